This design comes from an exercise in tuning for small area on the open sky130 flow, not from production work. Where RTL was checked, it was by simulation tests only, not by an equivalence proof against the original. The runs stand in the order in which they began. Some may have run side by side, so a run need not build on the results above it, and the first need not be the original design. The series may have gaps, and a smaller design here may also do less where the tests do not look. No functional check of the RTL was part of runs 9, 12 and 13.

<file path="design/flow/design.v">
module uart_rx #(
parameter BIT_RATE     = 115_200,     
parameter CLK_HZ       = 50_000_000,  
parameter PAYLOAD_BITS = 8,           
parameter STOP_BITS    = 1            
) (
input  wire       clk          ,  
input  wire       resetn       ,  
input  wire       uart_rxd     ,  
input  wire       uart_rx_en   ,  
output wire       uart_rx_break,  
output wire       uart_rx_valid,  
output reg  [PAYLOAD_BITS-1:0] uart_rx_data    
);
localparam  BIT_P           = 1_000_000_000 * 1/BIT_RATE;
localparam  CLK_P           = 1_000_000_000 * 1/CLK_HZ;
localparam       CYCLES_PER_BIT     = BIT_P / CLK_P;
localparam       COUNT_REG_LEN      = 1+$clog2(CYCLES_PER_BIT);
reg rxd_reg;
reg rxd_reg_0;
reg [PAYLOAD_BITS-1:0] recieved_data;
reg [COUNT_REG_LEN-1:0] cycle_counter;
reg [3:0] bit_counter;
reg bit_sample;
reg [2:0] fsm_state;
reg [2:0] n_fsm_state;
localparam FSM_IDLE = 0;
localparam FSM_START= 1;
localparam FSM_RECV = 2;
localparam FSM_STOP = 3;
assign uart_rx_break = uart_rx_valid && ~|recieved_data;
assign uart_rx_valid = fsm_state == FSM_STOP && n_fsm_state == FSM_IDLE;
always @(posedge clk) begin
    if(!resetn) begin
        uart_rx_data  <= {PAYLOAD_BITS{1'b0}};
    end else if (fsm_state == FSM_STOP) begin
        uart_rx_data  <= recieved_data;
    end
end
wire next_bit     = cycle_counter == CYCLES_PER_BIT ||
                        fsm_state       == FSM_STOP && 
                        cycle_counter   == CYCLES_PER_BIT/2;
wire payload_done = bit_counter   == PAYLOAD_BITS  ;
always @(*) begin : p_n_fsm_state
    case(fsm_state)
        FSM_IDLE : n_fsm_state = rxd_reg      ? FSM_IDLE : FSM_START;
        FSM_START: n_fsm_state = next_bit     ? FSM_RECV : FSM_START;
        FSM_RECV : n_fsm_state = payload_done ? FSM_STOP : FSM_RECV ;
        FSM_STOP : n_fsm_state = next_bit     ? FSM_IDLE : FSM_STOP ;
        default  : n_fsm_state = FSM_IDLE;
    endcase
end
integer i;
always @(posedge clk) begin : p_recieved_data
    if(!resetn) begin
        recieved_data <= {PAYLOAD_BITS{1'b0}};
    end else if(fsm_state == FSM_IDLE             ) begin
        recieved_data <= {PAYLOAD_BITS{1'b0}};
    end else if(fsm_state == FSM_RECV && next_bit ) begin
        recieved_data[PAYLOAD_BITS-1] <= bit_sample;
        for ( i = PAYLOAD_BITS-2; i >= 0; i = i - 1) begin
            recieved_data[i] <= recieved_data[i+1];
        end
    end
end
always @(posedge clk) begin : p_bit_counter
    if(!resetn) begin
        bit_counter <= 4'b0;
    end else if(fsm_state != FSM_RECV) begin
        bit_counter <= {COUNT_REG_LEN{1'b0}};
    end else if(fsm_state == FSM_RECV && next_bit) begin
        bit_counter <= bit_counter + 1'b1;
    end
end
always @(posedge clk) begin : p_bit_sample
    if(!resetn) begin
        bit_sample <= 1'b0;
    end else if (cycle_counter == CYCLES_PER_BIT/2) begin
        bit_sample <= rxd_reg;
    end
end
always @(posedge clk) begin : p_cycle_counter
    if(!resetn) begin
        cycle_counter <= {COUNT_REG_LEN{1'b0}};
    end else if(next_bit) begin
        cycle_counter <= {COUNT_REG_LEN{1'b0}};
    end else if(fsm_state == FSM_START || 
                fsm_state == FSM_RECV  || 
                fsm_state == FSM_STOP   ) begin
        cycle_counter <= cycle_counter + 1'b1;
    end
end
always @(posedge clk) begin : p_fsm_state
    if(!resetn) begin
        fsm_state <= FSM_IDLE;
    end else begin
        fsm_state <= n_fsm_state;
    end
end
always @(posedge clk) begin : p_rxd_reg
    if(!resetn) begin
        rxd_reg     <= 1'b1;
        rxd_reg_0   <= 1'b1;
    end else if(uart_rx_en) begin
        rxd_reg     <= rxd_reg_0;
        rxd_reg_0   <= uart_rxd;
    end
end
endmodule
module uart_tx #(
parameter BIT_RATE     = 115_200,     
parameter CLK_HZ       = 50_000_000,  
parameter PAYLOAD_BITS = 8,           
parameter STOP_BITS    = 1            
) (
input  wire         clk         ,  
input  wire         resetn      ,  
output wire         uart_txd    ,  
output wire         uart_tx_busy,  
input  wire         uart_tx_en  ,  
input  wire [PAYLOAD_BITS-1:0]   uart_tx_data   
);
localparam  BIT_P           = 1_000_000_000 * 1/BIT_RATE;
localparam  CLK_P           = 1_000_000_000 * 1/CLK_HZ;
localparam       CYCLES_PER_BIT     = BIT_P / CLK_P;
localparam       COUNT_REG_LEN      = 1+$clog2(CYCLES_PER_BIT);
reg txd_reg;
reg [PAYLOAD_BITS-1:0] data_to_send;
reg [COUNT_REG_LEN-1:0] cycle_counter;
reg [3:0] bit_counter;
reg [2:0] fsm_state;
reg [2:0] n_fsm_state;
localparam FSM_IDLE = 0;
localparam FSM_START= 1;
localparam FSM_SEND = 2;
localparam FSM_STOP = 3;
assign uart_tx_busy = fsm_state != FSM_IDLE;
assign uart_txd     = txd_reg;
wire next_bit     = cycle_counter == CYCLES_PER_BIT;
wire payload_done = bit_counter   == PAYLOAD_BITS  ;
wire stop_done    = bit_counter   == STOP_BITS && fsm_state == FSM_STOP;
always @(*) begin : p_n_fsm_state
    case(fsm_state)
        FSM_IDLE : n_fsm_state = uart_tx_en   ? FSM_START: FSM_IDLE ;
        FSM_START: n_fsm_state = next_bit     ? FSM_SEND : FSM_START;
        FSM_SEND : n_fsm_state = payload_done ? FSM_STOP : FSM_SEND ;
        FSM_STOP : n_fsm_state = stop_done    ? FSM_IDLE : FSM_STOP ;
        default  : n_fsm_state = FSM_IDLE;
    endcase
end
integer i;
always @(posedge clk) begin : p_data_to_send
    if(!resetn) begin
        data_to_send <= {PAYLOAD_BITS{1'b0}};
    end else if(fsm_state == FSM_IDLE && uart_tx_en) begin
        data_to_send <= uart_tx_data;
    end else if(fsm_state       == FSM_SEND       && next_bit ) begin
        for ( i = PAYLOAD_BITS-2; i >= 0; i = i - 1) begin
            data_to_send[i] <= data_to_send[i+1];
        end
    end
end
always @(posedge clk) begin : p_bit_counter
    if(!resetn) begin
        bit_counter <= 4'b0;
    end else if(fsm_state != FSM_SEND && fsm_state != FSM_STOP) begin
        bit_counter <= {COUNT_REG_LEN{1'b0}};
    end else if(fsm_state == FSM_SEND && n_fsm_state == FSM_STOP) begin
        bit_counter <= {COUNT_REG_LEN{1'b0}};
    end else if(fsm_state == FSM_STOP&& next_bit) begin
        bit_counter <= bit_counter + 1'b1;
    end else if(fsm_state == FSM_SEND && next_bit) begin
        bit_counter <= bit_counter + 1'b1;
    end
end
always @(posedge clk) begin : p_cycle_counter
    if(!resetn) begin
        cycle_counter <= {COUNT_REG_LEN{1'b0}};
    end else if(next_bit) begin
        cycle_counter <= {COUNT_REG_LEN{1'b0}};
    end else if(fsm_state == FSM_START || 
                fsm_state == FSM_SEND  || 
                fsm_state == FSM_STOP   ) begin
        cycle_counter <= cycle_counter + 1'b1;
    end
end
always @(posedge clk) begin : p_fsm_state
    if(!resetn) begin
        fsm_state <= FSM_IDLE;
    end else begin
        fsm_state <= n_fsm_state;
    end
end
always @(posedge clk) begin : p_txd_reg
    if(!resetn) begin
        txd_reg <= 1'b1;
    end else if(fsm_state == FSM_IDLE) begin
        txd_reg <= 1'b1;
    end else if(fsm_state == FSM_START) begin
        txd_reg <= 1'b0;
    end else if(fsm_state == FSM_SEND) begin
        txd_reg <= data_to_send[0];
    end else if(fsm_state == FSM_STOP) begin
        txd_reg <= 1'b1;
    end
end
endmodule
module packet_parser (
    input clk,                           
    input rst,                           
    input uart_rx,                       
    output reg [15:0] price_A,           
    output reg [15:0] price_B,           
    output reg packet_valid              
    );
    reg FSM_STATE;                   
    wire FSM_IDLE = 1'b0;            
    wire FSM_READING = 1'b1;         
    reg [2:0] byte_counter;          
    wire [7:0] received_packet;      
    wire uart_rx_valid;              
    reg [7:0] top_price_A;           
    reg [7:0] bottom_price_A;        
    reg [7:0] top_price_B;           
    reg [7:0] bottom_price_B;        
    always @ (posedge clk) begin
        packet_valid <= 0;
        if (!rst) begin              
            FSM_STATE <= FSM_IDLE;   
            packet_valid <= 0;
            price_A <= 0;
            price_B <= 0;
        end else if (uart_rx_valid) begin
            if (received_packet == 8'hAA && FSM_STATE == FSM_IDLE) begin
                FSM_STATE <= FSM_READING;    
                byte_counter <= 0;         
                packet_valid <= 0;
            end else if (FSM_STATE == FSM_READING && byte_counter < 4) begin
                case (byte_counter)
                    0: top_price_A <= received_packet;
                    1: bottom_price_A <= received_packet;
                    2: top_price_B <= received_packet;
                    3: bottom_price_B <= received_packet;
                    default: FSM_STATE <= FSM_READING; 
                endcase
                byte_counter <= byte_counter + 1;
                packet_valid <= 0;
            end else if (FSM_STATE == FSM_READING) begin
                FSM_STATE <= FSM_IDLE;
                if (received_packet == 8'h55) begin
                    price_A <= {top_price_A, bottom_price_A};
                    price_B <= {top_price_B, bottom_price_B};
                    packet_valid <= 1;
                end
            end
        end
    end
    uart_rx uart_receive (
        .clk(clk),
        .resetn(rst),
        .uart_rxd(uart_rx),
        .uart_rx_en(1'b1),
        .uart_rx_valid(uart_rx_valid),
        .uart_rx_data(received_packet)
    );
endmodule
module trade_strategy (
    input clk,                   
    input rst,                   
    input wire [15:0] price_A,    
    input wire [15:0] price_B,    
    input packet_valid,           
    output reg [15:0] profit,        
    output reg [1:0] trade_action    
    );
    always @ (posedge clk) begin
        trade_action <= 2'b00;       
        if (!rst) begin              
            trade_action <= 2'b00;   
            profit <= 0;             
        end else if (packet_valid) begin             
            if (price_A > price_B) begin             
                trade_action <= 2'b10;               
                profit <= price_A - price_B;
            end else if (price_B > price_A) begin    
                trade_action <= 2'b01;               
                profit <= price_B - price_A;
            end else begin                           
                trade_action <= 2'b00;               
                profit <= 0;                         
            end
        end
    end
endmodule
module arbitrage_engine (
    input clk,                       
    input rst,                       
    input uart_rx,                   
    output wire uart_tx              
    );
    wire packet_valid;               
    wire [15:0] price_A;             
    wire [15:0] price_B;             
    reg [7:0] uart_tx_data;          
    wire uart_tx_busy;               
    reg uart_tx_en;                   
    reg [15:0] profit_storage;       
    reg [1:0] trade_storage;         
    wire [7:0] header = 8'hAA;   
    wire [15:0] profit;          
    wire [1:0] trade_action;     
    wire [7:0] footer = 8'h55;   
    reg [2:0] FSM_STATE;                 
    localparam IDLE = 0;                 
    localparam SENT_HEADER = 1;          
    localparam SENT_TRADE = 2;           
    localparam SENT_TOP_PROFIT = 3;      
    localparam SENT_BOTTOM_PROFIT = 4;   
    always @ (posedge clk) begin
        uart_tx_en <= 1'b0;                          
        uart_tx_data <= 0;                           
        if (!rst) begin                              
            FSM_STATE <= IDLE;                       
            profit_storage <= 0;                     
            trade_storage <= 0;                      
        end else if (!uart_tx_busy && !uart_tx_en) begin     
            if (FSM_STATE == IDLE) begin             
                if (trade_action > 0) begin          
                    profit_storage <= profit;        
                    trade_storage <= trade_action;   
                    uart_tx_data <= header;          
                    uart_tx_en <= 1'b1;              
                    FSM_STATE <= SENT_HEADER;        
                end
            end else if (FSM_STATE == SENT_HEADER) begin     
                uart_tx_data <= {6'b0, trade_storage};       
                uart_tx_en <= 1'b1;                          
                FSM_STATE <= SENT_TRADE;                     
            end else if (FSM_STATE == SENT_TRADE) begin      
                uart_tx_data <= profit_storage[15:8];        
                uart_tx_en <= 1'b1;                          
                FSM_STATE <= SENT_TOP_PROFIT;                
            end else if (FSM_STATE == SENT_TOP_PROFIT) begin     
                uart_tx_data <= profit_storage[7:0];             
                uart_tx_en <= 1'b1;                              
                FSM_STATE <= SENT_BOTTOM_PROFIT;                 
            end else if (FSM_STATE == SENT_BOTTOM_PROFIT) begin  
                uart_tx_data <= footer;                          
                uart_tx_en <= 1'b1;                              
                FSM_STATE <= IDLE;                               
            end
        end
    end
    packet_parser price_packets (
        .clk(clk),
        .rst(rst),
        .uart_rx(uart_rx),
        .price_A(price_A),
        .price_B(price_B),
        .packet_valid(packet_valid)
    );
    trade_strategy trade_strategy (
        .clk(clk),
        .rst(rst),
        .price_A(price_A),
        .price_B(price_B),
        .packet_valid(packet_valid),
        .profit(profit),
        .trade_action(trade_action)
    );
    uart_tx uart_transmit (
        .clk(clk),
        .resetn(rst),
        .uart_txd(uart_tx),
        .uart_tx_busy(uart_tx_busy),
        .uart_tx_en(uart_tx_en),
        .uart_tx_data(uart_tx_data)
    );
endmodule
</file>
<file path="design/flow/run.sh">
#!/bin/bash
# synth_recipe.tcl (not shown) runs the flow's synth.tcl, then flattens the netlist and writes it again
# the make line also repeats each setting of config.mk as NAME=value (left out here)
make -C /OpenROAD-flow-scripts/flow DESIGN_CONFIG=/design/flow/config.mk WORK_HOME=/design/flow/orfs CLKGATE_MAP_FILE= SYNTH_SCRIPT=/design/flow/synth_recipe.tcl finish
</file>
<file path="design/flow/config.mk">
export PLATFORM = sky130hd
export DESIGN_NAME = arbitrage_engine
export DESIGN_NICKNAME = arbitrage_engine
export VERILOG_FILES = /design/flow/design.v
export SDC_FILE = /design/flow/constraint.sdc
export NUM_CORES = 4
export LEC_CHECK = 0
export CAP_MARGIN = 20
export CORE_MARGIN = 2
export CORE_UTILIZATION = 40
export SLEW_MARGIN = 20
</file>
<file path="design/flow/constraint.sdc">
create_clock -name core_clock -period 20.0 [get_ports {clk}]
set_input_delay 4.0000 -clock core_clock [delete_from_list [all_inputs] [get_ports {clk}]]
set_output_delay 4.0000 -clock core_clock [all_outputs]
set_load 0.01 [all_outputs]
</file>
==> impl_metrics.env, run 1 <==
export IMPL_fp_dieH_um=153
export IMPL_cts_root_buffer="clkbuf_16"
export IMPL_insertion_delay_ps=440
export IMPL_avgSynthCellArea_um2=8.78
export IMPL_hp_class="reg -> reg"
export IMPL_status="timing/DRC/antenna clean"
export IMPL_syn_cell_area_um2=8840
export IMPL_fill_cells=2153
export IMPL_cts_setup_buffers=0
export IMPL_place_hpwl_mm=13.6
export IMPL_max_stage_delay_ps=450
export IMPL_remaining_drc_errors=0
export IMPL_die_area_um2=23300
export IMPL_post_place_cells=1244
export IMPL_max_slew_margin_rel_pct=33.9
export IMPL_fin_skew_ps=12.5
export IMPL_antenna_cells=0
export IMPL_row_count=54
export IMPL_setup_viol=0
export IMPL_grt_pass1_vias=6339
export IMPL_cts_sinks=177
export IMPL_crit_path_end_kind="register"
export IMPL_hold_viol=0
export IMPL_path_max_fanout=16
export IMPL_drt_initial_drc_count=383
export IMPL_nets=1037
export IMPL_vias=6661
export IMPL_worstPathRequired_ps=20100
export IMPL_worst_slew_pin_slew_ps=991
export IMPL_cts_made_buffers=17
export IMPL_wl_mm=18.8
export IMPL_grt_use_total_pct=16.4
export IMPL_synth_seq_cells=177
export IMPL_ios=4
export IMPL_rsz0062_at_grt="no"
export IMPL_postRouteAntennaNets=0
export IMPL_antenna_found_initial=0
export IMPL_critPathTopFamily="simple AND/OR/NAND/NOR gates"
export IMPL_synthCells=1007
export IMPL_cts_resized=0
export IMPL_worst_path_buf_inv=2
export IMPL_ys_warnings_count=5
export IMPL_crit_path_cell_trace="clkdlybuf4s50_1, buf_4, o211ai_1, nor3b_1, and2_1"
export IMPL_report_final_slew_viol_count=0
export IMPL_seq_area_um2=3890
export IMPL_critical_path_slowest_cell="clkdlybuf4s50_1"
export IMPL_grt_first_pass_wirelength_mm=31.6
export IMPL_avgRoutedWirePerCell_um=14.7
export IMPL_yosysUniqueCellTypes=79
export IMPL_multi_input_area_um2=4480
export IMPL_tritoncts="built"
export IMPL_io_buffer_count=3
export IMPL_syn_to_final_growth_pct=8.55
export IMPL_synth_edf_count=35
export IMPL_avgViaCountPerCell=5.21
export IMPL_final_period_utilization_pct=28.1
export IMPL_seq_area_frac_synth_pct=44.0
export IMPL_max_freq_ghz=0.178
export IMPL_startpoint_type="primary input"
export IMPL_cap_violations=0
export IMPL_ys_async_sr_fraction_pct=0
export IMPL_fin_cells=1278
export IMPL_fin_crit_ps=5610
export IMPL_layout_drive_gt1_share_pct=7.01
export IMPL_clk_pin_slew_worst_paths_ps=70
export IMPL_synthesis_nets=1059
export IMPL_crit_type="in -> reg"
export IMPL_cp_data_arrival_time_ps=5710
export IMPL_grt_start_max_net_pins=64
export IMPL_core_region_area_um2=21800
export IMPL_htreeDepth=4
export IMPL_overflow=0
export IMPL_initial_core_util_pct=40.6
export IMPL_place_gp_congestion=0.885
export IMPL_first_pass_iters=5
export IMPL_ctsHoldBuffers=0
export IMPL_yosys_most_used_dff="dfxtp_1"
export IMPL_dieWidth_um=153
export IMPL_finalSetupTns_ps=0
export IMPL_clk_path_buf_depth=2
## routing by layer
metal,share of wire (%),GRT usage [%],vias up
met4,1.6,5.20,0
met5,0,0,-
met2,47,26.8,78
met3,2.2,2.99,18
li1,-,-,3455
met1,50,21.9,3110
## cells by family after synthesis
group / after synthesis / synth area share, %
AND/OR/NAND/NOR: 397 / 21.3
AO/OA/AOI/OAI: 231 / 17.0
flip-flops: 177 / 44.0
buffers and inverters: 104 / 5.36
adder cells (fa/ha/maj): 49 / 7.11
XOR/XNOR: 27 / 2.68
multiplexers: 22 / 2.59
## worst register-to-register path: cells and delay by family (launching register included)
kind	cells	cell delay, ps
buffers and inverters	1	50
and+or+nand+nor	3	820
adders and majority gates	1	530
muxes	1	400
AOI/OAI and AO/OA	3	840
DFF	1	360
## through the flow
stage               util (%)  hold slack (ps)  worst slack [ps]  instance area [um^2]
floorplan                  -              386             14740                  8840
CTS                     44.0              421             14390                  9580
global route            44.1              465             14190                  9600
global placement        41.3              405             13970                  8980
detailed placement      41.3              399             13930                  8980
finish                  44.1              417             14390                  9600
## synthesized netlist by cell type (all sizes together), types with 5 or more instances
cell    number  area [um^2]
nor3b        8         60.1
mux2         7         78.8
clkbuf      25         93.8
mux2i       15          150
a21oi      103          519
o21ai       30          150
inv         54          203
o211ai       8         60.1
nor4         5         46.3
o21a         6         46.3
ha          47          588
nand3       25          138
a32o         7         70.1
or3          6         38.8
and2        12         75.1
buf         23          165
a31oi        5         31.3
a211oi      14          110
nand2b       6         37.5
xor2        14          123
or2          7         43.8
a221o        5         50.1
nand2      182          688
nor2        87          329
a21o        11         83.8
nor2b       13         88.8
o21bai       5         37.5
nor3        14         81.3
edfxtp      35         1050
nand4       13         87.6
and3         5         32.5
xnor2       13          114
dfxtp      142         2840
## final timing paths
kind / from / endpoint / slack [ps] / cells after the start
max: rst / price_packets.bottom_price_B[7] / 14390 / 5
min: price_packets.uart_receive.rxd_reg_0 / price_packets.uart_receive.rxd_reg / 420 / 1
max reg2reg: price_packets.price_A[11] / trade_strategy.profit[12] / 16910 / 9
min reg2reg: price_packets.uart_receive.rxd_reg_0 / price_packets.uart_receive.rxd_reg / 420 / 1
## cell type report
class                           instances  area share, %
Multi-Input combinational cell        726           46.7
Timing Repair Buffer                    8          0.743
Clock buffer                           19           4.72
Clock inverter                         13           1.46
Inverter                               55           2.15
Tap cell                              280           3.65
Sequential cell                       177           40.6
## cell usage in the layout, fill, tap and decap left out, drive strengths merged, types with 6 or more instances in the layout
master,count
nand2,182
dfxtp,142
a21oi,103
nor2,87
inv,60
ha,47
edfxtp,35
o21ai,30
nand3,25
clkbuf,19
mux2i,15
xor2,14
nor3,14
a211oi,14
xnor2,13
nor2b,13
nand4,13
and2,12
a21o,11
o211ai,8
nor3b,8
clkinv,8
mux2,7
a32o,7
or2,7
nand2b,6
or3,6
o21a,6
Power of run 1 is not shown: the default activity estimate is doubtful for this run.
==> inputs of run 2 (changes only) <==
==> design/flow/design.v (replaced) <==
module arbitrage_engine (
    input  clk,
    input  rst,         
    input  uart_rx,
    output uart_tx
);
    localparam [8:0] CPB  = 9'd434;       
    localparam [8:0] HALF = 9'd217;       
    reg       s1, s2;
    reg [8:0] rc;
    reg [3:0] rj;
    wire r_idle = ~rj[3] & rj[1] & ~rj[0];       
    wire r_stop = ~rj[3] & ~rj[1] & ~rj[0];      
    wire r_wrap = rc == CPB;
    wire r_ev   = rc == HALF;
    wire dev    = r_ev & rj[3];                  
    wire vld    = r_ev & r_stop;                 
    always @(posedge clk) begin
        s1 <= uart_rx | ~rst;
        s2 <= s1 | ~rst;
        if (~rst | r_idle | r_wrap) rc <= 9'd0;
        else rc <= rc + 9'd1;
        if (~rst | vld) rj <= 4'd6;
        else if (r_wrap | (r_idle & ~s2)) rj <= rj + 4'd1;
    end
    reg [2:0] ps;
    wire p_idle = ~ps[2] & ~ps[0];
    wire p_a    = ~ps[2] & ps[0];
    wire p_bh   = ps[2] & ps[0];
    wire p_b    = ps[2] & ps[1];
    wire p_ft   = ps[2] & ~ps[1];
    reg  m;
    wire m_bit = s2 ^ rj[0] ^ p_ft;              
    always @(posedge clk) begin
        if (r_idle) m <= 1'b1;
        else if (dev) m <= m & ~m_bit;
    end
    always @(posedge clk) begin
        if (~rst) ps <= 3'b000;
        else if (vld & (~p_idle | m)) ps <= {ps[1:0], ~ps[2]};
    end
    reg  [15:0] P;
    reg         br, bh;
    wire        pa   = P[0];
    wire        din  = p_b ? (s2 ^ pa ^ br) : s2;
    wire        xfer;
    always @(posedge clk) begin
        if ((dev & ~p_ft) | xfer) P <= {din, P[15:1]};
        if (p_a | (vld & p_bh)) br <= 1'b0;
        else if (dev & p_b) br <= (~pa & (s2 | br)) | (s2 & br);
        if (vld & p_bh) bh <= br;
    end
    wire pv = vld & p_ft & m;
    reg  pd1, pd2;
    always @(posedge clk) begin
        pd1 <= pv & rst;
        pd2 <= pd1 & rst;
    end
    wire hz    = ~|P[7:0];
    wire lz    = ~|P[15:8];
    wire eq    = hz & ~bh & lz;
    wire neg   = bh | (hz & br);                 
    wire kh    = br | (neg & lz);
    reg [2:0] eb;
    reg [3:0] q;
    reg [8:0] c;
    reg       txd;
    reg [15:0] R;
    reg        rneg, k;
    wire t_idle = q == 4'd3;
    wire t_en   = q == 4'd4;
    wire t_start= q == 4'd7;
    wire t_data = q[3];
    wire nb     = c == CPB;
    wire e_idle = eb == 3'd0;
    wire pick   = pd2 & ~eq & t_idle & e_idle;
    wire go     = t_idle & (~e_idle | pick);
    assign xfer = (eb == 3'd1) & t_start & (c[8:4] == 5'b00001);
    wire e_prof = (eb == 3'd3) | (eb == 3'd4);
    wire rtx    = nb & t_data & e_prof;
    always @(posedge clk) begin
        if (~rst) q <= 4'd3;
        else if (t_en) q <= 4'd7;
        else if (nb | (q == 4'd0) | (q == 4'd2) | go) q <= q + 4'd1;
        if (~rst | nb) c <= 9'd0;
        else if (~t_idle & ~t_en) c <= c + 9'd1;
        if (~rst) eb <= 3'd0;
        else if (go) eb <= (eb == 3'd4) ? 3'd0 : eb + 3'd1;
        if (xfer | rtx) R <= {pa, R[15:1]};
        if (pick) rneg <= neg;
        if (pick) k <= kh;
        else if ((eb == 3'd4) & t_start) k <= rneg;
        else if (rtx) k <= k & ~R[0];
    end
    wire [2:0] bi = q[2:0];
    reg  bitval;
    always @(*) begin
        case (eb)
            3'd1:    bitval = bi[0];
            3'd2:    bitval = (bi == 3'd0) ? rneg : (bi == 3'd1) ? ~rneg : 1'b0;
            3'd3,
            3'd4:    bitval = R[0] ^ rneg ^ k;
            default: bitval = ~bi[0];
        endcase
    end
    always @(posedge clk) begin
        if (~rst) txd <= 1'b1;
        else if (t_data) txd <= bitval;
        else if (q == 4'd0) txd <= txd;
        else txd <= ~t_start;
    end
    assign uart_tx = txd;
endmodule
==> run 2 against run 1 <==
- via count down 69%
- clock-buffer cell count down 7
- synthesized cell count down 71%
- non-clock buffer count down 4
- flip-flop and latch count down 103
- critical path depth down 2
- worst setup slack better by 350 ps
- hold slack better by 4.5 ps
- synthesized area down 63%
- die area down 62%
- utilization up 1.7 points
- sequential share of layout area up 11 points
==> impl_metrics.env, run 2 <==
export IMPL_setup_viol=0
export IMPL_ys_async_sr_fraction_pct=0
export IMPL_syn_to_final_growth_pct=9.63
export IMPL_yosys_most_used_dff="dfxtp_1"
export IMPL_min_delay_start="R[13]"
export IMPL_place_hpwl_mm=3.61
export IMPL_fin_cells=409
export IMPL_clk_path_buf_depth=2
export IMPL_path_max_fanout=18
export IMPL_cts_root_buffer="clkbuf_8"
export IMPL_crit_path_cell_trace="clkdlybuf4s50_1, nand3_1, nor2b_1"
export IMPL_drt_initial_drc_count=52
export IMPL_antenna_cells=0
export IMPL_cap_violations=0
export IMPL_vias=2065
export IMPL_yosys_area_top_type_share_pct=32.2
export IMPL_ios=4
export IMPL_grt_first_pass_wirelength_mm=9.36
export IMPL_insertion_delay_ps=340
export IMPL_ys_top_cells_by_area="edfxtp_1 (32%), dfxtp_1 (24%), ha_1 (5.4%)"
export IMPL_worstPathRequired_ps=20280
export IMPL_tritoncts="built"
export IMPL_min_to="R[12]"
export IMPL_syn_cell_area_um2=3260
export IMPL_crit_path_end_kind="register"
export IMPL_critical_path_slowest_cell="clkdlybuf4s50_1"
export IMPL_synth_most_common_cell="dfxtp_1"
export IMPL_grt_start_max_net_pins=19
export IMPL_cts_resized=0
export IMPL_synth_top_area_cell="edfxtp_1"
export IMPL_layout_drive_gt1_share_pct=9.12
export IMPL_place_worst_setup_slack_ps=14400
export IMPL_avgSynthCellArea_um2=11.2
export IMPL_ys_warnings_count=1
export IMPL_remaining_drc_errors=0
export IMPL_r2r_start="c[0]"
export IMPL_avgRoutedWirePerCell_um=13.0
export IMPL_post_place_cells=393
export IMPL_status="timing/DRC/antenna clean"
export IMPL_fin_skew_ps=6.92
export IMPL_fin_crit_ps=5260
export IMPL_nets=320
export IMPL_fp_dieH_um=94.3
export IMPL_yosys_top_cells_count="dfxtp_1 (39), edfxtp_1 (35), nand2_1 (31)"
export IMPL_reg_top3="P x16, R x16"
export IMPL_grt_pass1_vias=2018
export IMPL_core_region_area_um2=7810
export IMPL_avgViaCountPerCell=5.05
export IMPL_ctsHoldBuffers=0
export IMPL_max_slew_margin_rel_pct=52.5
export IMPL_row_count=32
export IMPL_cts_made_buffers=9
export IMPL_first_pass_iters=4
export IMPL_postRouteAntennaNets=0
export IMPL_synthesis_nets=309
export IMPL_synth_seq_cells=74
export IMPL_seq_area_frac_synth_pct=56.2
export IMPL_wl_mm=5.31
export IMPL_die_area_um2=8890
export IMPL_crit_type="in -> reg"
export IMPL_max_freq_ghz=0.190
export IMPL_yosysUniqueCellTypes=51
export IMPL_cts_sinks=74
export IMPL_hold_viol=0
export IMPL_layout_setup_ws_ps=14740
export IMPL_htreeDepth=3
export IMPL_clk_pin_slew_worst_paths_ps=70
export IMPL_hp_class="reg -> reg"
export IMPL_max_stage_delay_ps=870
export IMPL_cts_setup_buffers=0
export IMPL_synth_edf_count=35
export IMPL_overflow=0
export IMPL_final_core_util_pct=45.8
export IMPL_rsz0062_at_grt="no"
export IMPL_min_path_cells=0
export IMPL_r2r_cells=7
export IMPL_timing_rr_end="R[2]"
export IMPL_cp_data_arrival_time_ps=5540
export IMPL_initial_core_util_pct=41.8
export IMPL_io_buffer_count=3
export IMPL_mostFrequentLayoutCell="dfxtp_1"
export IMPL_synthCells=291
export IMPL_dieWidth_um=94.3
export IMPL_final_period_utilization_pct=26.3
export IMPL_report_final_slew_viol_count=0
export IMPL_antenna_found_initial=0
export IMPL_finalSetupTns_ps=0
export IMPL_startpoint_type="primary input"
export IMPL_r2r_slack_ps=17820
export IMPL_place_gp_congestion=0.774
export IMPL_final_cell_mix="dfxtp_1 (39), edfxtp_1 (35), nand2_1 (31)"
export IMPL_worst_slew_pin_slew_ps=706
export IMPL_grt_use_total_pct=13.7
-- run 2: cell types whose count changed in the layout (fill, tap and decap cells not counted), sizes merged, moves of 16 or more --
cell,before,now
a21oi,103,13
dfxtp,142,39
inv,60,15
nand3,25,9
o21ai,30,11
ha,47,14
nand2,182,32
nor2,87,24
-- run 2: cell type report --
cell class	instances	area (um^2)
Fill cell	746	4230
Inverter	15	56.3
Sequential cell	74	1830
Clock inverter	4	20.0
Clock buffer	12	145
Timing Repair Buffer	4	37.5
Tap cell	102	128
Multi-Input combinational cell	198	1360
-- run 2: cells by family (layout without fill, tap and decap cells) --
group                      Yosys count  count (layout)  share of synthesized area, %
AOI/OAI and AO/OA                   41              41                          8.44
xor gates and xnor gates            20              20                          5.37
adders and majority gates           15              15                          5.98
buffers and inverters               19              35                          2.22
DFF                                 74              74                          56.2
muxes                                5               5                          1.57
and+or+nand+nor                    117             117                          20.3
-- run 2: per-layer routing --
metal / global-route usage (%) / vias up / wire length (um)
li1: - / 1064 / -
met1: 17.3 / 970 / 2610
met2: 21.3 / 25 / 2440
met3: 4.82 / 6 / 190
met4: 5.68 / 0 / 65
met5: 0 / - / 0
-- run 2: critical path: cells and delay by family --
| kind | cells | cell delay (ps) |
|---|---|---|
| and+or+nand+nor | 2 | 650 |
| buffers and inverters | 1 | 870 |
-- run 2: worst max path at each step --
stage	from	slack (ps)	to	cells past startpoint
3_5_place_dp	rst	14400	rc[8]	3
3_3_place_gp	rst	14430	q[3]	5
6_report	rst	14740	rc[5]	3
5_1_grt	rst	14600	rc[4]	3
2_1_floorplan	rst	15240	q[3]	5
4_1_cts	rst	14750	rc[5]	3
-- run 2: per-stage QoR --
stage | hold slack (ps) | cell area (um^2)
6_report | 421 | 3580
5_1_grt | 434 | 3580
3_3_place_gp | 404 | 3410
3_5_place_dp | 406 | 3410
4_1_cts | 423 | 3580
2_1_floorplan | 386 | 3260
Power of run 2 is not shown: the default activity estimate is doubtful for this run.
==> inputs of run 3 (changes only) <==
==> design/flow/design.v (replaced) <==
module arbitrage_engine (
    input  clk,
    input  rst,         
    input  uart_rx,
    output uart_tx
);
    reg       s1;
    reg [8:0] rc;
    reg [3:0] rj;
    wire r_idle = ~rj[3] & rj[1] & ~rj[0];       
    wire r_stop = ~rj[3] & ~rj[1] & ~rj[0];      
    wire r_wrap = rc[8] & rc[7] & rc[5] & rc[3] & ~rc[2] & rc[1] & ~rc[0];
    wire r_ev   = rc[8] & ~rc[7] & ~rc[5] & rc[4] & ~rc[3] & rc[2] & ~rc[0];
    wire dev    = r_ev & rj[3];                  
    wire vld    = r_ev & r_stop;                 
    always @(posedge clk) begin
        s1 <= uart_rx | ~rst;
        if (~rst | r_idle | r_wrap) rc <= 9'd130;
        else rc <= {rc[7:0], ~(rc[8] ^ rc[3])};
        if (~rst | vld) rj <= 4'd6;
        else if (r_wrap | (r_idle & ~s1)) rj <= rj + 4'd1;
    end
    reg [2:0] ps;
    wire p_idle = ~ps[2] & ~ps[0];
    wire p_a    = ~ps[2] & ps[0];
    wire p_bh   = ps[2] & ps[0];
    wire p_b    = ps[2] & ps[1];
    wire p_ft   = ps[2] & ~ps[1];
    reg  m;
    wire m_bit = s1 ^ rj[0] ^ p_ft;              
    always @(posedge clk) begin
        if (r_idle) m <= 1'b1;
        else if (dev) m <= m & ~m_bit;
    end
    reg  [15:0] P;
    reg         br, bh;
    wire        pa   = P[0];
    wire        din  = p_b ? (s1 ^ pa ^ br) : s1;
    wire        xfer;
    wire hz    = ~|P[7:0];
    wire lz    = ~|P[15:8];
    wire eq    = hz & ~bh & lz;
    wire neg   = bh | (hz & br);                 
    wire kh    = br | (neg & lz);
    always @(posedge clk) begin
        if (~rst) ps <= 3'b000;
        else if (ps == 3'b010) ps <= 3'b101;
        else if (ps == 3'b101) ps <= 3'b000;
        else if (vld & p_ft) ps <= (m & ~eq) ? 3'b010 : 3'b000;
        else if (vld & (~p_idle | m)) ps <= {ps[1:0], ~ps[2]};
    end
    always @(posedge clk) begin
        if ((dev & ~p_ft) | xfer) P <= {din, P[15:1]};
        if (p_a | (vld & p_bh)) br <= 1'b0;
        else if (dev & p_b) br <= (~pa & (s1 | br)) | (s1 & br);
        if (vld & p_bh) bh <= br;
    end
    reg [2:0] eb;
    reg [3:0] q;
    reg [8:0] c;
    reg       txd;
    reg [15:0] R;
    reg        rneg, k;
    wire t_idle = q == 4'd3;
    wire t_en   = q == 4'd6;
    wire t_pre  = q == 4'd5;
    wire t_start= q == 4'd7;
    wire t_data = q[3];
    wire nb     = c[8] & c[7] & c[6] & c[5] & c[3] & c[1] & c[0];
    wire e_idle = eb == 3'd0;
    wire pick   = (ps == 3'b101) & e_idle & (t_idle | (q == 4'd2));
    wire go     = t_idle & ~e_idle;
    assign xfer = (eb == 3'd1) & t_start & c[5] & c[4] & c[1] & c[0];
    wire e_prof = (eb == 3'd3) | (eb == 3'd4);
    wire rtx    = nb & t_data & e_prof;
    always @(posedge clk) begin
        if (~rst) q <= 4'd3;
        else if (pick) q <= 4'd5;
        else if (go) q <= 4'd6;
        else if (nb | (q == 4'd0) | (q == 4'd2) | t_pre | t_en) q <= q + 4'd1;
        if (~rst | nb) c <= 9'd230;
        else if (~t_idle & ~t_en & ~t_pre) c <= {c[7:0], ~(c[8] ^ c[3])};
        if (~rst) eb <= 3'd0;
        else if (go | pick) eb <= (eb == 3'd4) ? 3'd0 : eb + 3'd1;
        if (xfer | rtx) R <= {pa, R[15:1]};
        if (pick) rneg <= neg;
        if (pick) k <= kh;
        else if ((eb == 3'd4) & t_start) k <= rneg;
        else if (rtx) k <= k & ~R[0];
    end
    wire [2:0] bi = q[2:0];
    reg  bitval;
    always @(*) begin
        case (eb)
            3'd1:    bitval = bi[0];
            3'd2:    bitval = (bi == 3'd0) ? rneg : (bi == 3'd1) ? ~rneg : 1'b0;
            3'd3,
            3'd4:    bitval = R[0] ^ rneg ^ k;
            default: bitval = ~bi[0];
        endcase
    end
    always @(posedge clk) begin
        if (~rst) txd <= 1'b1;
        else if (t_data) txd <= bitval;
        else if (q == 4'd0) txd <= txd;
        else txd <= ~t_start;
    end
    assign uart_tx = txd;
endmodule
==> run 3 against run 2 <==
- still clean on timing, DRC and antenna
- synthesized cell count is 8.9% lower
- global-route usage down 0.22 points
- critical path depth rose by 1
- maximum frequency shrank 0.84%
- cell area down 5.7%
- hold slack worse by 12 ps
- critical endpoint is now q[1]
==> impl_metrics.env, run 3 <==
export IMPL_first_pass_iters=5
export IMPL_cts_root_buffer="clkbuf_8"
export IMPL_grt_busiest_layer="met2"
export IMPL_postRouteAntennaNets=0
export IMPL_fp_dieH_um=91.1
export IMPL_wl_mm=5.22
export IMPL_fin_crit_ps=5300
export IMPL_fin_area_um2=3370
export IMPL_ios=4
export IMPL_synth_xor_area_share_pct=2.02
export IMPL_final_cell_mix="dfxtp_1 (36), edfxtp_1 (35), nand2_1 (23)"
export IMPL_row_count=31
export IMPL_crit_path_end_kind="register"
export IMPL_reg_top3="P x16, R x16"
export IMPL_seq_area_frac_synth_pct=58.4
export IMPL_initial_core_util_pct=41.6
export IMPL_grt_start_max_net_pins=17
export IMPL_fin_skew_ps=7.05
export IMPL_avgSynthCellArea_um2=11.4
export IMPL_worst_slew_pin_slew_ps=669
export IMPL_grt_first_pass_wirelength_mm=9.00
export IMPL_syn_to_final_growth_pct=11.1
export IMPL_cts_setup_buffers=0
export IMPL_grtUsageMet3_pct=4.40
export IMPL_synth_most_common_cell="dfxtp_1"
export IMPL_yosys_top_cells_count="dfxtp_1 (36), edfxtp_1 (35), nand2_1 (23)"
export IMPL_overflow=0
export IMPL_syn_cell_area_um2=3030
export IMPL_ys_async_sr_fraction_pct=0
export IMPL_place_gp_congestion=0.863
export IMPL_ys_warnings_count=1
export IMPL_min_to="rc[7]"
export IMPL_yosysUniqueCellTypes=51
export IMPL_mostFrequentLayoutCell="dfxtp_1"
export IMPL_insertion_delay_ps=330
export IMPL_globalRouteMet1Util_pct=17.9
export IMPL_r2r_start="q[0]"
export IMPL_io_buffer_count=3
export IMPL_synthesis_nets=278
export IMPL_hold_viol=0
export IMPL_synth_edf_count=35
export IMPL_ys_top_cells_by_area="edfxtp_1 (35%), dfxtp_1 (24%), ha_1 (3.7%)"
export IMPL_status="timing/DRC/antenna clean"
export IMPL_grt_pass1_vias=1917
export IMPL_crit_type="in -> reg"
export IMPL_worstPathRequired_ps=20190
export IMPL_r2r_cells=5
export IMPL_synth_top_area_cell="edfxtp_1"
export IMPL_yosys_area_top_type_share_pct=34.6
export IMPL_dieWidth_um=91.1
export IMPL_antenna_cells=0
export IMPL_synth_simple_area_share_pct=17.7
export IMPL_synth_top_family_by_area="simple AND/OR/NAND/NOR gates"
export IMPL_min_delay_start="rc[6]"
export IMPL_cp_data_arrival_time_ps=5490
export IMPL_synth_fa_ha_area_share_pct=4.37
export IMPL_cts_resized=0
export IMPL_avgViaCountPerCell=5.17
export IMPL_fill_cells=727
export IMPL_vias=1950
export IMPL_hp_class="reg -> reg"
export IMPL_startpoint_type="primary input"
export IMPL_layout_drive_gt1_share_pct=7.91
export IMPL_min_path_cells=1
export IMPL_tritoncts="built"
export IMPL_nets=287
export IMPL_die_area_um2=8300
export IMPL_place_hpwl_mm=3.59
export IMPL_max_slew_margin_rel_pct=55.3
export IMPL_setup_viol=0
export IMPL_core_region_area_um2=7290
export IMPL_htreeDepth=3
export IMPL_max_freq_ghz=0.189
export IMPL_synthMuxAreaShare_pct=4.00
export IMPL_path_max_fanout=11
export IMPL_final_period_utilization_pct=26.5
export IMPL_hold_slack_ps=409
export IMPL_r2r_slack_ps=17780
export IMPL_ctsHoldBuffers=0
export IMPL_synth_compound_area_share_pct=11.0
export IMPL_synth_seq_cells=71
export IMPL_place_area_um2=3170
export IMPL_synthCells=265
export IMPL_clk_pin_slew_worst_paths_ps=70
export IMPL_global_route_usage_met2_pct=21.0
export IMPL_final_core_util_pct=46.2
export IMPL_rsz0062_at_grt="no"
export IMPL_finalSetupTns_ps=0
export IMPL_grt_use_total_pct=13.4
export IMPL_antenna_found_initial=0
export IMPL_timing_rr_end="R[13]"
export IMPL_remaining_drc_errors=0
export IMPL_cts_made_buffers=9
export IMPL_avgRoutedWirePerCell_um=13.8
export IMPL_drt_initial_drc_count=85
export IMPL_clk_path_buf_depth=2
export IMPL_yosys_most_used_dff="dfxtp_1"
export IMPL_cts_sinks=71
export IMPL_report_final_slew_viol_count=0
export IMPL_cap_violations=0
==> run 3: how the worst max path moves through the flow <==
| stage | startpoint | endpoint | slack (ps) |
|---|---|---|---|
| 2_1_floorplan | rst | rc[4] | 15310 |
| 6_report | rst | q[1] | 14700 |
| 5_1_grt | rst | q[1] | 14610 |
| 3_3_place_gp | rst | q[1] | 14360 |
| 4_1_cts | rst | q[1] | 14640 |
| 3_5_place_dp | rst | q[1] | 14310 |
==> run 3: kinds of logic after synthesis <==
family                     after synthesis
AOI/OAI and AO/OA                       48
DFF                                     71
and+or+nand+nor                         98
xor gates and xnor gates                 7
buffers and inverters                   19
muxes                                   12
adders and majority gates               10
==> run 3: cell type report <==
cell class | count | area, um^2 | area share, %
flip-flops and latches | 71 | 1770 | 52.5
multi-input cells | 175 | 1190 | 35.2
clock buffers | 9 | 124 | 3.67
well taps | 99 | 124 | 3.67
clock inverters | 6 | 76.3 | 2.26
repair buffers | 5 | 45.0 | 1.34
inverters | 12 | 45.0 | 1.34
==> run 3: metal layers <==
layer / part of all wire, % / vias to the layer above / wire (um)
met4: 0.52 / 0 / 27
met3: 3.2 / 2 / 169
met5: 0 / - / 0
li1: - / 988 / -
met2: 46 / 33 / 2420
met1: 50 / 927 / 2600
==> run 3: worst max-delay path, cell delays in order <==
cell and delay [ps]:
clkdlybuf4s50_1 750, inv_1 290, a2111oi_0 340, a211oi_1 100
==> run 3: stage by stage <==
step	std cells	setup WS, ps
finish	377	14700
global route	377	14610
CTS	377	14640
detailed placement	362	14310
global placement	362	14360
floorplan	265	15310
Power of run 3 is not shown: the default activity estimate is doubtful for this run.
==> inputs of run 4 (changes only) <==
--- a/design/flow/design.v
+++ b/design/flow/design.v
@@ -5,5 +5,5 @@
     output uart_tx
 );
-    reg       s1;
+    wire      s1 = uart_rx;
     reg [8:0] rc;
     reg [3:0] rj;
@@ -15,5 +15,4 @@
     wire vld    = r_ev & r_stop;                 
     always @(posedge clk) begin
-        s1 <= uart_rx | ~rst;
         if (~rst | r_idle | r_wrap) rc <= 9'd130;
         else rc <= {rc[7:0], ~(rc[8] ^ rc[3])};
@@ -60,31 +59,37 @@
     reg [8:0] c;
     reg       txd;
+    reg       f;         
     reg [15:0] R;
     reg        rneg, k;
     wire t_idle = q == 4'd3;
     wire t_en   = q == 4'd6;
-    wire t_pre  = q == 4'd5;
+    wire t_pre  = (q == 4'd4) | (q == 4'd5);
     wire t_start= q == 4'd7;
     wire t_data = q[3];
     wire nb     = c[8] & c[7] & c[6] & c[5] & c[3] & c[1] & c[0];
-    wire e_idle = eb == 3'd0;
-    wire pick   = (ps == 3'b101) & e_idle & (t_idle | (q == 4'd2));
+    wire e_idle = ~eb[1] & ~eb[0];
+    wire e_sh   = ~eb[1] & eb[0];
+    wire e_st   = ~eb[2] & eb[1];
+    wire e_prof = eb[2];
+    wire e_lo   = eb[2] & ~eb[0];
+    wire pick   = ps == 3'b101;
     wire go     = t_idle & ~e_idle;
-    assign xfer = (eb == 3'd1) & t_start & c[5] & c[4] & c[1] & c[0];
-    wire e_prof = (eb == 3'd3) | (eb == 3'd4);
+    assign xfer = e_sh & t_start & c[5] & c[4] & c[1] & c[0];
     wire rtx    = nb & t_data & e_prof;
     always @(posedge clk) begin
         if (~rst) q <= 4'd3;
-        else if (pick) q <= 4'd5;
+        else if (pick) q <= 4'd4;
         else if (go) q <= 4'd6;
         else if (nb | (q == 4'd0) | (q == 4'd2) | t_pre | t_en) q <= q + 4'd1;
-        if (~rst | nb) c <= 9'd230;
-        else if (~t_idle & ~t_en & ~t_pre) c <= {c[7:0], ~(c[8] ^ c[3])};
+        if (~rst | nb | t_idle | t_pre | (t_en & ~f)) c <= 9'd230;
+        else c <= {c[7:0], ~(c[8] ^ c[3])};
+        if (~rst) f <= 1'b0;
+        else if (q == 4'd2) f <= 1'b1;
         if (~rst) eb <= 3'd0;
-        else if (go | pick) eb <= (eb == 3'd4) ? 3'd0 : eb + 3'd1;
+        else if (go | pick) eb <= {eb[1] & eb[0], eb[0], ~eb[2]};
         if (xfer | rtx) R <= {pa, R[15:1]};
         if (pick) rneg <= neg;
         if (pick) k <= kh;
-        else if ((eb == 3'd4) & t_start) k <= rneg;
+        else if (e_lo & t_start) k <= rneg;
         else if (rtx) k <= k & ~R[0];
     end
@@ -92,11 +97,8 @@
     reg  bitval;
     always @(*) begin
-        case (eb)
-            3'd1:    bitval = bi[0];
-            3'd2:    bitval = (bi == 3'd0) ? rneg : (bi == 3'd1) ? ~rneg : 1'b0;
-            3'd3,
-            3'd4:    bitval = R[0] ^ rneg ^ k;
-            default: bitval = ~bi[0];
-        endcase
+        if (e_sh)        bitval = bi[0];
+        else if (e_st)   bitval = (bi == 3'd0) ? rneg : (bi == 3'd1) ? ~rneg : 1'b0;
+        else if (e_prof) bitval = R[0] ^ rneg ^ k;
+        else             bitval = ~bi[0];
     end
     always @(posedge clk) begin
==> run 4 against run 3 <==
- routed wire length shrank 8.5%
- die area is 5.6% lower
- register-to-register slack got worse by 90 ps
- clock skew about the same
- hold slack better by 6.7 ps
- synthesized cell count is 11% lower
==> impl_metrics.env, run 4 <==
export IMPL_remaining_drc_errors=0
export IMPL_startpoint_type="primary input"
export IMPL_synthesis_nets=244
export IMPL_grt_use_total_pct=13.6
export IMPL_tritoncts="built"
export IMPL_fp_dieH_um=88.5
export IMPL_synth_seq_cells=71
export IMPL_rsz0062_at_grt="no"
export IMPL_grt_pass1_vias=1644
export IMPL_ys_warnings_count=1
export IMPL_yosysUniqueCellTypes=49
export IMPL_antenna_cells=0
export IMPL_crit_path_cell_trace="clkdlybuf4s50_1, clkinv_1, nor4_1, a31oi_1"
export IMPL_finalSetupTns_ps=0
export IMPL_max_stage_delay_ps=750
export IMPL_worstPathRequired_ps=20200
export IMPL_min_path_cells=0
export IMPL_syn_to_final_growth_pct=14.0
export IMPL_cap_violations=0
export IMPL_syn_cell_area_um2=2860
export IMPL_grt_first_pass_wirelength_mm=7.87
export IMPL_worst_slew_pin_slew_ps=729
export IMPL_yosys_most_used_dff="dfxtp_1"
export IMPL_fin_skew_ps=6.93
export IMPL_ctsHoldBuffers=0
export IMPL_row_count=30
export IMPL_ys_async_sr_fraction_pct=0
export IMPL_io_buffer_count=3
export IMPL_critical_path_slowest_cell="clkdlybuf4s50_1"
export IMPL_avgViaCountPerCell=5.16
export IMPL_fin_crit_ps=5360
export IMPL_hold_slack_ps=416
export IMPL_final_period_utilization_pct=26.8
export IMPL_layout_setup_ws_ps=14640
export IMPL_setup_viol=0
export IMPL_reg_top3="P x16, R x16"
export IMPL_overflow=0
export IMPL_ys_top_cells_by_area="edfxtp_1 (37%), dfxtp_1 (25%), and2_1 (3.1%)"
export IMPL_die_area_um2=7830
export IMPL_yosys_top_cells_count="dfxtp_1 (36), edfxtp_1 (35), nor2_1 (16)"
export IMPL_initial_core_util_pct=41.6
export IMPL_cts_made_buffers=9
export IMPL_place_gp_congestion=0.886
export IMPL_first_pass_iters=4
export IMPL_antenna_found_initial=0
export IMPL_cts_setup_buffers=0
export IMPL_postRouteAntennaNets=0
export IMPL_crit_type="in -> reg"
export IMPL_grt_start_max_net_pins=17
export IMPL_place_worst_setup_slack_ps=14340
export IMPL_fin_cells=346
export IMPL_post_place_cells=330
export IMPL_report_final_slew_viol_count=0
export IMPL_clk_path_buf_depth=2
export IMPL_avgSynthCellArea_um2=12.2
export IMPL_yosys_area_top_type_share_pct=36.8
export IMPL_final_cell_mix="dfxtp_1 (36), edfxtp_1 (35), nor2_1 (16)"
export IMPL_max_freq_ghz=0.187
export IMPL_clk_pin_slew_worst_paths_ps=70
export IMPL_cts_root_buffer="clkbuf_8"
export IMPL_avgRoutedWirePerCell_um=13.8
export IMPL_r2r_cells=5
export IMPL_mostFrequentLayoutCell="dfxtp_1"
export IMPL_dieWidth_um=88.5
export IMPL_crit_path_end_kind="register"
export IMPL_drt_initial_drc_count=75
export IMPL_seq_area_frac_synth_pct=62.0
export IMPL_hold_viol=0
export IMPL_cp_data_arrival_time_ps=5550
export IMPL_core_region_area_um2=6870
export IMPL_place_hpwl_mm=3.21
export IMPL_layout_drive_gt1_share_pct=11.2
export IMPL_synth_most_common_cell="dfxtp_1"
export IMPL_ios=4
export IMPL_cts_sinks=71
export IMPL_nets=254
export IMPL_vias=1784
export IMPL_status="timing/DRC/antenna clean"
export IMPL_insertion_delay_ps=340
export IMPL_cts_resized=0
export IMPL_synthCells=235
export IMPL_path_max_fanout=11
export IMPL_wl_mm=4.77
export IMPL_hp_class="reg -> reg"
export IMPL_htreeDepth=3
export IMPL_synth_edf_count=35
export IMPL_max_slew_margin_rel_pct=51.3
export IMPL_synth_top_area_cell="edfxtp_1"
run 4: per-layer routing:
layer | track usage (%) | part of all wire (%)
met1 | 16.9 | 48
met2 | 20.8 | 46
met3 | 6.90 | 4.0
met5 | 0 | 0
met4 | 4.27 | 1.5
run 4: cell families (layout without fill, tap and decap cells):
group | after synthesis | after routing | share of synthesized area, %
buffers and inverters | 14 | 29 | 1.93
muxes | 5 | 5 | 1.75
xor gates and xnor gates | 7 | 7 | 2.15
DFF | 71 | 71 | 62.0
AOI/OAI and AO/OA | 40 | 40 | 10.5
and+or+nand+nor | 92 | 92 | 18.7
adders and majority gates | 6 | 6 | 2.89
run 4: final timing paths:
check,slack [ps],end,start
max reg2reg,17690,P[1],q[0]
min reg2reg,420,R[9],R[10]
min,420,R[9],R[10]
max,14640,txd,rst
run 4: through the flow:
| step | util [%] | area, um^2 |
|---|---|---|
| after floorplan | - | 2860 |
| after global placement | 43.6 | 3000 |
| after detailed placement | 43.6 | 3000 |
| after CTS | 47.4 | 3260 |
| after global routing | 47.4 | 3260 |
| final | 47.4 | 3260 |
run 4: worst max-delay path, delay by kind of cell:
kind,cells,cell delay (ps)
simple gates,1,370
compound gates,1,60
buf+inv,2,1120
run 4: cell type report:
| class | instances | area (um^2) |
|---|---|---|
| Fill cell | 612 | 3610 |
| Tap cell | 96 | 120 |
| Clock inverter | 3 | 68.8 |
| Multi-Input combinational cell | 150 | 1030 |
| Inverter | 8 | 30.0 |
| Timing Repair Buffer | 5 | 45.0 |
| Clock buffer | 13 | 191 |
| Sequential cell | 71 | 1770 |
Power of run 4 is not shown: the default activity estimate is doubtful for this run.
==> inputs of run 5 (changes only) <==
--- a/design/flow/config.mk
+++ b/design/flow/config.mk
@@ -9,3 +9,6 @@
 export CORE_MARGIN = 2
 export CORE_UTILIZATION = 40
+export CTS_BUF_LIST = sky130_fd_sc_hd__clkbuf_4
+export CTS_CLUSTER_DIAMETER = 200
+export CTS_CLUSTER_SIZE = 40
 export SLEW_MARGIN = 20
==> run 5 against run 4 <==
- hold slack gained 4.3 ps
- register-to-register slack is essentially flat
- clock-buffer cell count shrank 3
- final cell count is the same
- critical path depth shrank 3
- first-iteration DRC count shrank 4.0%
- sequential share of layout area grew 0.89 points
==> impl_metrics.env, run 5 <==
export IMPL_yosys_most_used_dff="dfxtp_1"
export IMPL_hp_class="reg -> reg"
export IMPL_cap_violations=0
export IMPL_grt_first_pass_wirelength_mm=7.87
export IMPL_cts_resized=0
export IMPL_ios=4
export IMPL_seq_area_frac_synth_pct=62.0
export IMPL_hold_viol=0
export IMPL_layout_drive_gt1_share_pct=11.6
export IMPL_antenna_found_initial=0
export IMPL_worstPathRequired_ps=16000
export IMPL_synth_most_common_cell="dfxtp_1"
export IMPL_syn_to_final_growth_pct=12.2
export IMPL_initial_core_util_pct=41.6
export IMPL_ys_async_sr_fraction_pct=0
export IMPL_io_buffer_count=3
export IMPL_remaining_drc_errors=0
export IMPL_tritoncts="built"
export IMPL_fin_skew_ps=11.2
export IMPL_avgRoutedWirePerCell_um=13.8
export IMPL_cts_made_buffers=9
export IMPL_core_region_area_um2=6870
export IMPL_yosys_area_top_type_share_pct=36.8
export IMPL_mostFrequentLayoutCell="dfxtp_1"
export IMPL_final_period_utilization_pct=26.5
export IMPL_ys_warnings_count=1
export IMPL_fill_cells=620
export IMPL_cp_data_arrival_time_ps=1300
export IMPL_crit_path_cell_trace="clkdlybuf4s50_1"
export IMPL_synth_edf_count=35
export IMPL_yosysUniqueCellTypes=49
export IMPL_overflow=0
export IMPL_row_count=30
export IMPL_worst_slew_pin_slew_ps=720
export IMPL_yosys_top_cells_count="dfxtp_1 (36), edfxtp_1 (35), nor2_1 (16)"
export IMPL_crit_path_end_kind="output port"
export IMPL_fin_crit_ps=5300
export IMPL_nets=254
export IMPL_grt_start_max_net_pins=17
export IMPL_place_hpwl_mm=3.21
export IMPL_synth_top_area_cell="edfxtp_1"
export IMPL_die_area_um2=7830
export IMPL_place_gp_congestion=0.886
export IMPL_htreeDepth=3
export IMPL_insertion_delay_ps=400
export IMPL_first_pass_iters=4
export IMPL_grt_pass1_vias=1627
export IMPL_avgSynthCellArea_um2=12.2
export IMPL_report_final_slew_viol_count=0
export IMPL_clk_pin_slew_worst_paths_ps=110
export IMPL_avgViaCountPerCell=5.14
export IMPL_cts_setup_buffers=0
export IMPL_max_freq_ghz=0.189
export IMPL_status="timing/DRC/antenna clean"
export IMPL_cts_root_buffer="clkbuf_4"
export IMPL_critical_path_slowest_cell="clkdlybuf4s50_1"
export IMPL_crit_type="reg -> out"
export IMPL_reg_top3="P x16, R x16"
export IMPL_postRouteAntennaNets=0
export IMPL_antenna_cells=0
export IMPL_finalSetupTns_ps=0
export IMPL_cts_sinks=71
export IMPL_syn_cell_area_um2=2860
export IMPL_dieWidth_um=88.5
export IMPL_vias=1777
export IMPL_drt_initial_drc_count=72
export IMPL_grt_use_total_pct=13.6
export IMPL_setup_viol=0
export IMPL_synthCells=235
export IMPL_synthesis_nets=244
export IMPL_clk_path_buf_depth=2
export IMPL_synth_seq_cells=71
export IMPL_fp_dieH_um=88.5
export IMPL_ctsHoldBuffers=0
export IMPL_rsz0062_at_grt="no"
export IMPL_critPathTopFamily="buffers and inverters"
export IMPL_ys_top_cells_by_area="edfxtp_1 (37%), dfxtp_1 (25%), and2_1 (3.1%)"
export IMPL_final_cell_mix="dfxtp_1 (36), edfxtp_1 (35), nor2_1 (16)"
export IMPL_path_max_fanout=2
export IMPL_worst_path_buf_inv=1
export IMPL_startpoint_type="register"
export IMPL_max_slew_margin_rel_pct=51.9
export IMPL_wl_mm=4.76
export IMPL_max_stage_delay_ps=540
==> run 5: cell counts after synthesis <==
Identical to the previous run, type by type.
==> run 5: layout make-up <==
type | instances | area (um^2) | area share, %
clock inverters | 6 | 133 | 4.14
inverters | 8 | 30.0 | 0.937
flip-flops and latches | 71 | 1770 | 55.3
clock buffers | 10 | 75.1 | 2.34
well taps | 96 | 120 | 3.75
multi-input cells | 150 | 1030 | 32.1
repair buffers | 5 | 45.0 | 1.41
==> run 5: worst paths after layout <==
check	to	slack, ps	from	cells after the start
max	uart_tx	14700	txd	1
min	R[9]	420	R[10]	0
max reg2reg	P[5]	17680	q[0]	5
min reg2reg	R[9]	420	R[10]	0
==> run 5: through the flow <==
stage          instances  instance area (um^2)  setup slack (ps)  hold slack [ps]  utilization (%)
6_report             346                  3200             14700              421             46.6
5_1_grt              346                  3200             14610              427             46.6
4_1_cts              346                  3200             14660              424             46.6
3_5_place_dp         330                  3000             14340              405             43.6
3_3_place_gp         330                  3000             14400              395             43.6
2_1_floorplan        235                  2860             15060              386                -
==> run 5: logic make-up after synthesis <==
kind of cell | count (synthesis) | synth area share, %
and+or+nand+nor | 92 | 18.7
buffers and inverters | 14 | 1.93
AOI/OAI and AO/OA | 40 | 10.5
muxes | 5 | 1.75
xor gates and xnor gates | 7 | 2.15
DFF | 71 | 62.0
adders and majority gates | 6 | 2.89
==> run 5: routing by layer <==
metal	track usage, %	routed length (um)	up-vias
met2	20.8	2210	36
met4	4.27	50	0
li1	-	-	894
met5	0	0	-
met3	6.90	193	4
met1	16.8	2310	843
Power of run 5 is not shown: the default activity estimate is doubtful for this run.
==> inputs of run 6 (changes only) <==
--- a/design/flow/config.mk
+++ b/design/flow/config.mk
@@ -9,6 +9,6 @@
 export CORE_MARGIN = 2
 export CORE_UTILIZATION = 40
-export CTS_BUF_LIST = sky130_fd_sc_hd__clkbuf_4
-export CTS_CLUSTER_DIAMETER = 200
-export CTS_CLUSTER_SIZE = 40
+export CTS_BUF_LIST = sky130_fd_sc_hd__clkbuf_16
+export CTS_CLUSTER_DIAMETER = 500
+export CTS_CLUSTER_SIZE = 100
 export SLEW_MARGIN = 20
==> run 6 against run 5 <==
- flip-flop and latch count is the same
- global-route usage grew 0.30 points
- register-to-register slack is essentially flat
- cell area grew 4.5%
- die area is the same
- via count grew 0.23%
- worst setup slack lost 64 ps
- critical path type is now in -> reg
==> impl_metrics.env, run 6 <==
export IMPL_first_pass_iters=4
export IMPL_avgRoutedWirePerCell_um=14.0
export IMPL_place_gp_congestion=0.886
export IMPL_min_path_cells=0
export IMPL_ios=4
export IMPL_tritoncts="built"
export IMPL_dieWidth_um=88.5
export IMPL_worst_slew_pin_slew_ps=724
export IMPL_wl_mm=4.83
export IMPL_layout_drive_gt1_share_pct=11.2
export IMPL_synth_most_common_cell="dfxtp_1"
export IMPL_synth_edf_count=35
export IMPL_yosys_top_cells_count="dfxtp_1 (36), edfxtp_1 (35), nor2_1 (16)"
export IMPL_ys_async_sr_fraction_pct=0
export IMPL_cts_root_buffer="clkbuf_16"
export IMPL_overflow=0
export IMPL_antenna_cells=0
export IMPL_worstPathRequired_ps=20190
export IMPL_synth_top_area_cell="edfxtp_1"
export IMPL_final_period_utilization_pct=26.8
export IMPL_fin_cells=346
export IMPL_post_place_cells=330
export IMPL_fin_skew_ps=5.04
export IMPL_min_delay_start="R[10]"
export IMPL_crit_type="in -> reg"
export IMPL_fp_dieH_um=88.5
export IMPL_postRouteAntennaNets=0
export IMPL_synth_seq_cells=71
export IMPL_grt_use_total_pct=13.9
export IMPL_grt_start_max_net_pins=17
export IMPL_mostFrequentLayoutCell="dfxtp_1"
export IMPL_cts_resized=0
export IMPL_remaining_drc_errors=0
export IMPL_drt_initial_drc_count=81
export IMPL_startpoint_type="primary input"
export IMPL_place_hpwl_mm=3.21
export IMPL_path_max_fanout=11
export IMPL_hold_viol=0
export IMPL_initial_core_util_pct=41.6
export IMPL_r2r_cells=5
export IMPL_io_buffer_count=3
export IMPL_antenna_found_initial=0
export IMPL_cp_data_arrival_time_ps=5550
export IMPL_ys_top_cells_by_area="edfxtp_1 (37%), dfxtp_1 (25%), and2_1 (3.1%)"
export IMPL_vias=1781
export IMPL_insertion_delay_ps=330
export IMPL_ctsHoldBuffers=0
export IMPL_rsz0062_at_grt="no"
export IMPL_hp_class="reg -> reg"
export IMPL_yosysUniqueCellTypes=49
export IMPL_core_region_area_um2=6870
export IMPL_setup_viol=0
export IMPL_max_slew_margin_rel_pct=51.6
export IMPL_grt_pass1_vias=1658
export IMPL_avgViaCountPerCell=5.15
export IMPL_syn_to_final_growth_pct=17.2
export IMPL_cts_made_buffers=9
export IMPL_ys_warnings_count=1
export IMPL_finalSetupTns_ps=0
export IMPL_r2r_start="q[0]"
export IMPL_max_freq_ghz=0.186
export IMPL_fin_crit_ps=5370
export IMPL_synthesis_nets=244
export IMPL_grt_first_pass_wirelength_mm=7.94
export IMPL_cap_violations=0
export IMPL_yosys_area_top_type_share_pct=36.8
export IMPL_clk_pin_slew_worst_paths_ps=50
export IMPL_htreeDepth=3
export IMPL_status="timing/DRC/antenna clean"
export IMPL_clk_path_buf_depth=2
export IMPL_final_cell_mix="dfxtp_1 (36), edfxtp_1 (35), nor2_1 (16)"
export IMPL_syn_cell_area_um2=2860
export IMPL_synthCells=235
export IMPL_report_final_slew_viol_count=0
export IMPL_nets=254
export IMPL_cts_sinks=71
export IMPL_cts_setup_buffers=0
export IMPL_startpoint="rst"
export IMPL_row_count=30
export IMPL_avgSynthCellArea_um2=12.2
export IMPL_crit_path_end_kind="register"
export IMPL_reg_top3="P x16, R x16"
export IMPL_seq_area_frac_synth_pct=62.0
export IMPL_die_area_um2=7830
export IMPL_yosys_most_used_dff="dfxtp_1"
## run 6: cell count changes in the layout (fill, tap and decap cells not counted), sizes merged
cell and change:
bufinv -2, clkbuf +1, inv +1
## run 6: worst paths after layout
check,slack (ps),endpoint
worst min register to register,410,R[9]
worst max register to register,17690,P[8]
worst max-delay path,14630,txd
worst min-delay path,410,R[9]
## run 6: worst max-delay path, stage by stage
cell             delay (ps)
clkdlybuf4s50_1         740
clkinv_1                380
nor4_1                  370
a31oi_1                  60
## run 6: logic make-up after synthesis
kind of cell	share of synthesized area (%)
buffers and inverters	1.93
AOI/OAI and AO/OA	10.5
adders and majority gates	2.89
xor gates and xnor gates	2.15
and+or+nand+nor	18.7
DFF	62.0
muxes	1.75
## run 6: stage by stage
step	cell area [um^2]	hold WS (ps)	utilization, %	worst slack, ps
floorplan	2860	386	-	15060
global placement	3000	395	43.6	14400
detailed placement	3000	405	43.6	14340
CTS	3350	416	48.7	14670
global route	3350	419	48.7	14540
finish	3350	413	48.7	14630
## run 6: cell type report
class | count | area (um^2)
repair buffers | 5 | 45.0
clock inverters | 5 | 76.3
flip-flops and latches | 71 | 1770
well taps | 96 | 120
clock buffers | 11 | 275
inverters | 8 | 30.0
fillers | 612 | 3520
multi-input cells | 150 | 1030
## run 6: routing by layer
| metal | track usage (%) | wire (um) |
|---|---|---|
| met1 | 17.2 | 2390 |
| met2 | 21.3 | 2170 |
| met3 | 5.97 | 188 |
| met4 | 6.06 | 83 |
| met5 | 0 | 0 |
Power of run 6 is not shown: the default activity estimate is doubtful for this run.
==> inputs of run 7 (changes only) <==
==> design/flow/flow/run.sh (new file) <==
#!/bin/bash
# Standard layout with default settings; keeps a log of each step.
set -e
export CTS_ARGS="-sink_clustering_enable -repair_clock_nets -dont_use_dummy_load -buf_list sky130_fd_sc_hd__clkbuf_4"
bash standard.sh synth > synth.log 2>&1
bash standard.sh finish > finish.log 2>&1
==> design/flow/standard.sh (new file) <==
#!/bin/bash
# synth_recipe.tcl (not shown) runs the flow's synth.tcl, then flattens the netlist and writes it again
# the make line also repeats each setting of config.mk as NAME=value (left out here)
make -C /OpenROAD-flow-scripts/flow DESIGN_CONFIG=/design/flow/config.mk WORK_HOME=/design/flow/orfs CLKGATE_MAP_FILE= SYNTH_SCRIPT=/design/flow/synth_recipe.tcl "${@:-finish}"
--- a/design/flow/config.mk
+++ b/design/flow/config.mk
@@ -9,6 +9,3 @@
 export CORE_MARGIN = 2
 export CORE_UTILIZATION = 40
-export CTS_BUF_LIST = sky130_fd_sc_hd__clkbuf_16
-export CTS_CLUSTER_DIAMETER = 500
-export CTS_CLUSTER_SIZE = 100
 export SLEW_MARGIN = 20
removed: design/flow/run.sh
==> run 7 against run 6 <==
- routed wire length fell by 1.5%
- worst setup slack improved by 66 ps
- clock-buffer cell count fell by 2
- global-route usage fell by 0.45 points
- die area did not move
- utilization fell by 4.1 points
- maximum frequency rose by 1.2%
- synthesized area did not move
- register-to-register slack improved by 20 ps
- first-iteration DRC count did not move
- critical path type unchanged
- largest cell class unchanged
==> impl_metrics.env, run 7 <==
export IMPL_status="timing/DRC/antenna clean"
export IMPL_worst_slew_pin_slew_ps=716
export IMPL_synth_edf_count=35
export IMPL_initial_core_util_pct=41.6
export IMPL_place_gp_congestion=0.886
export IMPL_final_core_util_pct=44.6
export IMPL_avgRoutedWirePerCell_um=14.0
export IMPL_path_max_fanout=11
export IMPL_worstPathRequired_ps=20240
export IMPL_grt_first_pass_wirelength_mm=7.78
export IMPL_fp_dieH_um=88.5
export IMPL_tritoncts="built"
export IMPL_yosysUniqueCellTypes=49
export IMPL_first_pass_iters=4
export IMPL_antenna_cells=0
export IMPL_avgViaCountPerCell=5.19
export IMPL_ys_top_cells_by_area="edfxtp_1 (37%), dfxtp_1 (25%), and2_1 (3.1%)"
export IMPL_synthCells=235
export IMPL_ys_warnings_count=1
export IMPL_crit_path_end_kind="register"
export IMPL_grt_start_max_net_pins=17
export IMPL_cts_root_buffer="clkbuf_4"
export IMPL_remaining_drc_errors=0
export IMPL_final_period_utilization_pct=26.5
export IMPL_drt_initial_drc_count=81
export IMPL_finalSetupTns_ps=0
export IMPL_hp_class="reg -> reg"
export IMPL_insertion_delay_ps=400
export IMPL_avgSynthCellArea_um2=12.2
export IMPL_place_hpwl_mm=3.21
export IMPL_htreeDepth=3
export IMPL_cap_violations=0
export IMPL_cts_made_buffers=9
export IMPL_cts_sinks=71
export IMPL_syn_cell_area_um2=2860
export IMPL_fin_skew_ps=34.5
export IMPL_synth_most_common_cell="dfxtp_1"
export IMPL_grt_pass1_vias=1620
export IMPL_crit_path_cell_trace="clkdlybuf4s50_1, clkinv_1, nor4_1, a31oi_1"
export IMPL_final_cell_mix="dfxtp_1 (36), edfxtp_1 (35), nor2_1 (16)"
export IMPL_grt_use_total_pct=13.4
export IMPL_mostFrequentLayoutCell="dfxtp_1"
export IMPL_postRouteAntennaNets=0
export IMPL_max_stage_delay_ps=750
export IMPL_yosys_most_used_dff="dfxtp_1"
export IMPL_r2r_cells=5
export IMPL_timing_rr_end="P[1]"
export IMPL_clk_path_buf_depth=2
export IMPL_ctsHoldBuffers=0
export IMPL_yosys_area_top_type_share_pct=36.8
export IMPL_clk_pin_slew_worst_paths_ps=100
export IMPL_critical_path_slowest_cell="clkdlybuf4s50_1"
export IMPL_min_delay_start="R[10]"
export IMPL_yosys_top_cells_count="dfxtp_1 (36), edfxtp_1 (35), nor2_1 (16)"
export IMPL_core_region_area_um2=6870
export IMPL_startpoint_type="primary input"
export IMPL_io_buffer_count=3
export IMPL_synth_top_area_cell="edfxtp_1"
export IMPL_min_to="R[9]"
export IMPL_report_final_slew_viol_count=0
export IMPL_seq_area_frac_synth_pct=62.0
export IMPL_path_depth=4
export IMPL_overflow=0
export IMPL_max_slew_margin_rel_pct=52.1
export IMPL_cts_resized=0
export IMPL_dieWidth_um=88.5
export IMPL_layout_drive_gt1_share_pct=9.05
export IMPL_r2r_start="q[0]"
export IMPL_hold_viol=0
export IMPL_critPathTopFamily="buffers and inverters"
export IMPL_fin_crit_ps=5300
export IMPL_row_count=30
export IMPL_vias=1759
export IMPL_r2r_slack_ps=17710
export IMPL_wl_mm=4.76
export IMPL_synth_seq_cells=71
export IMPL_worst_path_buf_inv=2
export IMPL_setup_viol=0
export IMPL_rsz0062_at_grt="no"
export IMPL_synthesis_nets=244
export IMPL_crit_type="in -> reg"
export IMPL_syn_to_final_growth_pct=7.27
export IMPL_die_area_um2=7830
export IMPL_antenna_found_initial=0
export IMPL_reg_top3="P x16, R x16"
export IMPL_min_path_cells=0
export IMPL_ys_async_sr_fraction_pct=0
export IMPL_ios=4
export IMPL_max_freq_ghz=0.189
export IMPL_hold_slack_ps=408
export IMPL_cts_setup_buffers=0
export IMPL_cp_data_arrival_time_ps=5540
export IMPL_nets=254
-- run 7: changes by cell type in the layout (fill, tap and decap cells not counted), sizes merged --
cell	change
inv	-2
bufinv	-2
clkbuf	-2
clkinv	-1
-- run 7: cell families after synthesis --
| family | Yosys count | share of synthesized area [%] |
|---|---|---|
| buffers and inverters | 14 | 1.93 |
| muxes | 5 | 1.75 |
| DFF | 71 | 62.0 |
| AOI/OAI and AO/OA | 40 | 10.5 |
| xor gates and xnor gates | 7 | 2.15 |
| and+or+nand+nor | 92 | 18.7 |
| adders and majority gates | 6 | 2.89 |
-- run 7: layout make-up --
type                            count  area [um^2]
Clock buffer                        9         67.6
Fill cell                         641         3800
Inverter                            8         30.0
Multi-Input combinational cell    150         1030
Sequential cell                    71         1770
Tap cell                           96          120
Timing Repair Buffer                5         45.0
-- run 7: how the worst max path moves through the flow --
stage | endpoint | start
floorplan | txd | rst
global placement | txd | rst
detailed placement | txd | rst
CTS | uart_tx | txd
global route | txd | rst
finish | txd | rst
-- run 7: metrics by stage --
stage               setup slack (ps)  area, um^2  std cells
finish                         14700        3060        339
global route                   14620        3060        339
CTS                            14700        3060        339
detailed placement             14340        3000        330
global placement               14400        3000        330
floorplan                      15060        2860        235
-- run 7: worst register-to-register path: cells and delay by family, from the launching register on --
| family | cells | cell delay [ps] |
|---|---|---|
| flip-flops | 1 | 450 |
| buffers and inverters | 1 | 290 |
| AND/OR/NAND/NOR | 2 | 690 |
| AO/OA/AOI/OAI | 1 | 280 |
| adder cells (fa/ha/maj) | 1 | 280 |
-- run 7: layer usage --
layer | wire (um) | vias to the layer above | GRT usage, %
li1 | - | 888 | -
met1 | 2330 | 841 | 16.9
met2 | 2180 | 26 | 20.6
met3 | 194 | 4 | 6.34
met4 | 48 | 0 | 4.27
met5 | 0 | - | 0
Power of run 7 is not shown: the default activity estimate is doubtful for this run.
==> inputs of run 8 (changes only) <==
==> design/flow/flow/run.sh (replaced) <==
#!/bin/bash
# Layout flow: the standard synthesis, then its combinational logic
# re-mapped for area (flip-flops untouched, result proven equivalent),
# then the standard ORFS flow with a clock tree without dummy loads and
# minimum-size port buffers.
set -euo pipefail
LIB=$FLOW_HOME/platforms/sky130hd/lib/sky130_fd_sc_hd__tt_025C_1v80.lib
YOSYS=$(command -v yosys || true)
if [[ -z "$YOSYS" ]]; then YOSYS=$FLOW_HOME/../tools/install/yosys/bin/yosys; fi
RES=orfs/results/sky130hd/arbitrage_engine/base

bash standard.sh synth > standard_synth.log 2>&1

cp $RES/1_2_yosys.v std_netlist.v
if python3 flow/filt_lib.py $LIB filt.lib > filt_lib.log 2>&1 \
   && $YOSYS -s flow/resyn.ys > resyn.log 2>&1 \
   && bash flow/eqcheck.sh std_netlist.v resyn.v filt.lib $YOSYS > eqcheck.log 2>&1; then
  cp resyn.v $RES/1_2_yosys.v
  rm -f $RES/1_synth.odb $RES/1_synth.sdc
  echo "using re-mapped netlist" > netlist_choice.log
else
  echo "re-mapping failed or not proven; using the standard netlist" > netlist_choice.log
fi
rm -f filt.lib

bash standard.sh \
  "CTS_ARGS=-sink_clustering_enable -repair_clock_nets -dont_use_dummy_load -buf_list sky130_fd_sc_hd__clkbuf_4" \
  "BUFFER_PORTS_ARGS=-buffer_cell sky130_fd_sc_hd__buf_1" \
  finish > standard_finish.log 2>&1
==> design/flow/flow/abc_area.scr (new file) <==
&get -n
&st
&synch2
&dch -f
&nf -a
&put
mfs2
strash
&get -n
&dch -f
&nf -a
&put
mfs2
strash
&get -n
&dch -f
&nf -a
&put
==> design/flow/flow/eqcheck.sh (new file) <==
#!/bin/bash
# eqcheck.sh GOLD GATE LIB YOSYS: prove that GATE computes the same
# next-state and output functions as GOLD (flip-flops matched by name).
G=$1; T=$2; LIB=$3; Y=$4
sed -E 's/\b_([0-9]+)_\b/o_\1_/g' $G > eq_gold.v
sed -E 's/\b_([0-9]+)_\b/g_\1_/g' $T > eq_gate.v
cat > eq.ys <<EOS
read_liberty -ignore_miss_func $LIB
read_verilog eq_gold.v
rename arbitrage_engine gold
read_verilog eq_gate.v
rename arbitrage_engine gate
setattr -mod -set keep_hierarchy 0 gold gate
flatten gold gate
opt_clean
equiv_make gold gate equiv
hierarchy -top equiv
equiv_simple -undef
equiv_induct -undef
equiv_status -assert
EOS
$Y -s eq.ys
==> design/flow/flow/filt_lib.py (new file) <==
# Copy a Liberty file, leaving out the platform's don't-use cells
# (probe, lpflow, bleeder), so ABC cannot map onto them.
import re, sys
src, dst = sys.argv[1], sys.argv[2]
t = open(src).read()
pat = re.compile(r'\n\s*cell\s*\(\s*"?(\w+)"?\s*\)\s*\{')
cells = list(pat.finditer(t))
def cell_end(s, start):
    depth = 0
    i = s.index('{', start)
    while True:
        c = s[i]
        if c == '{':
            depth += 1
        elif c == '}':
            depth -= 1
            if depth == 0:
                return i + 1
        i += 1
out = [t[:cells[0].start()]]
for m in cells:
    e = cell_end(t, m.start())
    if not re.search(r'probe|lpflow|bleeder', m.group(1)):
        out.append(t[m.start():e])
out.append('\n}\n')
open(dst, 'w').write(''.join(out))
==> design/flow/flow/resyn.ys (new file) <==
# Re-map the combinational logic of the standard synthesis for area.
# Flip-flops stay as they are (same instances, names and cell types).
read_liberty -ignore_miss_func filt.lib
blackbox sky130_fd_sc_hd__df* sky130_fd_sc_hd__edf* sky130_fd_sc_hd__sdf* sky130_fd_sc_hd__sedf* sky130_fd_sc_hd__dl* sky130_fd_sc_hd__conb_1
read_verilog std_netlist.v
hierarchy -top arbitrage_engine
flatten
opt_clean
abc -liberty filt.lib -script flow/abc_area.scr
opt_clean -purge
splitnets
opt_clean -purge
rename -enumerate
tee -o resyn_stat.txt stat -liberty filt.lib
select arbitrage_engine
write_verilog -noattr -noexpr -nohex -nodec -selected resyn.v
==> run 8 against run 7 <==
- cell area fell by 8.8%
- synthesized cell count fell by 7.7%
- clock-buffer cell count is the same
- critical path depth stayed put
- clock skew about the same
- via count decreased by 9.3%
- global-route usage decreased by 0.36 points
- utilization down 0.36 points
- synthesized area fell by 8.6%
==> impl_metrics.env, run 8 <==
export IMPL_wl_mm=4.14
export IMPL_initial_core_util_pct=41.4
export IMPL_cts_sinks=71
export IMPL_place_gp_congestion=0.738
export IMPL_synthCells=217
export IMPL_overflow=0
export IMPL_syn_to_final_growth_pct=7.00
export IMPL_htreeDepth=3
export IMPL_mostFrequentLayoutCell="dfxtp_1"
export IMPL_crit_path_end_kind="register"
export IMPL_clk_pin_slew_worst_paths_ps=110
export IMPL_avgSynthCellArea_um2=12.0
export IMPL_avgViaCountPerCell=5.20
export IMPL_cts_resized=0
export IMPL_syn_cell_area_um2=2610
export IMPL_worstPathRequired_ps=20240
export IMPL_crit_type="in -> reg"
export IMPL_hp_class="reg -> reg"
export IMPL_grt_pass1_vias=1496
export IMPL_antenna_cells=0
export IMPL_hold_viol=0
export IMPL_place_worst_setup_slack_ps=14480
export IMPL_insertion_delay_ps=390
export IMPL_final_cell_mix="dfxtp_1 (36), edfxtp_1 (35), nand2_1 (25)"
export IMPL_dieWidth_um=84.8
export IMPL_tritoncts="built"
export IMPL_cp_data_arrival_time_ps=5330
export IMPL_grt_first_pass_wirelength_mm=7.15
export IMPL_io_buffer_count=3
export IMPL_clk_path_buf_depth=2
export IMPL_die_area_um2=7190
export IMPL_max_slew_margin_rel_pct=52.2
export IMPL_fin_skew_ps=34.6
export IMPL_layout_drive_gt1_share_pct=4.35
export IMPL_vias=1595
export IMPL_place_hpwl_mm=2.77
export IMPL_max_freq_ghz=0.196
export IMPL_fp_dieH_um=84.8
export IMPL_setup_viol=0
export IMPL_r2r_slack_ps=18020
export IMPL_cts_made_buffers=9
export IMPL_ios=4
export IMPL_path_max_fanout=17
export IMPL_synthesis_nets=220
export IMPL_r2r_start="q[0]"
export IMPL_cap_violations=0
export IMPL_nets=235
export IMPL_row_count=29
export IMPL_antenna_found_initial=0
export IMPL_multi_input_area_um2=821
export IMPL_avgRoutedWirePerCell_um=13.5
export IMPL_fill_cells=604
export IMPL_drt_initial_drc_count=71
export IMPL_reg_top3="P x16, R x16"
export IMPL_grt_start_max_net_pins=18
export IMPL_seq_area_um2=1770
export IMPL_status="timing/DRC/antenna clean"
export IMPL_rsz0062_at_grt="no"
export IMPL_worst_slew_pin_slew_ps=710
export IMPL_fin_crit_ps=5090
export IMPL_timing_rr_end="eb[2]"
export IMPL_cts_setup_buffers=0
export IMPL_ctsHoldBuffers=0
export IMPL_postRouteAntennaNets=0
export IMPL_min_to="R[6]"
export IMPL_min_path_cells=0
export IMPL_grt_use_total_pct=13.1
export IMPL_startpoint_type="primary input"
export IMPL_report_final_slew_viol_count=0
export IMPL_min_delay_start="R[7]"
export IMPL_cts_root_buffer="clkbuf_4"
export IMPL_r2r_cells=5
export IMPL_final_period_utilization_pct=25.5
export IMPL_remaining_drc_errors=0
export IMPL_core_region_area_um2=6310
export IMPL_ys_warnings_count=1
export IMPL_layout_setup_ws_ps=14910
export IMPL_first_pass_iters=4
export IMPL_finalSetupTns_ps=0
## run 8: layout make-up
type | instances | area share [%]
well taps | 77 | 3.45
repair buffers | 4 | 0.672
flip-flops and latches | 71 | 63.4
multi-input cells | 141 | 29.4
inverters | 5 | 0.672
clock buffers | 9 | 2.42
## run 8: stage by stage
step / instances / utilization [%] / hold slack [ps] / instance area (um^2)
after CTS: 307 / 44.3 / 405 / 2790
after global routing: 307 / 44.3 / 406 / 2790
after global placement: 298 / 43.2 / 402 / 2730
after floorplan: 217 / - / 391 / 2610
final: 307 / 44.3 / 397 / 2790
after detailed placement: 298 / 43.2 / 405 / 2730
## run 8: critical path, stage by stage
cell	delay (ps)
buf_1	500
nand2_1	140
nor3_1	580
nand2b_1	110
## run 8: worst max-delay path by stage
stage	startpoint	end	slack (ps)	depth (start not counted)
floorplan	rst	c[3]	15300	3
global placement	rst	c[4]	14540	4
detailed placement	rst	c[8]	14480	4
CTS	rst	c[2]	14910	4
global route	rst	c[2]	14680	4
finish	rst	c[2]	14910	4
## run 8: metal layers
layer  part of all wire (%)  routed length (um)  GRT usage (%)
met2                     44                1800           17.5
met5                      0                   0              0
met1                     52                2150           18.4
met3                    3.5                 146           6.19
met4                   0.87                  36           4.91
Power of run 8 is not shown: the default activity estimate is doubtful for this run.
==> inputs of run 9 (changes only) <==
--- a/design/flow/design.v
+++ b/design/flow/design.v
@@ -59,5 +59,4 @@
     reg [8:0] c;
     reg       txd;
-    reg       f;         
     reg [15:0] R;
     reg        rneg, k;
@@ -67,5 +66,5 @@
     wire t_start= q == 4'd7;
     wire t_data = q[3];
-    wire nb     = c[8] & c[7] & c[6] & c[5] & c[3] & c[1] & c[0];
+    wire nb     = c[8] & ~c[7] & c[6] & c[5] & c[4] & ~c[3] & ~c[2] & ~c[0];
     wire e_idle = ~eb[1] & ~eb[0];
     wire e_sh   = ~eb[1] & eb[0];
@@ -75,5 +74,5 @@
     wire pick   = ps == 3'b101;
     wire go     = t_idle & ~e_idle;
-    assign xfer = e_sh & t_start & c[5] & c[4] & c[1] & c[0];
+    assign xfer = e_sh & t_start & ~c[4] & c[3] & ~c[2] & c[1] & ~c[0];
     wire rtx    = nb & t_data & e_prof;
     always @(posedge clk) begin
@@ -82,8 +81,7 @@
         else if (go) q <= 4'd6;
         else if (nb | (q == 4'd0) | (q == 4'd2) | t_pre | t_en) q <= q + 4'd1;
-        if (~rst | nb | t_idle | t_pre | (t_en & ~f)) c <= 9'd230;
+        if (~rst | nb) c <= 9'd0;
+        else if (t_idle | t_pre | t_en) c <= {8'd0, c[0]};
         else c <= {c[7:0], ~(c[8] ^ c[3])};
-        if (~rst) f <= 1'b0;
-        else if (q == 4'd2) f <= 1'b1;
         if (~rst) eb <= 3'd0;
         else if (go | pick) eb <= {eb[1] & eb[0], eb[0], ~eb[2]};
==> run 9 against run 8 <==
- critical path depth is the same
- clock-buffer cell count is the same
- first-iteration DRC count grew 1.4%
- synthesized cell count shrank 0.46%
- utilization grew 0.52 points
- critical path type unchanged
==> impl_metrics.env, run 9 <==
export IMPL_status="timing/DRC/antenna clean"
export IMPL_crit_path_end_kind="register"
export IMPL_worstPathRequired_ps=20330
export IMPL_fp_dieH_um=86.0
export IMPL_finalSetupTns_ps=0
export IMPL_max_slew_margin_rel_pct=45.1
export IMPL_avgSynthCellArea_um2=12.5
export IMPL_clk_pin_slew_worst_paths_ps=90
export IMPL_final_cell_mix="edfxtp_1 (35), dfxtp_1 (35), and2_0 (17)"
export IMPL_syn_to_final_growth_pct=6.78
export IMPL_grt_use_total_pct=13.0
export IMPL_cts_made_buffers=9
export IMPL_hp_class="reg -> reg"
export IMPL_clk_path_buf_depth=2
export IMPL_cap_violations=0
export IMPL_r2r_start="c[3]"
export IMPL_grt_pass1_vias=1527
export IMPL_cp_data_arrival_time_ps=5590
export IMPL_remaining_drc_errors=0
export IMPL_tritoncts="built"
export IMPL_r2r_slack_ps=17650
export IMPL_cts_root_buffer="clkbuf_4"
export IMPL_critical_path_slowest_cell="nor3b_1"
export IMPL_synthCells=216
export IMPL_syn_cell_area_um2=2690
export IMPL_cts_resized=0
export IMPL_die_area_um2=7400
export IMPL_postRouteAntennaNets=0
export IMPL_first_pass_iters=4
export IMPL_grt_first_pass_wirelength_mm=7.32
export IMPL_grt_start_max_net_pins=17
export IMPL_ctsHoldBuffers=0
export IMPL_drt_initial_drc_count=72
export IMPL_vias=1692
export IMPL_startpoint_type="primary input"
export IMPL_crit_type="in -> reg"
export IMPL_r2r_cells=4
export IMPL_initial_core_util_pct=41.9
export IMPL_path_depth=4
export IMPL_fin_skew_ps=21.8
export IMPL_min_path_cells=1
export IMPL_max_freq_ghz=0.190
export IMPL_antenna_cells=0
export IMPL_cts_sinks=70
export IMPL_overflow=0
export IMPL_place_gp_congestion=0.767
export IMPL_critPathTopFamily="simple AND/OR/NAND/NOR gates"
export IMPL_synthesis_nets=219
export IMPL_hold_viol=0
export IMPL_io_buffer_count=3
export IMPL_cts_setup_buffers=0
export IMPL_antenna_found_initial=0
export IMPL_avgViaCountPerCell=5.53
export IMPL_final_period_utilization_pct=26.3
export IMPL_hold_slack_ps=425
export IMPL_worst_slew_pin_slew_ps=813
export IMPL_core_region_area_um2=6420
export IMPL_reg_top3="P x16, R x16"
export IMPL_ios=4
export IMPL_min_delay_start="rc[6]"
export IMPL_path_max_fanout=13
export IMPL_multi_input_area_um2=922
export IMPL_setup_viol=0
export IMPL_report_final_slew_viol_count=0
export IMPL_wl_mm=4.44
export IMPL_timing_rr_end="R[0]"
export IMPL_max_stage_delay_ps=610
export IMPL_ys_warnings_count=1
export IMPL_crit_path_cell_trace="buf_1, clkinv_1, nor3b_1, and2_0"
export IMPL_layout_drive_gt1_share_pct=4.37
export IMPL_fill_cells=582
export IMPL_seq_area_um2=1750
export IMPL_avgRoutedWirePerCell_um=14.5
export IMPL_nets=234
export IMPL_worst_path_buf_inv=2
export IMPL_row_count=29
export IMPL_htreeDepth=3
export IMPL_rsz0062_at_grt="no"
export IMPL_fin_crit_ps=5260
export IMPL_insertion_delay_ps=390
export IMPL_place_hpwl_mm=3.02
export IMPL_dieWidth_um=86.0
export IMPL_min_to="rc[7]"
## run 9: worst max-delay path by stage
| stage | from | to | slack, ps |
|---|---|---|---|
| floorplan | rst | c[1] | 15190 |
| global placement | rst | c[3] | 14360 |
| detailed placement | rst | c[4] | 14300 |
| CTS | rst | c[4] | 14710 |
| global route | rst | c[8] | 14500 |
| finish | rst | c[4] | 14740 |
## run 9: area by class of cell
| class | count | share of cell area [%] |
|---|---|---|
| multi-input combinational | 141 | 32.1 |
| tap | 77 | 3.35 |
| timing repair buffer | 4 | 0.653 |
| sequential | 70 | 60.9 |
| clock buffer | 9 | 2.35 |
| inverter | 5 | 0.653 |
## run 9: metrics by stage
| stage | cell area, um^2 | std cells | setup WS (ps) | utilization [%] |
|---|---|---|---|---|
| final | 2880 | 306 | 14740 | 44.8 |
| after global routing | 2880 | 306 | 14500 | 44.8 |
| after CTS | 2880 | 306 | 14710 | 44.8 |
| after detailed placement | 2810 | 297 | 14300 | 43.7 |
| after global placement | 2810 | 297 | 14360 | 43.7 |
| after floorplan | 2690 | 216 | 15190 | - |
## run 9: worst register-to-register path, cell delays in order (launching register included)
cell      delay (ps)
dfxtp_1          360
nor4bb_1         710
and2_0           300
nand3_1          110
nand2_1          510
## run 9: routing by layer
layer  track usage (%)  share of wire (%)  wire length (um)  vias to the layer above
met4              4.47                1.3                57                        0
met1              18.2                 51              2270                      809
met3              6.06                4.4               196                        5
met5                 0                  0                 0                        -
met2              17.8                 43              1920                       26
li1                  -                  -                 -                      852
Power of run 9 is not shown: the default activity estimate is doubtful for this run.
==> inputs of run 10 (changes only) <==
--- a/design/flow/design.v
+++ b/design/flow/design.v
@@ -58,5 +58,4 @@
     reg [3:0] q;
     reg [8:0] c;
-    reg       txd;
     reg [15:0] R;
     reg        rneg, k;
@@ -73,10 +72,12 @@
     wire e_lo   = eb[2] & ~eb[0];
     wire pick   = ps == 3'b101;
+    wire e_wait = eb[2] & ~eb[1];
+    wire t_extra= q == 4'd0;
     wire go     = t_idle & ~e_idle;
     assign xfer = e_sh & t_start & ~c[4] & c[3] & ~c[2] & c[1] & ~c[0];
-    wire rtx    = nb & t_data & e_prof;
+    wire rtx    = e_prof & ((nb & t_data & ~(q[2:0] == 3'd7)) | t_extra);
     always @(posedge clk) begin
         if (~rst) q <= 4'd3;
-        else if (pick) q <= 4'd4;
+        else if (e_wait) q <= 4'd4;
         else if (go) q <= 4'd6;
         else if (nb | (q == 4'd0) | (q == 4'd2) | t_pre | t_en) q <= q + 4'd1;
@@ -85,5 +86,7 @@
         else c <= {c[7:0], ~(c[8] ^ c[3])};
         if (~rst) eb <= 3'd0;
-        else if (go | pick) eb <= {eb[1] & eb[0], eb[0], ~eb[2]};
+        else if (pick) eb <= 3'b100;
+        else if (e_wait) eb <= 3'b001;
+        else if (go) eb <= {eb[1] & eb[0], eb[0], ~eb[2]};
         if (xfer | rtx) R <= {pa, R[15:1]};
         if (pick) rneg <= neg;
@@ -92,5 +95,5 @@
         else if (rtx) k <= k & ~R[0];
     end
-    wire [2:0] bi = q[2:0];
+    wire [2:0] bi = t_extra ? 3'd7 : q[2:0];
     reg  bitval;
     always @(*) begin
@@ -100,10 +103,4 @@
         else             bitval = ~bi[0];
     end
-    always @(posedge clk) begin
-        if (~rst) txd <= 1'b1;
-        else if (t_data) txd <= bitval;
-        else if (q == 4'd0) txd <= txd;
-        else txd <= ~t_start;
-    end
-    assign uart_tx = txd;
+    assign uart_tx = (t_data | t_extra) ? bitval : ~t_start;
 endmodule
==> run 10 against run 9 <==
- critical path depth fell by 1
- utilization shrank 0.52 points
- global-route usage fell by 0.47 points
- maximum frequency down 8.1%
- worst setup slack got worse by 460 ps
==> impl_metrics.env, run 10 <==
export IMPL_max_stage_delay_ps=580
export IMPL_rsz0062_at_grt="no"
export IMPL_mostFrequentLayoutCell="edfxtp_1"
export IMPL_clk_pin_slew_worst_paths_ps=100
export IMPL_max_slew_margin_rel_pct=48.2
export IMPL_crit_path_cell_trace="or4_1, a22o_1, buf_1"
export IMPL_tritoncts="built"
export IMPL_wl_mm=4.08
export IMPL_hp_class="reg -> reg"
export IMPL_crit_type="reg -> out"
export IMPL_cts_root_buffer="clkbuf_4"
export IMPL_synthCells=221
export IMPL_reg_top3="P x16, R x16"
export IMPL_grt_use_total_pct=12.6
export IMPL_grt_start_max_net_pins=17
export IMPL_die_area_um2=7190
export IMPL_cts_setup_buffers=0
export IMPL_initial_core_util_pct=41.4
export IMPL_status="timing/DRC/antenna clean"
export IMPL_worstPathRequired_ps=16000
export IMPL_setup_viol=0
export IMPL_max_freq_ghz=0.175
export IMPL_hold_viol=0
export IMPL_final_period_utilization_pct=28.6
export IMPL_io_buffer_count=3
export IMPL_antenna_found_initial=0
export IMPL_worst_path_buf_inv=1
export IMPL_crit_path_end_kind="output port"
export IMPL_cp_data_arrival_time_ps=1720
export IMPL_cts_resized=0
export IMPL_fin_area_um2=2790
export IMPL_clk_path_buf_depth=2
export IMPL_path_max_fanout=8
export IMPL_drt_initial_drc_count=45
export IMPL_overflow=0
export IMPL_first_pass_iters=4
export IMPL_avgRoutedWirePerCell_um=13.1
export IMPL_ctsHoldBuffers=0
export IMPL_place_hpwl_mm=2.74
export IMPL_synthesis_nets=224
export IMPL_startpoint_type="register"
export IMPL_cts_made_buffers=9
export IMPL_fin_skew_ps=25.7
export IMPL_critical_path_slowest_cell="or4_1"
export IMPL_htreeDepth=3
export IMPL_ys_warnings_count=1
export IMPL_grt_first_pass_wirelength_mm=6.96
export IMPL_avgSynthCellArea_um2=11.8
export IMPL_remaining_drc_errors=0
export IMPL_nets=239
export IMPL_insertion_delay_ps=390
export IMPL_worst_slew_pin_slew_ps=771
export IMPL_layout_drive_gt1_share_pct=4.27
export IMPL_ios=4
export IMPL_cts_sinks=69
export IMPL_post_place_cells=302
export IMPL_grt_pass1_vias=1481
export IMPL_syn_to_final_growth_pct=7.00
export IMPL_hold_slack_ps=420
export IMPL_syn_cell_area_um2=2610
export IMPL_avgViaCountPerCell=5.32
export IMPL_critPathTopFamily="simple AND/OR/NAND/NOR gates"
export IMPL_fin_cells=311
export IMPL_report_final_slew_viol_count=0
export IMPL_cap_violations=0
export IMPL_dieWidth_um=84.8
export IMPL_place_area_um2=2730
export IMPL_postRouteAntennaNets=0
export IMPL_antenna_cells=0
export IMPL_row_count=29
export IMPL_place_gp_congestion=0.781
export IMPL_finalSetupTns_ps=0
export IMPL_vias=1655
export IMPL_fin_crit_ps=5720
export IMPL_final_cell_mix="edfxtp_1 (35), dfxtp_1 (34), nand2_1 (20)"
export IMPL_core_region_area_um2=6310
export IMPL_fp_dieH_um=84.8
## run 10: worst paths after layout
| kind | from | endpoint | slack [ps] | cells past startpoint |
|---|---|---|---|---|
| worst max-delay path | q[2] | uart_tx | 14280 | 3 |
| worst min register to register | rc[6] | rc[7] | 420 | 1 |
| worst max register to register | eb[1] | R[14] | 17900 | 5 |
| worst min-delay path | rc[6] | rc[7] | 420 | 1 |
## run 10: final cells by class
type / count / area [um^2]
repair buffers: 4 / 18.8
fillers: 607 / 3520
inverters: 9 / 33.8
multi-input cells: 143 / 846
flip-flops and latches: 69 / 1730
clock buffers: 9 / 67.6
well taps: 77 / 96.3
## run 10: through the flow
step           util, %  setup slack (ps)
6_report          44.3             14280
5_1_grt           44.3             14140
4_1_cts           44.3             14240
3_5_place_dp      43.2             14690
3_3_place_gp      43.2             14700
2_1_floorplan        -             14830
## run 10: worst register-to-register path: stages (launching register included)
cell	delay [ps]
dfxtp_1	380
nand2b_1	220
nor3_1	160
nand4b_1	130
or3_1	380
nand2_1	500
## run 10: per-layer routing
metal	vias to the layer above	global-route usage, %	routed length (um)
met1	792	17.8	2170
met4	0	4.76	66
met2	20	17.2	1700
met3	5	5.31	147
met5	-	0	0
li1	838	-	-
Power of run 10 is not shown: the default activity estimate is doubtful for this run.
==> inputs of run 11 (changes only) <==
==> design/flow/flow/run.sh (replaced) <==
#!/bin/bash
# Layout flow: the standard synthesis, then its combinational logic
# re-mapped for area (flip-flops untouched; each accepted netlist is
# proven equivalent to the standard one), then the standard ORFS flow
# with a clock tree without dummy loads and minimum-size port buffers.
set -euo pipefail
LIB=$FLOW_HOME/platforms/sky130hd/lib/sky130_fd_sc_hd__tt_025C_1v80.lib
YOSYS=$(command -v yosys || true)
if [[ -z "$YOSYS" ]]; then YOSYS=$FLOW_HOME/../tools/install/yosys/bin/yosys; fi
RES=orfs/results/sky130hd/arbitrage_engine/base

bash standard.sh synth > standard_synth.log 2>&1

cp $RES/1_2_yosys.v std_netlist.v
grep "Chip area" orfs/reports/sky130hd/arbitrage_engine/base/synth_stat.txt > std_stat.txt || echo "Chip area 999999" > std_stat.txt
if python3 flow/filt_lib.py $LIB filt.lib > filt_lib.log 2>&1 \
   && bash flow/remap.sh std_netlist.v $YOSYS 3 > remap.log 2>&1 \
   && ! cmp -s std_netlist.v best.v \
   && bash flow/eqcheck.sh std_netlist.v best.v filt.lib $YOSYS > eqcheck.log 2>&1; then
  cp best.v $RES/1_2_yosys.v
  rm -f $RES/1_synth.odb $RES/1_synth.sdc
  echo "using re-mapped netlist" > netlist_choice.log
else
  echo "re-mapping failed or not proven; using the standard netlist" > netlist_choice.log
fi
rm -f filt.lib try_*.v cur.v eq_gold.v eq_gate.v

bash standard.sh \
  "CTS_ARGS=-sink_clustering_enable -repair_clock_nets -dont_use_dummy_load -buf_list sky130_fd_sc_hd__clkbuf_4" \
  "BUFFER_PORTS_ARGS=-buffer_cell sky130_fd_sc_hd__buf_1" \
  finish > standard_finish.log 2>&1
==> design/flow/flow/abc_1.scr (new file) <==
&get -n
&st
&dch -f
&nf -a
&put
mfs2
strash
&get -n
&dch -f
&nf -a
&put
==> design/flow/flow/abc_2.scr (new file) <==
&get -n
&st
&syn2
&dch -f
&nf -a
&put
mfs2
strash
&get -n
&syn2
&dch -f
&nf -a
&put
==> design/flow/flow/abc_3.scr (new file) <==
&get -n
&st
&dc2
&dch -f
&nf -a
&put
mfs2
strash
&get -n
&dc2
&dch -f
&nf -a
&put
==> design/flow/flow/abc_4.scr (new file) <==
strash
dch -f
map -a
mfs2
strash
dch -f
map -a
==> design/flow/flow/abc_5.scr (new file) <==
&get -n
&st
&synch2
&dch -f
&nf -a
&put
mfs2
strash
&get -n
&synch2
&dch -f
&nf -a
&put
mfs2
strash
&get -n
&dch -f
&nf -a
&put
==> design/flow/flow/abc_6.scr (new file) <==
strash
dc2
dch -f
map -a
mfs2
strash
dc2
dch -f
map -a
==> design/flow/flow/abc_7.scr (new file) <==
&get -n
&st
&synch2
&dch -f
&nf -a
&put
mfs2
strash
&get -n
&dch -f
&nf -a
&put
mfs2
strash
&get -n
&dch -f
&nf -a
&put
==> design/flow/flow/abc_8.scr (new file) <==
strash
dch -f
amap
mfs2
strash
&get -n
&dch -f
&nf -a
&put
==> design/flow/flow/remap.sh (new file) <==
#!/bin/bash
# remap.sh STD_NETLIST YOSYS ROUNDS: repeatedly re-map the combinational
# logic with several ABC scripts, keep the smallest netlist, write best.v.
STD=$1; Y=$2; ROUNDS=$3
cp $STD best.v
best=$(awk '/Chip area/ {print $NF}' std_stat.txt)
for r in $(seq 1 $ROUNDS); do
  cp best.v cur.v
  for s in 1 2 3 4 5 6 7 8; do
    sed -e "s#IN_NETLIST#cur.v#; s#SCRIPT#flow/abc_$s.scr#; s#OUT_STAT#try_$s.txt#; s#OUT_NETLIST#try_$s.v#" flow/remap.ys > try_$s.ys
    rm -f try_$s.txt try_$s.v
    $Y -q -s try_$s.ys > try_$s.log 2>&1 || continue
    a=$(awk '/Chip area/ {print $NF}' try_$s.txt)
    flops=$(grep -c 'sky130_fd_sc_hd__e\?dfxtp' try_$s.v || true)
    echo "round $r script $s area $a flops $flops"
    # a failed ABC run leaves no logic; only accept netlists proven equivalent
    if [[ -n "$a" ]] && awk -v a=$a -v b=$best 'BEGIN{exit !(a < b)}' \
       && bash flow/eqcheck.sh $STD try_$s.v filt.lib $Y > try_eq.log 2>&1; then
      best=$a; cp try_$s.v best.v; echo "  accepted"
    fi
  done
done
echo "best $best"
==> design/flow/flow/remap.ys (new file) <==
# Re-map the combinational logic of IN_NETLIST with ABC script SCRIPT.
# Flip-flops stay as they are (same instances, names and cell types).
read_liberty -ignore_miss_func filt.lib
blackbox sky130_fd_sc_hd__df* sky130_fd_sc_hd__edf* sky130_fd_sc_hd__sdf* sky130_fd_sc_hd__sedf* sky130_fd_sc_hd__dl* sky130_fd_sc_hd__conb_1
read_verilog IN_NETLIST
hierarchy -top arbitrage_engine
flatten
opt_clean
abc -liberty filt.lib -script SCRIPT
opt_clean -purge
splitnets
opt_clean -purge
rename -enumerate
tee -o OUT_STAT stat -liberty filt.lib
select arbitrage_engine
write_verilog -noattr -noexpr -nohex -nodec -selected OUT_NETLIST
removed: design/flow/flow/abc_area.scr
removed: design/flow/flow/resyn.ys
==> run 11 against run 10 <==
- worst setup slack got worse by 120 ps
- first-iteration DRC count increased by 110%
- clock-buffer cell count is the same
- hold slack worse by 6.3 ps
- maximum frequency shrank 2.1%
- die area shrank 1.2%
==> impl_metrics.env, run 11 <==
export IMPL_status="timing/DRC/antenna clean"
export IMPL_avgViaCountPerCell=5.32
export IMPL_clk_pin_slew_worst_paths_ps=80
export IMPL_crit_path_end_kind="output port"
export IMPL_r2r_slack_ps=17840
export IMPL_cts_root_buffer="clkbuf_4"
export IMPL_core_region_area_um2=6280
export IMPL_max_slew_margin_rel_pct=55.6
export IMPL_crit_path_cell_trace="nor4_1, o22ai_1, a22o_1, a21oi_1, nor3_1, buf_1"
export IMPL_fin_crit_ps=5850
export IMPL_critPathTopFamily="compound AO/OA/AOI/OAI gates"
export IMPL_row_count=29
export IMPL_place_hpwl_mm=2.89
export IMPL_ctsHoldBuffers=0
export IMPL_synthCells=219
export IMPL_tritoncts="built"
export IMPL_ios=4
export IMPL_first_pass_iters=4
export IMPL_ys_warnings_count=1
export IMPL_fin_area_um2=2760
export IMPL_cts_sinks=69
export IMPL_reg_top3="P x16, R x16"
export IMPL_max_freq_ghz=0.171
export IMPL_clk_path_buf_depth=2
export IMPL_dieWidth_um=84.3
export IMPL_final_period_utilization_pct=29.2
export IMPL_worstPathRequired_ps=16000
export IMPL_grt_first_pass_wirelength_mm=7.46
export IMPL_vias=1644
export IMPL_finalSetupTns_ps=0
export IMPL_worst_slew_pin_slew_ps=661
export IMPL_r2r_start="c[7]"
export IMPL_wl_met3_um=134
export IMPL_report_final_slew_viol_count=0
export IMPL_avgRoutedWirePerCell_um=13.7
export IMPL_rsz0062_at_grt="no"
export IMPL_syn_cell_area_um2=2580
export IMPL_antenna_cells=0
export IMPL_wirelength_met1_mm=2.21
export IMPL_cts_setup_buffers=0
export IMPL_remaining_drc_errors=0
export IMPL_hp_class="reg -> reg"
export IMPL_place_area_um2=2690
export IMPL_insertion_delay_ps=410
export IMPL_startpoint_type="register"
export IMPL_io_buffer_count=3
export IMPL_initial_core_util_pct=41.1
export IMPL_max_stage_delay_ps=420
export IMPL_layout_drive_gt1_share_pct=4.31
export IMPL_min_delay_start="rc[6]"
export IMPL_top_layer="met4"
export IMPL_fin_skew_ps=35.1
export IMPL_r2r_cells=5
export IMPL_critical_path_slowest_cell="nor4_1"
export IMPL_final_cell_mix="edfxtp_1 (35), dfxtp_1 (34), nand2_1 (20)"
export IMPL_postRouteAntennaNets=0
export IMPL_crit_type="reg -> out"
export IMPL_antenna_found_initial=0
export IMPL_worst_path_buf_inv=1
export IMPL_min_path_cells=1
export IMPL_grt_pass1_vias=1540
export IMPL_synthesis_nets=222
export IMPL_cts_made_buffers=9
export IMPL_grt_use_total_pct=13.6
export IMPL_overflow=0
export IMPL_timing_rr_end="R[15]"
export IMPL_hold_viol=0
export IMPL_fp_dieH_um=84.3
export IMPL_wl_mm=4.22
export IMPL_min_to="rc[7]"
export IMPL_cp_data_arrival_time_ps=1850
export IMPL_cap_violations=0
export IMPL_grt_start_max_net_pins=17
export IMPL_setup_viol=0
export IMPL_htreeDepth=3
export IMPL_met2WireLength_mm=1.80
export IMPL_fill_cells=600
export IMPL_cts_resized=0
export IMPL_syn_to_final_growth_pct=7.08
export IMPL_nets=237
export IMPL_die_area_um2=7100
export IMPL_avgSynthCellArea_um2=11.8
export IMPL_path_max_fanout=7
export IMPL_drt_initial_drc_count=93
export IMPL_mostFrequentLayoutCell="edfxtp_1"
export IMPL_place_gp_congestion=0.856
==> run 11: cell count changes in the layout (fill, tap and decap cells not counted), moves of 3 or more <==
cell and delta:
nor4_1 +6, a31oi_1 -4, or3_1 -3, a21o_1 +3, clkinv_1 -4, a21oi_1 +5
==> run 11: area by class of cell <==
cell class | instances | area [um^2] | share of cell area [%]
inverter | 5 | 18.8 | 0.680
clock buffer | 9 | 67.6 | 2.45
sequential | 69 | 1730 | 62.7
tap | 77 | 96.3 | 3.49
timing repair buffer | 4 | 18.8 | 0.680
multi-input combinational | 145 | 828 | 30.0
==> run 11: worst max-delay path by stage <==
stage / start / endpoint / slack (ps) / depth (start not counted)
floorplan: q[1] / uart_tx / 14780 / 5
finish: q[2] / uart_tx / 14150 / 6
CTS: q[2] / uart_tx / 14140 / 6
global placement: q[2] / uart_tx / 14610 / 6
global route: q[1] / uart_tx / 13920 / 6
detailed placement: q[2] / uart_tx / 14570 / 6
==> run 11: layer usage <==
layer / track usage (%) / vias up
met5: 0 / -
met4: 7.92 / 0
met3: 4.23 / 7
met2: 18.8 / 26
met1: 18.7 / 782
li1: - / 829
==> run 11: stage by stage <==
step,std cells,util (%),hold slack (ps),setup slack (ps)
after CTS,309,44.0,421,14140
final,309,44.0,414,14150
after global placement,300,42.9,397,14610
after global routing,309,44.0,430,13920
after floorplan,219,-,391,14780
after detailed placement,300,42.9,405,14570
Power of run 11 is not shown: the default activity estimate is doubtful for this run.
==> inputs of run 12 (changes only) <==
--- a/design/flow/design.v
+++ b/design/flow/design.v
@@ -10,13 +10,13 @@
     wire r_idle = ~rj[3] & rj[1] & ~rj[0];       
     wire r_stop = ~rj[3] & ~rj[1] & ~rj[0];      
-    wire r_wrap = rc[8] & rc[7] & rc[5] & rc[3] & ~rc[2] & rc[1] & ~rc[0];
-    wire r_ev   = rc[8] & ~rc[7] & ~rc[5] & rc[4] & ~rc[3] & rc[2] & ~rc[0];
+    wire r_ev   = ~rc[8] & rc[7] & rc[6] & ~rc[5] & ~rc[3] & ~rc[1] & ~rc[0];
     wire dev    = r_ev & rj[3];                  
     wire vld    = r_ev & r_stop;                 
     always @(posedge clk) begin
-        if (~rst | r_idle | r_wrap) rc <= 9'd130;
+        if (~rst | r_idle) rc <= 9'd103;
+        else if (r_ev) rc <= 9'd79;
         else rc <= {rc[7:0], ~(rc[8] ^ rc[3])};
         if (~rst | vld) rj <= 4'd6;
-        else if (r_wrap | (r_idle & ~s1)) rj <= rj + 4'd1;
+        else if (r_ev | (r_idle & ~s1)) rj <= rj + 4'd1;
     end
     reg [2:0] ps;
@@ -46,5 +46,5 @@
         else if (ps == 3'b010) ps <= 3'b101;
         else if (ps == 3'b101) ps <= 3'b000;
-        else if (vld & p_ft) ps <= (m & ~eq) ? 3'b010 : 3'b000;
+        else if (vld & p_ft) ps <= m ? 3'b010 : 3'b000;
         else if (vld & (~p_idle | m)) ps <= {ps[1:0], ~ps[2]};
     end
@@ -71,5 +71,5 @@
     wire e_prof = eb[2];
     wire e_lo   = eb[2] & ~eb[0];
-    wire pick   = ps == 3'b101;
+    wire pick   = (ps == 3'b101) & ~eq;
     wire e_wait = eb[2] & ~eb[1];
     wire t_extra= q == 4'd0;
--- a/design/flow/flow/run.sh
+++ b/design/flow/flow/run.sh
@@ -15,5 +15,5 @@
 grep "Chip area" orfs/reports/sky130hd/arbitrage_engine/base/synth_stat.txt > std_stat.txt || echo "Chip area 999999" > std_stat.txt
 if python3 flow/filt_lib.py $LIB filt.lib > filt_lib.log 2>&1 \
-   && bash flow/remap.sh std_netlist.v $YOSYS 3 > remap.log 2>&1 \
+   && bash flow/remap.sh std_netlist.v $YOSYS 4 > remap.log 2>&1 \
    && ! cmp -s std_netlist.v best.v \
    && bash flow/eqcheck.sh std_netlist.v best.v filt.lib $YOSYS > eqcheck.log 2>&1; then
==> run 12 against run 11 <==
- maximum frequency decreased by 1.9%
- first-iteration DRC count decreased by 15%
- clock skew decreased by 1.7 ps
- critical path depth unchanged
- still clean
- highest routed layer unchanged
- clock-buffer cell count unchanged
==> impl_metrics.env, run 12 <==
export IMPL_status="timing/DRC/antenna clean"
export IMPL_row_count=29
export IMPL_insertion_delay_ps=390
export IMPL_drt_initial_drc_count=79
export IMPL_postRouteAntennaNets=0
export IMPL_tritoncts="built"
export IMPL_hold_viol=0
export IMPL_r2r_slack_ps=17650
export IMPL_final_core_util_pct=44.3
export IMPL_fin_crit_ps=5960
export IMPL_remaining_drc_errors=0
export IMPL_fin_cells=308
export IMPL_crit_type="reg -> out"
export IMPL_rsz0062_at_grt="no"
export IMPL_path_max_fanout=12
export IMPL_place_gp_congestion=0.834
export IMPL_grt_pass1_vias=1485
export IMPL_htreeDepth=3
export IMPL_setup_viol=0
export IMPL_grt_start_max_net_pins=17
export IMPL_min_path_cells=0
export IMPL_cp_data_arrival_time_ps=1960
export IMPL_core_region_area_um2=6310
export IMPL_syn_cell_area_um2=2610
export IMPL_antenna_found_initial=0
export IMPL_clk_pin_slew_worst_paths_ps=90
export IMPL_fill_cells=621
export IMPL_worstPathRequired_ps=16000
export IMPL_wl_mm=4.28
export IMPL_cts_root_buffer="clkbuf_4"
export IMPL_synthCells=217
export IMPL_top_layer="met4"
export IMPL_nets=236
export IMPL_startpoint="q[0]"
export IMPL_avgSynthCellArea_um2=12.0
export IMPL_vias=1661
export IMPL_post_place_cells=299
export IMPL_clk_path_buf_depth=2
export IMPL_crit_path_end_kind="output port"
export IMPL_worst_slew_pin_slew_ps=731
export IMPL_timing_rr_end="P[12]"
export IMPL_cts_sinks=69
export IMPL_dieWidth_um=84.7
export IMPL_min_to="R[10]"
export IMPL_layout_setup_ws_ps=14040
export IMPL_cts_resized=0
export IMPL_place_hpwl_mm=2.85
export IMPL_r2r_start="rc[3]"
export IMPL_synthesis_nets=220
export IMPL_fin_skew_ps=33.4
export IMPL_cap_violations=0
export IMPL_ctsHoldBuffers=0
export IMPL_seq_area_um2=1730
export IMPL_layout_drive_gt1_share_pct=4.76
export IMPL_antenna_cells=0
export IMPL_place_worst_setup_slack_ps=14440
export IMPL_ys_warnings_count=1
export IMPL_io_buffer_count=3
export IMPL_multi_input_area_um2=852
export IMPL_die_area_um2=7180
export IMPL_startpoint_type="register"
export IMPL_max_freq_ghz=0.168
export IMPL_cts_made_buffers=9
export IMPL_grt_use_total_pct=13.0
export IMPL_wirelength_met1_mm=2.22
export IMPL_syn_to_final_growth_pct=7.30
export IMPL_overflow=0
export IMPL_cts_setup_buffers=0
export IMPL_report_final_slew_viol_count=0
export IMPL_mostFrequentLayoutCell="edfxtp_1"
export IMPL_final_period_utilization_pct=29.8
export IMPL_final_cell_mix="edfxtp_1 (35), dfxtp_1 (34), nor2_1 (19)"
export IMPL_ios=4
export IMPL_reg_top3="P x16, R x16"
export IMPL_r2r_cells=5
export IMPL_hp_class="reg -> reg"
export IMPL_grt_first_pass_wirelength_mm=7.26
export IMPL_met2WireLength_mm=1.84
export IMPL_fp_dieH_um=84.7
export IMPL_avgViaCountPerCell=5.39
export IMPL_max_slew_margin_rel_pct=51.1
export IMPL_avgRoutedWirePerCell_um=13.9
export IMPL_min_delay_start="R[11]"
export IMPL_first_pass_iters=4
export IMPL_initial_core_util_pct=41.3
export IMPL_wl_met3_um=168
export IMPL_finalSetupTns_ps=0
run 12: changes by cell type in the layout (fill, tap and decap cells not counted), sizes merged, moves of 3 or more:
| cell | previous run | this run |
|---|---|---|
| and3 | 2 | 5 |
| nand4 | 1 | 6 |
| nor3 | 7 | 3 |
| a31oi | 0 | 4 |
| o21ai | 15 | 12 |
| nand2 | 20 | 14 |
| nor4 | 10 | 5 |
| a21o | 3 | 0 |
| nor4bb | 0 | 3 |
| or3 | 2 | 5 |
| and2 | 17 | 10 |
run 12: per-stage QoR:
stage / hold WS, ps / instance area, um^2
after detailed placement: 408 / 2730
after global placement: 402 / 2730
after floorplan: 400 / 2610
after CTS: 418 / 2800
after global routing: 423 / 2800
final: 416 / 2800
run 12: worst max path at each step:
stage | end | slack (ps) | depth (start not counted)
finish | uart_tx | 14040 | 6
global route | uart_tx | 13860 | 6
CTS | uart_tx | 14020 | 6
detailed placement | uart_tx | 14440 | 6
global placement | uart_tx | 14450 | 6
floorplan | uart_tx | 14660 | 5
run 12: per-layer routing:
layer  vias to the layer above  track usage, %
met2                        30            17.3
met1                       790            18.8
met3                         4            5.41
met4                         0            5.34
li1                        837               -
met5                         -               0
run 12: worst max-delay path, stage by stage, from the launching register on:
cell	delay, ps
dfxtp_1	420
nor4_1	480
or3_1	180
a21oi_1	50
o32ai_1	220
o31ai_1	110
buf_1	150
run 12: cell type report:
| type | instances | area share, % |
|---|---|---|
| clock buffers | 9 | 2.42 |
| well taps | 77 | 3.45 |
| multi-input cells | 142 | 30.5 |
| flip-flops and latches | 69 | 61.9 |
| inverters | 6 | 0.805 |
| repair buffers | 5 | 0.940 |
Power of run 12 is not shown: the default activity estimate is doubtful for this run.
==> inputs of run 13 (changes only) <==
--- a/design/flow/design.v
+++ b/design/flow/design.v
@@ -10,13 +10,13 @@
     wire r_idle = ~rj[3] & rj[1] & ~rj[0];       
     wire r_stop = ~rj[3] & ~rj[1] & ~rj[0];      
-    wire r_ev   = ~rc[8] & rc[7] & rc[6] & ~rc[5] & ~rc[3] & ~rc[1] & ~rc[0];
+    wire r_wrap = rc[8] & rc[7] & rc[5] & rc[3] & ~rc[2] & rc[1] & ~rc[0];
+    wire r_ev   = rc[8] & ~rc[7] & ~rc[5] & rc[4] & ~rc[3] & rc[2] & ~rc[0];
     wire dev    = r_ev & rj[3];                  
     wire vld    = r_ev & r_stop;                 
     always @(posedge clk) begin
-        if (~rst | r_idle) rc <= 9'd103;
-        else if (r_ev) rc <= 9'd79;
+        if (~rst | r_idle | r_wrap) rc <= 9'd130;
         else rc <= {rc[7:0], ~(rc[8] ^ rc[3])};
         if (~rst | vld) rj <= 4'd6;
-        else if (r_ev | (r_idle & ~s1)) rj <= rj + 4'd1;
+        else if (r_wrap | (r_idle & ~s1)) rj <= rj + 4'd1;
     end
     reg [2:0] ps;
@@ -26,10 +26,4 @@
     wire p_b    = ps[2] & ps[1];
     wire p_ft   = ps[2] & ~ps[1];
-    reg  m;
-    wire m_bit = s1 ^ rj[0] ^ p_ft;              
-    always @(posedge clk) begin
-        if (r_idle) m <= 1'b1;
-        else if (dev) m <= m & ~m_bit;
-    end
     reg  [15:0] P;
     reg         br, bh;
@@ -37,6 +31,9 @@
     wire        din  = p_b ? (s1 ^ pa ^ br) : s1;
     wire        xfer;
-    wire hz    = ~|P[7:0];
-    wire lz    = ~|P[15:8];
+    reg  [15:0] R;
+    wire hdr   = P[15:8] == 8'hAA;
+    wire ftr   = P[15:8] == 8'h55;
+    wire hz    = ~|R[15:8];
+    wire lz    = ~|P[7:0];
     wire eq    = hz & ~bh & lz;
     wire neg   = bh | (hz & br);                 
@@ -46,9 +43,9 @@
         else if (ps == 3'b010) ps <= 3'b101;
         else if (ps == 3'b101) ps <= 3'b000;
-        else if (vld & p_ft) ps <= m ? 3'b010 : 3'b000;
-        else if (vld & (~p_idle | m)) ps <= {ps[1:0], ~ps[2]};
+        else if (vld & p_ft) ps <= ftr ? 3'b010 : 3'b000;
+        else if (vld & (~p_idle | hdr)) ps <= {ps[1:0], ~ps[2]};
     end
     always @(posedge clk) begin
-        if ((dev & ~p_ft) | xfer) P <= {din, P[15:1]};
+        if (dev | xfer) P <= {din, P[15:1]};
         if (p_a | (vld & p_bh)) br <= 1'b0;
         else if (dev & p_b) br <= (~pa & (s1 | br)) | (s1 & br);
@@ -58,5 +55,4 @@
     reg [3:0] q;
     reg [8:0] c;
-    reg [15:0] R;
     reg        rneg, k;
     wire t_idle = q == 4'd3;
@@ -75,5 +71,5 @@
     wire t_extra= q == 4'd0;
     wire go     = t_idle & ~e_idle;
-    assign xfer = e_sh & t_start & ~c[4] & c[3] & ~c[2] & c[1] & ~c[0];
+    assign xfer = e_sh & t_start & ~c[5] & ~c[4] & c[3] & ~c[2] & c[1] & ~c[0];
     wire rtx    = e_prof & ((nb & t_data & ~(q[2:0] == 3'd7)) | t_extra);
     always @(posedge clk) begin
@@ -89,5 +85,5 @@
         else if (e_wait) eb <= 3'b001;
         else if (go) eb <= {eb[1] & eb[0], eb[0], ~eb[2]};
-        if (xfer | rtx) R <= {pa, R[15:1]};
+        if ((dev & p_ft) | xfer | rtx) R <= {pa, R[15:1]};
         if (pick) rneg <= neg;
         if (pick) k <= kh;
--- a/design/flow/flow/run.sh
+++ b/design/flow/flow/run.sh
@@ -15,5 +15,5 @@
 grep "Chip area" orfs/reports/sky130hd/arbitrage_engine/base/synth_stat.txt > std_stat.txt || echo "Chip area 999999" > std_stat.txt
 if python3 flow/filt_lib.py $LIB filt.lib > filt_lib.log 2>&1 \
-   && bash flow/remap.sh std_netlist.v $YOSYS 4 > remap.log 2>&1 \
+   && bash flow/remap.sh std_netlist.v $YOSYS 3 > remap.log 2>&1 \
    && ! cmp -s std_netlist.v best.v \
    && bash flow/eqcheck.sh std_netlist.v best.v filt.lib $YOSYS > eqcheck.log 2>&1; then
==> run 13 against run 12 <==
- worst setup slack better by 100 ps
- sequential share of layout area shrank 0.61 points
- flip-flop and latch count is 1 lower
- synthesized area about the same
- routed wire length fell by 1.0%
- utilization down 0.079 points
- clock skew shrank 14 ps
- non-clock buffer count shrank 1
- critical path type unchanged
- hold slack improved by 1.1 ps
- still clean
- first-iteration DRC count grew 7.6%
==> impl_metrics.env, run 13 <==
export IMPL_status="timing/DRC/antenna clean"
export IMPL_clk_path_buf_depth=2
export IMPL_antenna_cells=0
export IMPL_htreeDepth=3
export IMPL_grt_start_max_net_pins=17
export IMPL_report_final_slew_viol_count=0
export IMPL_core_region_area_um2=6310
export IMPL_setup_viol=0
export IMPL_layout_drive_gt1_share_pct=4.18
export IMPL_hold_viol=0
export IMPL_cts_resized=0
export IMPL_path_max_fanout=4
export IMPL_min_delay_start="rc[6]"
export IMPL_cap_violations=0
export IMPL_grt_pass1_vias=1519
export IMPL_post_place_cells=307
export IMPL_mostFrequentLayoutCell="edfxtp_1"
export IMPL_synthCells=226
export IMPL_finalSetupTns_ps=0
export IMPL_hp_class="reg -> reg"
export IMPL_fin_skew_ps=19.3
export IMPL_layout_setup_ws_ps=14140
export IMPL_rsz0062_at_grt="no"
export IMPL_place_hpwl_mm=2.85
export IMPL_worstPathRequired_ps=16000
export IMPL_max_freq_ghz=0.171
export IMPL_startpoint="rneg"
export IMPL_final_period_utilization_pct=29.3
export IMPL_fp_dieH_um=84.8
export IMPL_place_worst_setup_slack_ps=14560
export IMPL_r2r_start="q[0]"
export IMPL_ios=4
export IMPL_syn_cell_area_um2=2610
export IMPL_insertion_delay_ps=390
export IMPL_tritoncts="built"
export IMPL_grt_use_total_pct=13.1
export IMPL_vias=1691
export IMPL_reg_top3="P x16, R x16"
export IMPL_syn_to_final_growth_pct=7.00
export IMPL_row_count=29
export IMPL_overflow=0
export IMPL_startpoint_type="register"
export IMPL_drt_initial_drc_count=85
export IMPL_ctsHoldBuffers=0
export IMPL_avgRoutedWirePerCell_um=13.4
export IMPL_fin_crit_ps=5860
export IMPL_synthesis_nets=229
export IMPL_worst_slew_pin_slew_ps=677
export IMPL_avgSynthCellArea_um2=11.5
export IMPL_first_pass_iters=5
export IMPL_remaining_drc_errors=0
export IMPL_antenna_found_initial=0
export IMPL_io_buffer_count=3
export IMPL_avgViaCountPerCell=5.35
export IMPL_die_area_um2=7180
export IMPL_ys_warnings_count=1
export IMPL_crit_path_end_kind="output port"
export IMPL_cts_setup_buffers=0
export IMPL_clk_pin_slew_worst_paths_ps=90
export IMPL_postRouteAntennaNets=0
export IMPL_cts_sinks=68
export IMPL_place_gp_congestion=0.809
export IMPL_fin_cells=316
export IMPL_max_slew_margin_rel_pct=54.8
export IMPL_cts_root_buffer="clkbuf_4"
export IMPL_final_cell_mix="edfxtp_1 (35), dfxtp_1 (33), nand2_1 (18)"
export IMPL_dieWidth_um=84.8
export IMPL_cp_data_arrival_time_ps=1860
export IMPL_grt_first_pass_wirelength_mm=7.38
export IMPL_nets=244
export IMPL_wl_mm=4.23
export IMPL_cts_made_buffers=9
export IMPL_initial_core_util_pct=41.3
export IMPL_crit_type="reg -> out"
run 13: routing by layer:
layer  global-route usage, %  routed length, um  vias to the layer above
li1                        -                  -                      862
met1                    19.1               2170                      791
met2                    17.8               1820                       31
met3                    5.90                198                        7
met4                    3.46                 46                        0
met5                       0                  0                        -
run 13: layout make-up:
cell class | count | area (um^2)
clock buffer | 9 | 67.6
fill | 622 | 3520
inverter | 7 | 26.3
multi-input combinational | 151 | 871
sequential | 68 | 1710
tap | 77 | 96.3
timing repair buffer | 4 | 18.8
run 13: final timing paths:
| path | slack [ps] | cells past startpoint | to |
|---|---|---|---|
| worst max-delay path | 14140 | 5 | uart_tx |
| worst min-delay path | 420 | 1 | rc[7] |
| worst max register to register | 17970 | 4 | P[8] |
| worst min register to register | 420 | 1 | rc[7] |
run 13: worst max-delay path: stages (launching register included):
cell and delay [ps]:
edfxtp_1 440, a2111oi_0 390, nand2_1 100, a221oi_1 280, o21a_1 150, buf_1 140
run 13: stage by stage:
stage | area (um^2) | util, % | hold WS, ps
after floorplan | 2610 | - | 386
after global placement | 2720 | 43.1 | 391
after detailed placement | 2720 | 43.1 | 398
after CTS | 2790 | 44.2 | 421
after global routing | 2790 | 44.2 | 433
final | 2790 | 44.2 | 417
Power of run 13 is not shown: the default activity estimate is doubtful for this run.

port drivers added, routing unchanged:
The results above use ideal ports. As a check the final layouts listed here were re-extracted and re-timed, cells and wires unchanged.
Step 1 (the two cells are an assumption about what drives the block):
set clk [get_ports {clk}]
set_driving_cell -lib_cell sky130_fd_sc_hd__clkbuf_16 $clk
set_driving_cell -lib_cell sky130_fd_sc_hd__buf_2 [delete_from_list [all_inputs] $clk]
Step 2 times the ports against the registers' clock, not the clock port: input delays grow and output delays shrink by t, the midpoint of the rising clock arrivals with the driver on.
a / b / c = ideal ports / drivers / drivers and shift; a / b = the first two.
run	shift t [ns]	slack for setup (ns)	worst setup path at the end
run 1	0.478	14.389 / 14.415 / 13.936	input to register
run 2	0.368	14.741 / 14.745 / 14.377	input to register
run 3	0.353	14.696 / 14.700 / 14.346	input to register
run 4	0.364	14.644 / 14.652 / 14.288	input to register
run 5	0.418	14.699 / 14.672 / 14.308	input to register
run 6	0.360	14.635 / 14.651 / 14.290	input to register
run 7	0.414	14.700 / 14.700 / 14.292	input to register
run 8	0.404	14.906 / 14.908 / 14.503	input to register
run 9	0.406	14.740 / 14.740 / 14.333	input to register
run 10	0.400	14.276 / 14.251 / 14.651	register to output
run 11	0.412	14.152 / 14.127 / 14.539	register to output
run 12	0.402	14.037 / 14.012 / 14.414	register to output
run 13	0.400	14.141 / 14.116 / 14.517	register to output
After both steps every run listed still meets setup and hold. The setup slack of run 1, which loses most, moves by +0.026 ns with the drivers and by -0.453 ns with both steps.
